Context: an optimization exercise on an open-source flow, tuned for small area, a short achievable clock period and few clock cycles. The choices shown serve that exercise and are no tape-out recipe.
Function was checked by simulation only, so behaviour that the tests miss may differ from the original.
Order is by start time. A run may have started before the one above it ended, and the first run may already hold edits.
Not every run is shown, and edits may drop behaviour that the tests do not exercise.
No activity file was given, so power comes from the tool's default toggle rates.

==> flow/design.v <==
`timescale 1ns / 1ps
module ALU (
    input      [31:0] A,
    input      [31:0] B,
    input      [ 3:0] aluOp,
    input      [ 4:0] shamt,
    output reg [31:0] R
);
  always @(*) begin
    case (aluOp)
      4'd0: R = A + B;
      4'd1: R = A - B;
      4'd2: R = A & B;
      4'd3: R = A | B;
      4'd4: R = A ^ B;
      4'd5: R = ~(A | B);
      4'd6: R = B << shamt;
      4'd7: R = B >> shamt;
      4'd8: R = ($signed(B)) >>> shamt;
      4'd9: R = (A < B) ? 32'd1 : 32'd0;   
      4'd10: R = ($signed(A) < $signed(B)) ? 32'd1 : 32'd0;   
      4'd11: R = {B[15:0], {16{1'b0}}};   
      default: R = 32'd0;
    endcase
  end
endmodule
`timescale 1ns / 1ps
module CMP (
    input      [31:0] A,
    input      [31:0] B,
    input      [ 2:0] branchType,
    output reg        branchEn
);
  always @(*) begin
    case (branchType)
      3'd0: begin
        branchEn = 0;
      end
      3'd1: begin
        if (A == B) begin
          branchEn = 1;
        end else begin
          branchEn = 0;
        end
      end
      3'd2: begin
        if ($signed(A) > 0) begin
          branchEn = 1;
        end else begin
          branchEn = 0;
        end
      end
      3'd3: begin
        if ($signed(A) <= 0) begin
          branchEn = 1;
        end else begin
          branchEn = 0;
        end
      end
      3'd4: begin
        if ($signed(A) >= 0) begin
          branchEn = 1;
        end else begin
          branchEn = 0;
        end
      end
      3'd5: begin
        if ($signed(A) < 0) begin
          branchEn = 1;
        end else begin
          branchEn = 0;
        end
      end
      3'd6: begin
        if (A == B) begin
          branchEn = 0;
        end else begin
          branchEn = 1;
        end
      end
      default: branchEn = 0;
    endcase
  end
endmodule
`timescale 1ns / 1ps
module Controller (
    input  [31:0] nInstr,
    input  [ 5:0] op,
    input  [ 5:0] fn,
    output [ 1:0] regDst,
    output        aluSrc,
    output        regWrite,
    output        memRead,
    output        memWrite,
    output [ 2:0] memToR,
    output [ 1:0] extOp,
    output [ 2:0] branchType,
    output [ 2:0] jumpOp,
    output [ 3:0] aluOp,
    output        isShamt,
    output [ 2:0] mudiOp,
    output        hiWrite,
    output        loWrite,
    output        hiRead,
    output        loRead,
    output        start,
    output [ 2:0] loadOp,
    output [ 1:0] storeOp
);
  wire nInstr_20_16;
  assign nInstr_20_16 = nInstr[20:16];
  reg Addu, Subu, Sub, Add, And, Or, Xor, Nor, Sll, Sllv, Slt, Sltu, Sra, Srav, Srl, Srlv;
  reg Jr, Jalr, Jal, J;
  reg Lui, Ori, Addi, Addiu, Andi, Xori, Slti, Sltiu;
  reg Beq, Bne, Bgtz, Blez, Bgez, Bltz;
  reg Mfhi, Mflo;
  reg Mthi, Mtlo;
  reg Mult, Multu, Div, Divu;
  reg Lw, Lb, Lbu, Lh, Lhu;
  reg Sw, Sb, Sh;
  reg Nop;
  always @(*) begin
    Addu  = 0;
    Subu  = 0;
    Sub   = 0;
    Add   = 0;
    And   = 0;
    Or    = 0;
    Xor   = 0;
    Nor   = 0;
    Sll   = 0;
    Sllv  = 0;
    Slt   = 0;
    Sltu  = 0;
    Sra   = 0;
    Srav  = 0;
    Srl   = 0;
    Srlv  = 0;
    Beq   = 0;
    Bne   = 0;
    Bgtz  = 0;
    Blez  = 0;
    Bgez  = 0;
    Bltz  = 0;
    Jr    = 0;
    Jalr  = 0;
    Jal   = 0;
    J     = 0;
    Sw    = 0;
    Sb    = 0;
    Sh    = 0;
    Lw    = 0;
    Lb    = 0;
    Lbu   = 0;
    Lh    = 0;
    Lhu   = 0;
    Mfhi  = 0;
    Mflo  = 0;
    Mthi  = 0;
    Mtlo  = 0;
    Mult  = 0;
    Multu = 0;
    Div   = 0;
    Divu  = 0;
    Lui   = 0;
    Ori   = 0;
    Addi  = 0;
    Addiu = 0;
    Andi  = 0;
    Xori  = 0;
    Slti  = 0;
    Sltiu = 0;
    Nop   = 0;
    case (op)
      6'b000000: begin
        case (fn)
          6'b100001: Addu = 1;
          6'b100011: Subu = 1;
          6'b100010: Sub = 1;
          6'b100000: Add = 1;
          6'b100100: And = 1;
          6'b100101: Or = 1;
          6'b100110: Xor = 1;
          6'b100111: Nor = 1;
          6'b000000: begin
            if (nInstr != 32'b0) Sll = 1;
            else Nop = 1;
          end
          6'b000100: Sllv = 1;
          6'b101010: Slt = 1;
          6'b101011: Sltu = 1;
          6'b000011: Sra = 1;
          6'b000111: Srav = 1;
          6'b000010: Srl = 1;
          6'b000110: Srlv = 1;
          6'b001000: Jr = 1;
          6'b001001: Jalr = 1;
          6'b010000: Mfhi = 1;
          6'b010010: Mflo = 1;
          6'b010001: Mthi = 1;
          6'b010011: Mtlo = 1;
          6'b011000: Mult = 1;
          6'b011001: Multu = 1;
          6'b011010: Div = 1;
          6'b011011: Divu = 1;
          default: Nop = 1;
        endcase
      end
      6'b000100: Beq = 1;
      6'b000101: Bne = 1;
      6'b000111: Bgtz = 1;
      6'b000110: Blez = 1;
      6'b000001: begin
        if (nInstr_20_16 == 5'b0) Bltz = 1;
        else if (nInstr_20_16 == 5'b1) Bgez = 1;
      end
      6'b001111: Lui = 1;
      6'b001101: Ori = 1;
      6'b001000: Addi = 1;
      6'b001001: Addiu = 1;
      6'b001100: Andi = 1;
      6'b001110: Xori = 1;
      6'b001010: Slti = 1;
      6'b001011: Sltiu = 1;
      6'b100011: Lw = 1;
      6'b100000: Lb = 1;
      6'b100100: Lbu = 1;
      6'b100001: Lh = 1;
      6'b100101: Lhu = 1;
      6'b101011: Sw = 1;
      6'b101000: Sb = 1;
      6'b101001: Sh = 1;
      6'b000010: J = 1;
      6'b000011: Jal = 1;
      default: Nop = 1;
    endcase
  end
  wire cali, calr, calmudi, store, load, branch, jump1, jump2, writehl, readhl;
  assign cali = Lui | Ori | Addi | Addiu | Andi | Xori | Slti | Sltiu;
  assign calr = Add | Addu | Sub | Subu | And | Or | Xor | Nor | Sll | Sllv | Sra | Srav | Srl | Srlv | Slt | Sltu;
  assign calmudi = Mult | Multu | Div | Divu;
  assign readhl = Mflo | Mfhi;
  assign writehl = Mthi | Mtlo;
  assign jump1 = Jalr | Jr;
  assign jump2 = J | Jal;
  assign branch = Beq | Bgtz | Blez | Bgez | Bltz | Bne;
  assign load = Lw | Lb | Lbu | Lh | Lhu;
  assign store = Sw | Sb | Sh;
  assign regDst = (calr | Jalr | readhl) ? 2'b01 : (Jal) ? 2'b10 : 2'b00;
  assign regWrite = calr | cali | readhl | Jal | Jalr | load;
  assign memWrite = store;
  assign aluSrc = cali | store | load;
  assign memRead = load;
  assign extOp = (Xori | Andi | Ori) ? 2'b00 : 2'b01;
  assign memToR = (load) ? 3'b001 : (Jal | Jalr) ? 3'b010 : (Mfhi | Mflo) ? 3'b011 : 3'b000;
  assign branchType = Beq ? 3'b001 : Bgtz ? 3'b010 : Blez ? 3'b011 : Bgez ? 3'b100 : Bltz ? 3'b101 : Bne ? 3'b110 : 3'b000;
  assign jumpOp = branch ? 3'b001 : jump2 ? 3'b010 : jump1 ? 3'b011 : 3'b000;
  assign aluOp =  (Addu||Add||Addi||Addiu||load||store)?4'b0000:
    (Subu|Sub)?4'b0001:
    (And|Andi)?4'b0010:
						 (Ori|Or)?4'b0011:
						 (Xor|Xori)?4'b0100:
              (Nor)?4'b0101:
						 (Sll|Sllv)?4'b0110:
						 (Srl|Srlv)?4'b0111:
						 (Sra|Srav)?4'b1000:
             (Sltu|Sltiu)?4'b1001:
						 (Slt|Slti)?4'b1010:
						 (Lui)?4'b1011:
						 4'b0000;
  assign isShamt = Srl | Sra | Sll;
  assign loadOp = Lbu ? 3'b001 : Lb ? 3'b010 : Lhu ? 3'b011 : Lh ? 3'b100 : 3'b000;
  assign storeOp = Sh ? 2'b01 : Sb ? 2'b10 : 2'b00;
  assign start = calmudi;
  assign mudiOp = Mult ? 3'b000 : Multu ? 3'b001 : Div ? 3'b010 : Divu ? 3'b011 : 3'b000;
  assign hiRead = Mfhi;
  assign loRead = Mflo;
  assign hiWrite = Mthi;
  assign loWrite = Mtlo;
endmodule
`timescale 1ns / 1ps
module DM (
    input             clk,
    input             reset,
    input             WE,
    input             RE,
    input      [ 1:0] storeOp,
    input      [ 2:0] loadOp,
    input      [31:0] A,
    input      [31:0] m_data_rdata,
    output reg [ 3:0] writeBytesEn,
    output reg [31:0] RD
);
  reg     [31:0] ram   [0:4095];
  wire    [11:0] addr;
  integer        i;
  wire    [ 1:0] A_1_0;
  assign A_1_0 = A[1:0];
  always @(*) begin
    if (WE == 1'b0 || reset) begin
      writeBytesEn = 4'b0000;
    end else begin
      writeBytesEn = 4'b0000;
      case (storeOp)
        2'd0: begin   
          writeBytesEn = 4'b1111;
        end
        2'd1: begin   
          writeBytesEn = (A_1_0[1] == 1'b1) ? 4'b1100 : 4'b0011;
        end
        2'd2: begin   
          writeBytesEn = (A_1_0 == 2'b00) ? 4'b0001 : (A_1_0 == 2'b01) ? 4'b0010 : (A_1_0 == 2'b10) ? 4'b0100 : (A_1_0 == 2'b11) ? 4'b1000 : 4'b0000;
        end
        default: begin
          writeBytesEn = 4'b0000;
        end
      endcase
    end
  end
  always @(*) begin
    if (RE == 1) begin
      case (loadOp)
        3'd0: begin   
          RD = m_data_rdata;
        end
        3'd1: begin   
          case (A_1_0)
            2'b00:   RD = {{24{1'b0}}, m_data_rdata[7:0]};
            2'b01:   RD = {{24{1'b0}}, m_data_rdata[15:8]};
            2'b10:   RD = {{24{1'b0}}, m_data_rdata[23:16]};
            2'b11:   RD = {{24{1'b0}}, m_data_rdata[31:24]};
            default: RD = 32'b0;
          endcase
        end
        3'd2: begin   
          case (A_1_0)
            2'b00:   RD = {{24{m_data_rdata[7]}}, m_data_rdata[7:0]};
            2'b01:   RD = {{24{m_data_rdata[15]}}, m_data_rdata[15:8]};
            2'b10:   RD = {{24{m_data_rdata[23]}}, m_data_rdata[23:16]};
            2'b11:   RD = {{24{m_data_rdata[31]}}, m_data_rdata[31:24]};
            default: RD = 32'b0;
          endcase
        end
        3'd3: begin   
          case (A_1_0[1])
            1'b0: RD = {{16{1'b0}}, m_data_rdata[15:0]};
            1'b1: RD = {{16{1'b0}}, m_data_rdata[31:16]};
            default: RD = 32'b0;
          endcase
        end
        3'd4: begin   
          case (A_1_0[1])
            1'b0: RD = {{16{m_data_rdata[15]}}, m_data_rdata[15:0]};
            1'b1: RD = {{16{m_data_rdata[31]}}, m_data_rdata[31:16]};
            default: RD = 32'b0;
          endcase
        end
        default: RD = 32'b0;
      endcase
    end else begin
      RD = 32'b0;
    end
  end
endmodule
`timescale 1ns / 1ps
module EXT (
    input      [15:0] dataIn,
    input      [ 1:0] extOp,
    output reg [31:0] dataOut
);
  always @(*) begin
    if (extOp == 2'b00) begin
      dataOut = {{16{1'b0}}, dataIn};
    end else if (extOp == 2'b01) begin
      dataOut = {{16{dataIn[15]}}, dataIn};
    end else begin
      dataOut = 0;
    end
  end
endmodule
`timescale 1ns / 1ps
module EX_MEM (
    input             clk,
    input             reset,
    input             enable,
    input      [31:0] E_nInstr,
    input      [31:0] E_pc,
    input      [31:0] E_pcPlus4,
    input      [31:0] E_pcPlus8,
    input      [31:0] E_rtData,
    input      [31:0] E_aluRes,
    input      [31:0] E_extImm,
    input      [31:0] E_hiloData,
    output reg [31:0] nInstr_M,
    output reg [31:0] pc_M,
    output reg [31:0] pcPlus4_M,
    output reg [31:0] pcPlus8_M,
    output reg [31:0] rtData_M,
    output reg [31:0] aluRes_M,
    output reg [31:0] extImm_M,
    output reg [31:0] hiloData_M
);
  always @(posedge clk) begin
    if (reset) begin
      nInstr_M   <= 0;
      pc_M       <= 32'h00003000;
      pcPlus4_M  <= 32'h00003004;
      pcPlus8_M  <= 32'h00003008;
      rtData_M   <= 0;
      aluRes_M   <= 0;
      extImm_M   <= 0;
      hiloData_M <= 0;
    end else if (enable) begin
      nInstr_M   <= E_nInstr;
      pc_M       <= E_pc;
      pcPlus4_M  <= E_pcPlus4;
      pcPlus8_M  <= E_pcPlus8;
      rtData_M   <= E_rtData;
      aluRes_M   <= E_aluRes;
      extImm_M   <= E_extImm;
      hiloData_M <= E_hiloData;
    end
  end
endmodule
`timescale 1ns / 1ps
module GRF (
    input         clk,
    input         reset,
    input         WE,
    input  [ 4:0] A1,
    input  [ 4:0] A2,
    input  [ 4:0] A3,
    input  [31:0] WD,
    input  [31:0] pc,
    output [31:0] RD1,
    output [31:0] RD2
);
  reg     [31:0] regfile[0:31];
  integer        i;
  always @(posedge clk) begin
    if (reset == 1'b1) begin
      for (i = 0; i < 32; i = i + 1) begin
        regfile[i] <= 32'd0;
      end
    end else begin
      if (WE == 1'b1) begin
        if (A3 != 5'd0) begin
          regfile[A3] <= WD;
        end else begin
          regfile[0] <= 32'd0;
        end
      end
    end
  end
  assign RD1 = (WE == 1 && A3 != 5'd0 && A3 == A1) ? WD : regfile[A1];
  assign RD2 = (WE == 1 && A3 != 5'd0 && A3 == A2) ? WD : regfile[A2];
endmodule
`timescale 1ns / 1ps
module Haz_Decoder (
    input      [31:0] nInstr,
    output            cali,
    output            calr,
    output            calmudi,
    output            store,
    output            load,
    output            branch,
    output            writehl,
    output            readhl,
    output            allmudi,
    output reg        Jr,
    output reg        Jalr,
    output reg        Jal
);
  wire nInstr_20_16;
  assign nInstr_20_16 = nInstr[20:16];
  reg Addu, Subu, Sub, Add, And, Or, Xor, Nor, Sll, Sllv, Slt, Sltu, Sra, Srav, Srl, Srlv;
  reg J;
  reg Lui, Ori, Addi, Addiu, Andi, Xori, Slti, Sltiu;
  reg Beq, Bne, Bgtz, Blez, Bgez, Bltz;
  reg Mfhi, Mflo;
  reg Mthi, Mtlo;
  reg Mult, Multu, Div, Divu;
  reg Lw, Lb, Lbu, Lh, Lhu;
  reg Sw, Sb, Sh;
  reg Nop;
  always @(*) begin
    Addu  = 0;
    Subu  = 0;
    Sub   = 0;
    Add   = 0;
    And   = 0;
    Or    = 0;
    Xor   = 0;
    Nor   = 0;
    Sll   = 0;
    Sllv  = 0;
    Slt   = 0;
    Sltu  = 0;
    Sra   = 0;
    Srav  = 0;
    Srl   = 0;
    Srlv  = 0;
    Beq   = 0;
    Bne   = 0;
    Bgtz  = 0;
    Blez  = 0;
    Bgez  = 0;
    Bltz  = 0;
    Jr    = 0;
    Jalr  = 0;
    Jal   = 0;
    J     = 0;
    Sw    = 0;
    Sb    = 0;
    Sh    = 0;
    Lw    = 0;
    Lb    = 0;
    Lbu   = 0;
    Lh    = 0;
    Lhu   = 0;
    Mfhi  = 0;
    Mflo  = 0;
    Mthi  = 0;
    Mtlo  = 0;
    Mult  = 0;
    Multu = 0;
    Div   = 0;
    Divu  = 0;
    Lui   = 0;
    Ori   = 0;
    Addi  = 0;
    Addiu = 0;
    Andi  = 0;
    Xori  = 0;
    Slti  = 0;
    Sltiu = 0;
    Nop   = 0;
    case (nInstr[31:26])
      6'b000000: begin
        case (nInstr[5:0])
          6'b100001: Addu = 1;
          6'b100011: Subu = 1;
          6'b100010: Sub = 1;
          6'b100000: Add = 1;
          6'b100100: And = 1;
          6'b100101: Or = 1;
          6'b100110: Xor = 1;
          6'b100111: Nor = 1;
          6'b000000: begin
            if (nInstr != 32'b0) Sll = 1;
            else Nop = 1;
          end
          6'b000100: Sllv = 1;
          6'b101010: Slt = 1;
          6'b101011: Sltu = 1;
          6'b000011: Sra = 1;
          6'b000111: Srav = 1;
          6'b000010: Srl = 1;
          6'b000110: Srlv = 1;
          6'b001000: Jr = 1;
          6'b001001: Jalr = 1;
          6'b010000: Mfhi = 1;
          6'b010010: Mflo = 1;
          6'b010001: Mthi = 1;
          6'b010011: Mtlo = 1;
          6'b011000: Mult = 1;
          6'b011001: Multu = 1;
          6'b011010: Div = 1;
          6'b011011: Divu = 1;
          default: Nop = 1;
        endcase
      end
      6'b000100: Beq = 1;
      6'b000101: Bne = 1;
      6'b000111: Bgtz = 1;
      6'b000110: Blez = 1;
      6'b000001: begin
        if (nInstr_20_16 == 5'b0) Bltz = 1;
        else if (nInstr_20_16 == 5'b1) Bgez = 1;
      end
      6'b001111: Lui = 1;
      6'b001101: Ori = 1;
      6'b001000: Addi = 1;
      6'b001001: Addiu = 1;
      6'b001100: Andi = 1;
      6'b001110: Xori = 1;
      6'b001010: Slti = 1;
      6'b001011: Sltiu = 1;
      6'b100011: Lw = 1;
      6'b100000: Lb = 1;
      6'b100100: Lbu = 1;
      6'b100001: Lh = 1;
      6'b100101: Lhu = 1;
      6'b101011: Sw = 1;
      6'b101000: Sb = 1;
      6'b101001: Sh = 1;
      6'b000010: J = 1;
      6'b000011: Jal = 1;
      default: Nop = 1;
    endcase
  end
  assign cali    = Lui | Ori | Addi | Addiu | Andi | Xori | Slti | Sltiu;
  assign calr    = Add | Addu | Sub | Subu | And | Or | Xor | Nor | Sll | Sllv | Sra | Srav | Srl | Srlv | Slt | Sltu;
  assign calmudi = Mult | Multu | Div | Divu;
  assign readhl  = Mflo | Mfhi;
  assign writehl = Mthi | Mtlo;
  assign branch  = Beq | Bgtz | Blez | Bgez | Bltz | Bne;
  assign load    = Lw | Lb | Lbu | Lh | Lhu;
  assign store   = Sw | Sb | Sh;
  assign allmudi = calmudi | readhl | writehl;
endmodule
`timescale 1ns / 1ps
module Haz_Processor (
    input  [31:0] D_nInstr,
    input  [31:0] E_nInstr,
    input  [31:0] M_nInstr,
    input  [31:0] W_nInstr,
    input         busy,
    output        enableIFU,
    output        enableD,
    output        clearE,
    output [ 2:0] DrsSel,
    output [ 2:0] DrtSel,
    output [ 2:0] ErsSel,
    output [ 2:0] ErtSel,
    output [ 2:0] MrtSel
);
  wire [4:0] rsD, rsE, rtD, rtE, rsM, rtM, rdM, rsW, rtW, rdW, rdE;
  assign rsD = D_nInstr[25:21];
  assign rtD = D_nInstr[20:16];
  assign rsE = E_nInstr[25:21];
  assign rdE = E_nInstr[15:11];
  assign rtE = E_nInstr[20:16];
  assign rsM = M_nInstr[25:21];
  assign rtM = M_nInstr[20:16];
  assign rdM = M_nInstr[15:11];
  assign rsW = W_nInstr[25:21];
  assign rtW = W_nInstr[20:16];
  assign rdW = W_nInstr[15:11];
  wire branchD, calrD, caliD, loadD, storeD, jrD, jalD, jalrD, allmudiD, calmudiD, readhlD, writehlD;
  Haz_Decoder D_Decoder (
      .nInstr (D_nInstr),
      .cali   (caliD),
      .calr   (calrD),
      .calmudi(calmudiD),
      .store  (storeD),
      .load   (loadD),
      .branch (branchD),
      .writehl(writehlD),
      .readhl (readhlD),
      .allmudi(allmudiD),
      .Jr     (jrD),
      .Jalr   (jalrD),
      .Jal    (jalD)
  );
  wire branchE, calrE, caliE, loadE, storeE, jrE, jalE, jalrE, allmudiE, calmudiE, readhlE;
  Haz_Decoder E_Decoder (
      .nInstr (E_nInstr),
      .cali   (caliE),
      .calr   (calrE),
      .calmudi(calmudiE),
      .store  (storeE),
      .load   (loadE),
      .branch (branchE),
      .readhl (readhlE),
      .allmudi(allmudiE),
      .Jr     (jrE),
      .Jalr   (jalrE),
      .Jal    (jalE)
  );
  wire branchM, calrM, caliM, loadM, storeM, jrM, jalM, jalrM, allmudiM, calmudiM, readhlM;
  Haz_Decoder M_Decoder (
      .nInstr (M_nInstr),
      .cali   (caliM),
      .calr   (calrM),
      .calmudi(calmudiM),
      .store  (storeM),
      .load   (loadM),
      .branch (branchM),
      .readhl (readhlM),
      .allmudi(allmudiM),
      .Jr     (jrM),
      .Jalr   (jalrM),
      .Jal    (jalM)
  );
  wire branchW, calrW, caliW, loadW, storeW, jrW, jalW, jalrW, allmudiW, calmudiW, readhlW;
  Haz_Decoder W_Decoder (
      .nInstr (W_nInstr),
      .cali   (caliW),
      .calr   (calrW),
      .calmudi(calmudiW),
      .store  (storeW),
      .load   (loadW),
      .branch (branchW),
      .readhl (readhlW),
      .allmudi(allmudiW),
      .Jr     (jrW),
      .Jalr   (jalrW),
      .Jal    (jalW)
  );
  wire stall_rs;
  wire stall_rt;
  wire stall_mudi;
  wire stall;
  assign stall_rt = (branchD && loadE && rtE == rtD && rtD) || (branchD && caliE && rtE == rtD && rtD) || (branchD && calrE && rdE == rtD && rtD) || (branchD && loadM && rtM == rtD && rtD) || (calrD && loadE && rtD == rtE && rtE) || (calmudiD && loadE && rtD == rtE && rtD);
  assign stall_rs = (branchD && loadE && rtE == rsD && rsD) ||
                        (branchD && caliE && rtE == rsD && rsD) ||
                        (branchD && calrE && rdE == rsD && rsD) ||
                        (branchD && loadM && rtM == rsD && rsD) ||
                        (calrD && loadE && rsD == rtE && rsD) ||
                        (caliD && loadE && rsD == rtE && rsD) ||
                        (loadD && loadE && rsD == rtE && rsD) ||
                        (storeD && loadE && rsD == rtE && rsD) ||
                        (calmudiD && loadE && rsD==rtE && rsD) ||
                        (jrD && loadE && rtE == rsD && rsD) ||
                        (jrD && caliE && rtE == rsD && rsD) ||
                        (jrD && calrE && rdE == rsD && rsD) ||
                        (jrD && loadM && rtM == rsD && rsD)||
                        ((jalrD || writehlD) && loadE && rtE == rsD && rsD)||
                        (jalrD && caliE && rtE==rsD && rsD)||
                        (jalrD && calrE && rdE==rsD && rsD)||
                        (jalrD && loadM && rtM==rsD && rsD);
  assign stall_mudi = (allmudiD && busy) || (allmudiD && calmudiE);
  assign stall = stall_rs || stall_rt || stall_mudi;
  assign enableIFU = ~stall;
  assign enableD = ~stall;
  assign clearE = stall;
  assign DrsSel = (rsD == rdE && readhlE && rsD) ? 1 : (rsD == 5'd31 && jalE && rsD || rsD == rdE && jalrE && rsD) ? 2 : (rsD == rtM && (caliM||loadM) && rsD) || (rsD == rdM && calrM && rsD) ? 3 : (rsD == 5'd31 && jalM && rsD || rsD == rdM&& jalrM && rsD) ? 4 : (rsD==rdM && readhlM && rsD)? 5 :(rsD == rtW && (loadW || caliW) && rsD) || (rsD == rdW && calrW && rsD) || (rsD==rdW && readhlW && rsD)? 6 : (rsD == 31 && jalW && rsD|| rsD==rdW && jalrW && rsD) ? 7 : 0;
  assign DrtSel = (rtD == rdE && readhlE && rtD) ? 1 : (rtD == 5'd31 && jalE && rtD || rtD == rdE && jalrE && rtD) ? 2 : (rtD == rtM && (caliM||loadM) && rtD) || (rtD == rdM && calrM && rtD) ? 3 : (rtD == 5'd31 && jalM && rtD || rtD == rdM&& jalrM && rtD) ? 4 : (rtD==rdM && readhlM && rtD)? 5 :(rtD == rtW && (loadW || caliW) && rtD) || (rtD == rdW && calrW && rtD) || (rtD==rdW && readhlW && rtD)? 6 : (rtD == 31 && jalW && rtD|| rtD==rdW && jalrW && rtD) ? 7 : 0;
  assign ErsSel = (rsE == rtM && (caliM || loadM) && rsE) || (rsE == rdM && calrM && rsE) ? 1 : (rsE == 31 && jalM && rsE || rsE == rdM && jalrM && rsE) ? 2 : (rsE == rdM && readhlM && rsE ) ? 3 : (rsE == rtW && (loadW || caliW) && rsE) || (rsE == rdW && calrW && rsE) || (rsE == rdW && readhlW && rsE) ? 4 : (rsE == 31 && jalW && rsE||rsE == rdW && jalrW && rsE) ? 5 : 0;
  assign ErtSel = (rtE == rtM && (caliM || loadM) && rtE) || (rtE == rdM && calrM && rtE) ? 1 : (rtE == 31 && jalM && rtE || rtE == rdM && jalrM && rtE) ? 2 : (rtE == rdM && readhlM && rtE ) ? 3 : (rtE == rtW && (loadW || caliW) && rtE) || (rtE == rdW && calrW && rtE) || (rtE == rdW && readhlW && rtE) ? 4 : (rtE == 31 && jalW && rtE||rtE == rdW && jalrW && rtE) ? 5 : 0;
  assign MrtSel = (rtM == rtW && (loadW || caliW) && rtM) || (rtM == rdW && calrW && rtM) || (rtM == rdW && readhlW && rtM) ? 1 : (rtM == 31 && jalW && rtM || rtM == rdW && jalrW && rtM) ? 2 : 0;
endmodule
`timescale 1ns / 1ps
module ID_EX (
    input             clk,
    input             reset,
    input             enable,
    input      [31:0] D_nInstr,
    input      [31:0] D_pc,
    input      [31:0] D_pcPlus4,
    input      [31:0] D_pcPlus8,
    input      [31:0] D_RD1,
    input      [31:0] D_RD2,
    input      [31:0] D_dataOut,
    output reg [31:0] nInstr_E,
    output reg [31:0] pc_E,
    output reg [31:0] pcPlus4_E,
    output reg [31:0] pcPlus8_E,
    output reg [31:0] rsData_E,
    output reg [31:0] rtData_E,
    output reg [31:0] extImm_E
);
  always @(posedge clk) begin
    if (reset) begin
      nInstr_E  <= 0;
      pc_E      <= 32'h00003000;
      pcPlus4_E <= 32'h00003004;
      pcPlus8_E <= 32'h00003008;
      rsData_E  <= 0;
      rtData_E  <= 0;
      extImm_E  <= 0;
    end else if (enable) begin
      nInstr_E  <= D_nInstr;
      pc_E      <= D_pc;
      pcPlus4_E <= D_pcPlus4;
      pcPlus8_E <= D_pcPlus8;
      rsData_E  <= D_RD1;
      rtData_E  <= D_RD2;
      extImm_E  <= D_dataOut;
    end
  end
endmodule
`timescale 1ns / 1ps
module IFU (
    input             clk,
    input             reset,
    input             enable,
    input             branchEn,
    input      [15:0] offset,
    input      [25:0] instr_index,
    input      [31:0] rsIn,
    input      [31:0] D_pcPlus4,
    input      [ 2:0] jumpOp,
    output reg [31:0] pc
);
  reg [31:0] rom  [0:4095];
  reg [31:0] pc_;
  reg [11:0] addr;
  reg [31:0] npc;
  always @(*) begin
    case (jumpOp)
      3'd0: begin
        npc = pc + 4;
      end
      3'd1: begin
        if (branchEn == 1'b1) begin
          npc = D_pcPlus4 + ({{16{offset[15]}}, offset} << 2);
        end else begin
          npc = pc + 4;
        end
      end
      3'd2: begin
        npc = {D_pcPlus4[31:28], instr_index, {2{1'b0}}};
      end
      3'd3: begin
        npc = rsIn;
      end
      default: npc = pc + 4;
    endcase
  end
  always @(posedge clk) begin
    if (reset == 1'b1) begin
      pc <= 32'h00003000;
    end else if (enable) begin
      pc <= npc;
    end
  end
endmodule
`timescale 1ns / 1ps
module IF_ID (
    input             clk,
    input             reset,
    input             enable,
    input      [31:0] F_pc,
    input      [31:0] F_nInstr,
    output reg [31:0] pc_D,
    output reg [31:0] pcPlus4_D,
    output reg [31:0] pcPlus8_D,
    output reg [31:0] nInstr_D
);
  always @(posedge clk) begin
    if (reset == 1) begin
      pc_D      <= 32'h00003000;
      pcPlus4_D <= 32'h00003004;
      pcPlus8_D <= 32'h00003008;
      nInstr_D  <= 32'h00000000;
    end else if (enable) begin
      pc_D      <= F_pc;
      pcPlus4_D <= F_pc + 4;
      pcPlus8_D <= F_pc + 8;
      nInstr_D  <= F_nInstr;
    end
  end
endmodule
`timescale 1ns / 1ps
module MEM_WB (
    input             clk,
    input             reset,
    input             enable,
    input      [31:0] M_nInstr,
    input      [31:0] M_pc,
    input      [31:0] M_pcPlus4,
    input      [31:0] M_pcPlus8,
    input      [31:0] M_rtData,
    input      [31:0] M_aluRes,
    input      [31:0] M_extImm,
    input      [31:0] M_dmData,
    input      [31:0] M_hiloData,
    output reg [31:0] nInstr_W,
    output reg [31:0] pc_W,
    output reg [31:0] pcPlus4_W,
    output reg [31:0] pcPlus8_W,
    output reg [31:0] rtData_W,
    output reg [31:0] aluRes_W,
    output reg [31:0] extImm_W,
    output reg [31:0] dmData_W,
    output reg [31:0] hiloData_W
);
  always @(posedge clk) begin
    if (reset) begin
      nInstr_W   <= 0;
      pc_W       <= 32'h00003000;
      pcPlus4_W  <= 32'h00003004;
      pcPlus8_W  <= 32'h00003008;
      rtData_W   <= 0;
      aluRes_W   <= 0;
      extImm_W   <= 0;
      dmData_W   <= 0;
      hiloData_W <= 0;
    end else if (enable) begin
      nInstr_W   <= M_nInstr;
      pc_W       <= M_pc;
      pcPlus4_W  <= M_pcPlus4;
      pcPlus8_W  <= M_pcPlus8;
      rtData_W   <= M_rtData;
      aluRes_W   <= M_aluRes;
      extImm_W   <= M_extImm;
      dmData_W   <= M_dmData;
      hiloData_W <= M_hiloData;
    end
  end
endmodule
`timescale 1ns / 1ps
module MUDI_Processor (
    input              clk,
    input              reset,
    input       [31:0] A,
    input       [31:0] B,
    input              start,
    input       [ 2:0] mudiOp,
    input              hiWrite,
    input              loWrite,
    input              hiRead,
    input              loRead,
    output reg  [31:0] HI,
    output reg  [31:0] LO,
    output wire        busy,
    output wire [31:0] mudiRD
);
  reg [31:0] hi;
  reg [31:0] lo;
  reg [ 5:0] cnt;
  reg        isDiv;
  reg        negQ;
  reg        negR;
  reg [31:0] dvsr;
  wire [32:0] trial = {hi, lo[31]} - {1'b0, dvsr};
  wire [31:0] absA = (mudiOp == 3'd2 && A[31]) ? (~A + 32'd1) : A;
  wire [31:0] absB = (mudiOp == 3'd2 && B[31]) ? (~B + 32'd1) : B;
  always @(posedge clk) begin
    if (reset) begin
      HI    = 0;
      LO    = 0;
      hi    = 0;
      lo    = 0;
      cnt   = 0;
      isDiv = 0;
      negQ  = 0;
      negR  = 0;
      dvsr  = 0;
    end else if (start) begin
      case (mudiOp)
        3'd0: begin
          {hi, lo} <= $signed(A) * $signed(B);
          cnt      <= 5;
          isDiv    <= 0;
        end
        3'd1: begin
          {hi, lo} <= A * B;
          cnt      <= 5;
          isDiv    <= 0;
        end
        3'd2, 3'd3: begin
          hi    <= 0;
          lo    <= absA;
          dvsr  <= absB;
          negQ  <= (mudiOp == 3'd2) && (A[31] ^ B[31]);
          negR  <= (mudiOp == 3'd2) && A[31];
          isDiv <= 1;
          cnt   <= 33;
        end
      endcase
    end else if (hiWrite) begin
      HI <= A;
    end else if (loWrite) begin
      LO <= A;
    end else if (cnt != 0) begin
      if (cnt == 6'd1) begin
        if (isDiv) begin
          LO <= negQ ? (~lo + 32'd1) : lo;
          HI <= negR ? (~hi + 32'd1) : hi;
        end else begin
          LO <= lo;
          HI <= hi;
        end
      end else if (isDiv) begin
        if (!trial[32]) begin
          hi <= trial[31:0];
          lo <= {lo[30:0], 1'b1};
        end else begin
          hi <= {hi[30:0], lo[31]};
          lo <= {lo[30:0], 1'b0};
        end
      end
      cnt <= cnt - 1;
    end
  end
  assign busy   = (start || (cnt) != 0) ? 1 : 0;
  assign mudiRD = (hiRead) ? HI : (loRead) ? LO : 0;
endmodule
`timescale 1ns / 1ps
module regDst_sel (
    input      [4:0] rt,
    input      [4:0] rd,
    input      [1:0] regDst,
    output reg [4:0] A3
);
  always @(*) begin
    case (regDst)
      2'b00: begin
        A3 = rt;
      end
      2'b01: begin
        A3 = rd;
      end
      2'b10: begin
        A3 = 5'd31;
      end
      default: begin
        A3 = 5'd0;
      end
    endcase
  end
endmodule
module aluSrc_sel (
    input  [31:0] RD2,
    input  [31:0] dataOut,
    input         aluSrc,
    output [31:0] B
);
  assign B = (aluSrc) ? dataOut : RD2;
endmodule
module memToR_sel (
    input      [31:0] aluRes,
    input      [31:0] dmData,
    input      [31:0] W_pcPlus8,
    input      [31:0] W_hiloData,
    input      [ 2:0] memToR,
    output reg [31:0] WD
);
  always @(*) begin
    case (memToR)
      3'b000: begin
        WD = aluRes;
      end
      3'b001: begin
        WD = dmData;
      end
      3'b010: begin
        WD = W_pcPlus8;
      end
      3'b011: begin
        WD = W_hiloData;
      end
      default: begin
        WD = 0;
      end
    endcase
  end
endmodule
module isShamt_sel (
    input  [4:0] shamt,
    input  [4:0] rs_4_0,
    input        isShamt,
    output [4:0] shamtData
);
  assign shamtData = (isShamt == 1) ? shamt : rs_4_0;
endmodule
`timescale 1ns / 1ps
module Drs_fsel (
    input      [ 2:0] DrsSel,
    input      [31:0] RD1,
    input      [31:0] E_pcPlus8,
    input      [31:0] M_aluRes,
    input      [31:0] M_pcPlus8,
    input      [31:0] WD,
    input      [31:0] W_pcPlus8,
    input      [31:0] E_hiloData,
    input      [31:0] M_hiloData,
    output reg [31:0] Drs_f
);
  always @(*) begin
    case (DrsSel)
      3'd0: Drs_f = RD1;
      3'd1: Drs_f = E_hiloData;
      3'd2: Drs_f = E_pcPlus8;
      3'd3: Drs_f = M_aluRes;
      3'd4: Drs_f = M_pcPlus8;
      3'd5: Drs_f = M_hiloData;
      3'd6: Drs_f = WD;
      3'd7: Drs_f = W_pcPlus8;
      default: Drs_f = 0;
    endcase
  end
endmodule
module Drt_fsel (
    input      [ 2:0] DrtSel,
    input      [31:0] RD2,
    input      [31:0] E_pcPlus8,
    input      [31:0] M_aluRes,
    input      [31:0] M_pcPlus8,
    input      [31:0] WD,
    input      [31:0] W_pcPlus8,
    input      [31:0] E_hiloData,
    input      [31:0] M_hiloData,
    output reg [31:0] Drt_f
);
  always @(*) begin
    case (DrtSel)
      3'd0: Drt_f = RD2;
      3'd1: Drt_f = E_hiloData;
      3'd2: Drt_f = E_pcPlus8;
      3'd3: Drt_f = M_aluRes;
      3'd4: Drt_f = M_pcPlus8;
      3'd5: Drt_f = M_hiloData;
      3'd6: Drt_f = WD;
      3'd7: Drt_f = W_pcPlus8;
      default: Drt_f = 0;
    endcase
  end
endmodule
module Ers_fsel (
    input      [ 2:0] ErsSel,
    input      [31:0] E_rsData,
    input      [31:0] M_aluRes,
    input      [31:0] M_pcPlus8,
    input      [31:0] WD,
    input      [31:0] W_pcPlus8,
    input      [31:0] M_hiloData,
    output reg [31:0] Ers_f
);
  always @(*) begin
    case (ErsSel)
      3'd0: Ers_f = E_rsData;
      3'd1: Ers_f = M_aluRes;
      3'd2: Ers_f = M_pcPlus8;
      3'd3: Ers_f = M_hiloData;
      3'd4: Ers_f = WD;
      3'd5: Ers_f = W_pcPlus8;
      default: Ers_f = 0;
    endcase
  end
endmodule
module Ert_fsel (
    input      [ 2:0] ErtSel,
    input      [31:0] E_rtData,
    input      [31:0] M_aluRes,
    input      [31:0] M_pcPlus8,
    input      [31:0] WD,
    input      [31:0] W_pcPlus8,
    input      [31:0] M_hiloData,
    output reg [31:0] Ert_f
);
  always @(*) begin
    case (ErtSel)
      3'd0: Ert_f = E_rtData;
      3'd1: Ert_f = M_aluRes;
      3'd2: Ert_f = M_pcPlus8;
      3'd3: Ert_f = M_hiloData;
      3'd4: Ert_f = WD;
      3'd5: Ert_f = W_pcPlus8;
      default: Ert_f = 0;
    endcase
  end
endmodule
module Mrt_fsel (
    input      [ 2:0] MrtSel,
    input      [31:0] M_rtData,
    input      [31:0] WD,
    input      [31:0] W_pcPlus8,
    output reg [31:0] Mrt_f
);
  always @(*) begin
    case (MrtSel)
      3'd0: Mrt_f = M_rtData;
      3'd1: Mrt_f = WD;
      3'd2: Mrt_f = W_pcPlus8;
      default: Mrt_f = 0;
    endcase
  end
endmodule
`timescale 1ns / 1ps
module mips (
    input          reset,
    input          clk,
    input  [ 31:0] i_inst_rdata,
    input  [ 31:0] m_data_rdata,
    output [ 31:0] i_inst_addr,
    output [ 31:0] m_data_addr,
    output [ 31:0] m_data_wdata,
    output [3 : 0] m_data_byteen,
    output [ 31:0] m_inst_addr,
    output         w_grf_we,
    output [  4:0] w_grf_addr,
    output [ 31:0] w_grf_wdata,
    output [ 31:0] w_inst_addr
);
  wire enableIFU, branchEn;
  wire [31:0] Drs_f, pcPlus4_D, nInstr_F, nInstr_D, pc_F;
  wire [2:0] jumpOpD;
  assign nInstr_F = i_inst_rdata;
  IFU mips_IFU (
      .clk        (clk),
      .reset      (reset),
      .enable     (enableIFU),
      .branchEn   (branchEn),
      .offset     (nInstr_D[15:0]),
      .instr_index(nInstr_D[25:0]),
      .rsIn       (Drs_f),
      .D_pcPlus4  (pcPlus4_D),
      .jumpOp     (jumpOpD),
      .pc         (pc_F)
  );
  assign i_inst_addr = reset ? 32'h00003000 : pc_F;
  wire enableD;
  wire [31:0] pc_D, pcPlus8_D;
  IF_ID mips_Dreg (
      .clk      (clk),
      .reset    (reset),
      .enable   (enableD),
      .F_pc     (pc_F),
      .F_nInstr (nInstr_F),
      .pc_D     (pc_D),
      .pcPlus4_D(pcPlus4_D),
      .pcPlus8_D(pcPlus8_D),
      .nInstr_D (nInstr_D)
  );
  wire [1:0] regDstD, extOpD;
  wire [2:0] branchTypeD;
  Controller mips_CtrlD (
      .nInstr    (nInstr_D),
      .op        (nInstr_D[31:26]),
      .fn        (nInstr_D[5:0]),
      .regDst    (regDstD),
      .extOp     (extOpD),
      .jumpOp    (jumpOpD),
      .branchType(branchTypeD)
  );
  wire [31:0] RD1, RD2, WD, pc_W;
  wire [4:0] A3;
  wire       regWriteW;
  assign w_grf_we    = reset ? 1'b0 : regWriteW;
  assign w_grf_addr  = reset ? 5'd0 : A3;
  assign w_grf_wdata = reset ? 32'd0 : WD;
  assign w_inst_addr = reset ? 32'h00003000 : pc_W;
  GRF mips_GRF (
      .clk  (clk),
      .reset(reset),
      .WE   (regWriteW),
      .A1   (nInstr_D[25:21]),
      .A2   (nInstr_D[20:16]),
      .A3   (A3),
      .WD   (WD),
      .pc   (pc_W),
      .RD1  (RD1),
      .RD2  (RD2)
  );
  wire [31:0] extImmD;
  EXT mips_EXT (
      .dataIn (nInstr_D[15:0]),
      .extOp  (extOpD),
      .dataOut(extImmD)
  );
  wire [31:0] Drt_f;
  CMP mips_CMP (
      .A         (Drs_f),
      .B         (Drt_f),
      .branchType(branchTypeD),
      .branchEn  (branchEn)
  );
  wire clearE;
  wire [31:0] nInstr_E, pc_E, pcPlus4_E, pcPlus8_E, rsData_E, rtData_E, extImm_E;
  ID_EX mips_Ereg (
      .clk      (clk),
      .reset    (reset || clearE),
      .enable   (1'b1),
      .D_nInstr (nInstr_D),
      .D_pc     (pc_D),
      .D_pcPlus4(pcPlus4_D),
      .D_pcPlus8(pcPlus8_D),
      .D_RD1    (Drs_f),
      .D_RD2    (Drt_f),
      .D_dataOut(extImmD),
      .nInstr_E (nInstr_E),
      .pc_E     (pc_E),
      .pcPlus4_E(pcPlus4_E),
      .pcPlus8_E(pcPlus8_E),
      .rsData_E (rsData_E),
      .rtData_E (rtData_E),
      .extImm_E (extImm_E)
  );
  wire aluSrcE, isShamtE, hiWriteE, loWriteE, hiReadE, loReadE, startE;
  wire [2:0] memToRE, mudiOpE;
  wire [3:0] aluOpE;
  Controller mips_CtrlE (
      .nInstr (nInstr_E),
      .op     (nInstr_E[31:26]),
      .fn     (nInstr_E[5:0]),
      .aluSrc (aluSrcE),
      .aluOp  (aluOpE),
      .isShamt(isShamtE),
      .mudiOp (mudiOpE),
      .hiWrite(hiWriteE),
      .loWrite(loWriteE),
      .hiRead (hiReadE),
      .loRead (loReadE),
      .start  (startE),
      .memToR (memToRE)
  );
  wire [31:0] Ert_f, B;
  aluSrc_sel mips_aluSrc_sel (
      .RD2    (Ert_f),
      .dataOut(extImm_E),
      .aluSrc (aluSrcE),
      .B      (B)
  );
  wire [31:0] Ers_f, aluResE;
  wire       zero;
  wire [4:0] shamtE;
  isShamt_sel mips_isShamt_sel (
      .shamt    (nInstr_E[10:6]),
      .rs_4_0   (Ers_f[4:0]),
      .isShamt  (isShamtE),
      .shamtData(shamtE)
  );
  ALU mips_ALU (
      .A    (Ers_f),
      .B    (B),
      .aluOp(aluOpE),
      .shamt(shamtE),
      .R    (aluResE)
  );
  wire busyE;
  wire [31:0] HIE, LOE, hiloDataE;
  MUDI_Processor mips_MUDIP (
      .clk    (clk),
      .reset  (reset),
      .A      (Ers_f),
      .B      (Ert_f),
      .start  (startE),
      .mudiOp (mudiOpE),
      .hiWrite(hiWriteE),
      .loWrite(loWriteE),
      .hiRead (hiReadE),
      .loRead (loReadE),
      .HI     (HIE),
      .LO     (LOE),
      .busy   (busyE),
      .mudiRD (hiloDataE)
  );
  wire [31:0] hiloData_M, nInstr_M, pc_M, pcPlus4_M, pcPlus8_M, rtData_M, aluRes_M, extImm_M;
  EX_MEM mips_Mreg (
      .clk       (clk),
      .reset     (reset),
      .enable    (1'b1),
      .E_nInstr  (nInstr_E),
      .E_pc      (pc_E),
      .E_pcPlus4 (pcPlus4_E),
      .E_pcPlus8 (pcPlus8_E),
      .E_rtData  (Ert_f),
      .E_aluRes  (aluResE),
      .E_extImm  (extImm_E),
      .E_hiloData(hiloDataE),
      .nInstr_M  (nInstr_M),
      .pc_M      (pc_M),
      .pcPlus4_M (pcPlus4_M),
      .pcPlus8_M (pcPlus8_M),
      .rtData_M  (rtData_M),
      .aluRes_M  (aluRes_M),
      .extImm_M  (extImm_M),
      .hiloData_M(hiloData_M)
  );
  wire memReadM, memWriteM;
  wire [1:0] storeOpM;
  wire [2:0] loadOpM;
  Controller mips_CtrlM (
      .nInstr  (nInstr_M),
      .op      (nInstr_M[31:26]),
      .fn      (nInstr_M[5:0]),
      .memRead (memReadM),
      .memWrite(memWriteM),
      .storeOp (storeOpM),
      .loadOp  (loadOpM)
  );
  wire [31:0] Mrt_f, RD;
  assign m_data_wdata = reset ? 32'd0 : (memWriteM && storeOpM == 2'd1) ? {2{Mrt_f[15:0]}} : (memWriteM && storeOpM == 2'd2) ? {4{Mrt_f[7:0]}} : Mrt_f;
  assign m_data_addr  = reset ? 32'd0 : aluRes_M;
  assign m_inst_addr  = reset ? 32'h00003000 : pc_M;
  DM mips_DM (
      .clk         (clk),
      .reset       (reset),
      .WE          (memWriteM),
      .RE          (memReadM),
      .storeOp     (storeOpM),
      .loadOp      (loadOpM),
      .A           (aluRes_M),
      .m_data_rdata(m_data_rdata),
      .writeBytesEn(m_data_byteen),
      .RD          (RD)
  );
  wire [31:0] nInstr_W, pcPlus4_W, pcPlus8_W, rtData_W, aluRes_W, extImm_W, dmData_W, hiloData_W;
  MEM_WB mips_Wreg (
      .clk       (clk),
      .reset     (reset),
      .enable    (1'b1),
      .M_nInstr  (nInstr_M),
      .M_pc      (pc_M),
      .M_pcPlus4 (pcPlus4_M),
      .M_pcPlus8 (pcPlus8_M),
      .M_rtData  (rtData_M),
      .M_aluRes  (aluRes_M),
      .M_extImm  (extImm_M),
      .M_dmData  (RD),
      .M_hiloData(hiloData_M),
      .nInstr_W  (nInstr_W),
      .pc_W      (pc_W),
      .pcPlus4_W (pcPlus4_W),
      .pcPlus8_W (pcPlus8_W),
      .rtData_W  (rtData_W),
      .aluRes_W  (aluRes_W),
      .extImm_W  (extImm_W),
      .dmData_W  (dmData_W),
      .hiloData_W(hiloData_W)
  );
  wire [1:0] regDstW;
  wire [2:0] memToRW;
  Controller mips_CtrlW (
      .nInstr  (nInstr_W),
      .op      (nInstr_W[31:26]),
      .fn      (nInstr_W[5:0]),
      .regDst  (regDstW),
      .regWrite(regWriteW),
      .memToR  (memToRW)
  );
  regDst_sel mips_regDst_sel (
      .rt    (nInstr_W[20:16]),
      .rd    (nInstr_W[15:11]),
      .regDst(regDstW),
      .A3    (A3)
  );
  memToR_sel mips_memToR_sel (
      .aluRes    (aluRes_W),
      .dmData    (dmData_W),
      .W_hiloData(hiloData_W),
      .W_pcPlus8 (pcPlus8_W),
      .memToR    (memToRW),
      .WD        (WD)
  );
  wire [2:0] DrsSel, DrtSel, ErsSel, ErtSel, MrtSel;
  Haz_Processor mips_HazP (
      .D_nInstr (nInstr_D),
      .E_nInstr (nInstr_E),
      .M_nInstr (nInstr_M),
      .W_nInstr (nInstr_W),
      .busy     (busyE),
      .enableIFU(enableIFU),
      .enableD  (enableD),
      .clearE   (clearE),
      .DrsSel   (DrsSel),
      .DrtSel   (DrtSel),
      .ErsSel   (ErsSel),
      .ErtSel   (ErtSel),
      .MrtSel   (MrtSel)
  );
  Drs_fsel mips_Drs_fsel (
      .DrsSel    (DrsSel),
      .RD1       (RD1),
      .E_pcPlus8 (pcPlus8_E),
      .M_aluRes  (aluRes_M),
      .M_pcPlus8 (pcPlus8_M),
      .WD        (WD),
      .W_pcPlus8 (pcPlus8_W),
      .E_hiloData(hiloDataE),
      .M_hiloData(hiloData_M),
      .Drs_f     (Drs_f)
  );
  Drt_fsel mips_Drt_fsel (
      .DrtSel    (DrtSel),
      .RD2       (RD2),
      .E_pcPlus8 (pcPlus8_E),
      .M_aluRes  (aluRes_M),
      .M_pcPlus8 (pcPlus8_M),
      .WD        (WD),
      .W_pcPlus8 (pcPlus8_W),
      .E_hiloData(hiloDataE),
      .M_hiloData(hiloData_M),
      .Drt_f     (Drt_f)
  );
  Ers_fsel mips_Ers_fsel (
      .ErsSel    (ErsSel),
      .E_rsData  (rsData_E),
      .M_aluRes  (aluRes_M),
      .M_pcPlus8 (pcPlus8_M),
      .WD        (WD),
      .W_pcPlus8 (pcPlus8_W),
      .M_hiloData(hiloData_M),
      .Ers_f     (Ers_f)
  );
  Ert_fsel mips_Ert_fsel (
      .ErtSel    (ErtSel),
      .E_rtData  (rtData_E),
      .M_aluRes  (aluRes_M),
      .M_pcPlus8 (pcPlus8_M),
      .WD        (WD),
      .W_pcPlus8 (pcPlus8_W),
      .M_hiloData(hiloData_M),
      .Ert_f     (Ert_f)
  );
  Mrt_fsel mips_Mrt_fsel (
      .MrtSel   (MrtSel),
      .M_rtData (rtData_M),
      .WD       (WD),
      .W_pcPlus8(pcPlus8_W),
      .Mrt_f    (Mrt_f)
  );
endmodule
==> flow/run.sh <==
#!/bin/bash
# synth_recipe.tcl (not shown) runs the flow's synth.tcl, then flattens the netlist and writes it again
# the make line also repeats each setting of config.mk as NAME=value (left out here)
make -C /OpenROAD-flow-scripts/flow DESIGN_CONFIG=/design/flow/config.mk WORK_HOME=/design/flow/orfs CLKGATE_MAP_FILE= SYNTH_SCRIPT=/design/flow/synth_recipe.tcl finish
==> flow/config.mk <==
export PLATFORM = sky130hd
export DESIGN_NAME = mips
export DESIGN_NICKNAME = mips
export VERILOG_FILES = /design/flow/design.v
export SDC_FILE = /design/flow/constraint.sdc
export NUM_CORES = 4
export LEC_CHECK = 0
export CAP_MARGIN = 20
export CORE_MARGIN = 2
export CORE_UTILIZATION = 40
export PLACE_DENSITY = 0.6
export SLEW_MARGIN = 20
==> flow/constraint.sdc <==
create_clock -name core_clock -period 20.0 [get_ports {clk}]
set_input_delay 4.0000 -clock core_clock [delete_from_list [all_inputs] [get_ports {clk}]]
set_output_delay 4.0000 -clock core_clock [all_outputs]
set_load 0.01 [all_outputs]
==> flow_summary.yaml, run 1 <==
outcome:
  status: "complete, no violations"
sta:
  setup_violations: 0
  worst_slack_ps: 5511
  max_freq_ghz: 0.06902
  grt_setup_unrepaired: "false"
  fin_skew_ps: 83.20
  setup-tns-final_ps: 0
  period_needed_ps: 14490
  maxSlewHeadroom_pct: 8.114
  slew_violations: 0
  fin_crit_sh_pct: 72.45
  worst_pin_slew_ps: 1378
  hold_violations: 0
finish:
  regMostFlops: "mips_GRF.regfile"
  fillers: 37195
  final_core_util_pct: 44.55
  layout.nets: 17755
  layout.cells.non_filler: 21090
  drive_gt1_share_pct: 11.77
  largest_reg_flops: 1024
  synthToLayoutAreaGrowth_pct: 10.93
drt:
  wl_met1_um: 269400
  post_drt_via_cell_ratio: 6.299
  final_antenna_net_count: 0
  wl_met3_um: 101900
  drt_first_pass_iters: 10
  avgRoutedWirePerCell_um: 35.06
  dr_total_vias: 132844
  drt-initial-drc-count: 20171
  wirelength_um: 739500
  top_layer: "met5"
  drcViolationCount: 0
  met2_length_um: 301100
pwr:
  peakVddDrop_v: 0.0002912
  p_per_area_mw_per_mm2: 157.4
  p_leak_nw: 69.58
  power_mw: 27.48
worst_setup_path:
  critPathTopFamily: "compound AO/OA/AOI/OAI gates"
  cp_num_cells: 44
  required_ps: 20840
  cp-end-kind: "flop"
  critPathLaunchType: "flop"
  arrival_ps: 15330
  reg2regPathDepth: 44
  crit_fanout: 51
  slowest_stage: "clkinv_1"
  critPathMaxStageDelay_ps: 670
  cp.buffers_inverters: 9
  criticalPathCategory: "flop to flop"
  path_common_cell: "fa_1"
clock_network:
  ctsLongestPathBuffers: 4
  cts_tree: "done"
  cts.sinks: 1897
  clock_latency_ps: 950
  cts_setup_buffers: 0
  root_buffer: "clkbuf_16"
  h-tree-depth: 4
  post_cts_resized: 0
  clk_pin_slew_ps: 60
  numCtsBuffers: 213
  hold_buffers: 0
global_route:
  grt_usage_pct: 36.54
  grt_max_degree: 205
  grt-ovfl-total: 0
  grt_pass1_wl_um: 1022000
  grt_antenna_before_repair: 93
  grt_pass1_vias: 129408
hold_path:
  holdPathStages: 1
  hp-class: "flop to flop"
logic_synthesis:
  async_flop_share_pct: 0
  synth_warnings: 20
  synth-edff-count: 1024
  synth_cell_types: 123
  synth_area_mm2: 0.1574
  synth_cells: 15808
  yosysSeqAreaShare_pct: 30.64
  yosys_most_used_dff: "edfxtp_1"
  synth-seq-cells: 1897
  syn_avg_cell_area_um2: 9.956
place:
  pre_cts_slack_ps: 5397
  port_buffers: 267
  gp_congestion: 1.066
  dp.cells: 20661
  hpwl_um: 527900
floorplanning:
  die_y_um: 631.3
  fp-row-count: 230
  pin_count: 268
  dieArea_mm2: 0.3985
  start_util_pct: 40.16
  core_mm2: 0.3920
  chipWidth_um: 631.3
run:
  drv_cap: 0
-- placed cells by master (no fill, tap or decap), drive strengths merged, types with 475 or more instances in the layout --
cell type and instances:
ha 554, mux4 639, dfxtp 873, nor2 2464, nand2 1173, buf 475
fa 1476, inv 1835, edfxtp 1024, a21oi 673
-- layer usage --
layer | track usage, % | vias to the layer above
li1 | - | 53711
met2 | 51.67 | 9838
met3 | 12.81 | 2466
met1 | 46.31 | 66743
met5 | 0.2295 | -
met4 | 26.19 | 86
-- report_power, final --
part	internal [mW]	leakage [nW]	switching [mW]
Clock	2.26	3.38	1.75
Sequential	4.33	17.7	0.275
Combinational	6.50	48.5	12.4
-- cell type report --
type	count	area, um^2	area share (%)
Clock inverter	94	904.6	0.5181
Tap cell	5220	6531	3.741
Timing Repair Buffer	741	6375	3.651
Inverter	1844	6927	3.967
Sequential cell	1897	48260	27.64
Multi-Input combinational cell	10962	99530	57.00
Antenna cell	45	112.6	0.06449
Clock buffer	287	5964	3.416
-- worst reg2reg max path: cells and delay by family (launching register included) --
| family | cells | cell delay (ps) |
|---|---|---|
| flip-flops | 1 | 440 |
| buffers and inverters | 9 | 2560 |
| AO/OA/AOI/OAI | 15 | 4250 |
| adder cells (fa/ha/maj) | 9 | 4180 |
| AND/OR/NAND/NOR | 10 | 2670 |
| XOR/XNOR | 1 | 340 |
-- kinds of logic (layout without fill, tap and decap cells) --
kind of cell / count (synthesis) / in the layout / synth area share, %
and+or+nand+nor: 4923 / 4923 / 13.76
AOI/OAI and AO/OA: 2497 / 2497 / 11.02
xor gates and xnor gates: 502 / 502 / 2.794
DFF: 1897 / 1897 / 30.64
muxes: 978 / 978 / 11.36
buffers and inverters: 2980 / 2966 / 7.243
adders and majority gates: 2030 / 2030 / 23.18
other: 1 / 77 / 0.002383
-- cells in the mapped netlist, types with 59 or more instances --
master	instances	area share (%)
nor2_1	2463	5.9
inv_1	1825	4.4
fa_1	1476	19
nand2_1	1170	2.8
edfxtp_1	1024	20
clkbuf_1	912	2.2
dfxtp_1	873	11
a21oi_1	670	2.1
mux4_2	639	9.1
ha_1	554	4.4
o21ai_0	357	1.1
nor2b_1	310	1.2
xnor2_1	306	1.7
mux2i_1	267	1.7
a211oi_1	242	1.2
and2_1	200	0.79
xor2_1	196	1.1
nor3_1	163	0.52
nand3_1	154	0.49
a221oi_1	125	0.70
buf_1	109	0.26
buf_2	100	0.32
a22o_1	98	0.55
a21o_1	91	0.43
o211ai_1	89	0.42
a31oi_1	79	0.31
nand2b_1	79	0.31
a22oi_1	77	0.37
a222oi_1	75	0.48
nor4_1	73	0.29
a221o_1	68	0.43
mux2_2	62	0.44
and3_1	59	0.23
-- worst paths after layout --
path | start | end | slack, ps
max | mips_Mreg.nInstr_M[28] | mips_MUDIP.hi[31] | 5510
min | mips_Mreg.nInstr_M[7] | mips_Wreg.nInstr_W[7] | 400
max reg2reg | mips_Mreg.nInstr_M[28] | mips_MUDIP.hi[31] | 5510
min reg2reg | mips_Mreg.nInstr_M[7] | mips_Wreg.nInstr_W[7] | 400
-- stage by stage --
stage	hold slack (ps)	cell area, um^2
finish	399.2	174600
global route	427.8	174500
CTS	414.9	174400
detailed placement	403.0	167600
global placement	414.2	167500
floorplan	389.5	157500
Testbench counts, summed over its fixed seeds: cycles 68,684.
==> run 2, diff against run 1 <==
==> flow/design.v (replaced) <==
`timescale 1ns / 1ps
module mips (
    input          reset,
    input          clk,
    input  [ 31:0] i_inst_rdata,
    input  [ 31:0] m_data_rdata,
    output [ 31:0] i_inst_addr,
    output [ 31:0] m_data_addr,
    output [ 31:0] m_data_wdata,
    output [3 : 0] m_data_byteen,
    output [ 31:0] m_inst_addr,
    output         w_grf_we,
    output [  4:0] w_grf_addr,
    output [ 31:0] w_grf_wdata,
    output [ 31:0] w_inst_addr
);
  reg rq;
  always @(posedge clk) rq <= reset;
  reg  [31:0] pcF;
  assign i_inst_addr = pcF;
  reg  [31:0] irX, pcX;
  wire [ 5:0] op = irX[31:26];
  wire [ 5:0] fn = irX[5:0];
  wire [ 4:0] rs = irX[25:21];
  wire [ 4:0] rt = irX[20:16];
  wire [ 4:0] rd = irX[15:11];
  wire [15:0] imm = irX[15:0];
  wire opR = op == 6'b000000;
  wire opRegimm = op == 6'b000001;
  wire opJ = op == 6'b000010;
  wire opJal = op == 6'b000011;
  wire opBeq = op == 6'b000100;
  wire opBne = op == 6'b000101;
  wire opBlez = op == 6'b000110;
  wire opBgtz = op == 6'b000111;
  wire opImm = op[5:3] == 3'b001;
  wire opLoad = op[5:3] == 3'b100;
  wire opStore = op[5:3] == 3'b101;
  wire opLui = op == 6'b001111;
  wire opLogImm = opImm & op[2] & ~(op[1] & op[0]);   
  wire rShift = opR & (fn[5:3] == 3'b000);
  wire rJr = opR & (fn[5:1] == 5'b00100);
  wire rJalr = opR & (fn == 6'b001001);
  wire rMf = opR & (fn[5:3] == 3'b010) & ~fn[0];
  wire rMt = opR & (fn[5:3] == 3'b010) & fn[0];
  wire rMd = opR & (fn[5:3] == 3'b011);
  wire rAlu = opR & fn[5];
  wire regWrite = rAlu | rShift | rJalr | rMf | opImm | opLoad | opJal;
  wire [4:0] dest = (opImm | opLoad) ? rt : opJal ? 5'd31 : rd;
  wire usesRs = ~(opJ | opJal);
  wire usesRt = opR | opBeq | opBne | opStore;
  reg         weM, ldM;
  reg  [ 4:0] rdM;
  reg  [31:0] resM;
  wire [31:0] wdM;
  wire [31:0] rfq[0:31];
  assign rfq[0] = 32'd0;
  wire [31:0] rfD = rq ? 32'd0 : wdM;
  genvar g;
  generate
    for (g = 1; g < 32; g = g + 1) begin : RF
      reg [31:0] r;
      wire en = rq | (weM && rdM == g);
      always @(posedge clk) if (en) r <= rfD;
      assign rfq[g] = r;
    end
  endgenerate
  wire hitS = weM && (rdM == rs);
  wire hitT = weM && (rdM == rt);
  wire ldStall = ldM & ((hitS & usesRs) | (hitT & usesRt));
  wire [31:0] rsv = hitS ? resM : rfq[rs];
  wire [31:0] rtv = hitT ? resM : rfq[rt];
  wire eq = rsv == rtv;
  wire rsNeg = rsv[31];
  wire rsZero = rsv == 32'd0;
  wire taken = (opBeq & eq) | (opBne & ~eq) | (opBlez & (rsNeg | rsZero)) |
               (opBgtz & ~rsNeg & ~rsZero) | (opRegimm & (rsNeg ^ rt[0]));
  wire [31:0] pcX4 = pcX + 32'd4;
  wire [31:0] brTarget = pcX4 + {{14{imm[15]}}, imm, 2'b00};
  reg [31:0] HI, LO, MD;
  reg nHI, nLO;   
  reg [1:0] mdState;   
  wire busy = mdState != 2'd0;
  wire stall = (busy & (rMd | rMf | rMt)) | ldStall;
  wire [31:0] immExt = opLui ? {imm, 16'd0} : opLogImm ? {16'd0, imm} : {{16{imm[15]}}, imm};
  wire useImm = opImm | opLoad | opStore;
  wire [31:0] A = rsv;
  wire [31:0] B = useImm ? immExt : rtv;
  wire isSlt = (opR & (fn[5:1] == 5'b10101)) | (opImm & (op[2:1] == 2'b01));
  wire doSub = (opR & (fn[5:1] == 5'b10001)) | isSlt;
  wire [32:0] sum = {1'b0, A} + {1'b0, doSub ? ~B : B} + {32'd0, doSub};
  wire ltu = ~sum[32];
  wire lts = (A[31] ^ B[31]) ? A[31] : sum[31];
  wire sltUns = opR ? fn[0] : op[0];
  wire [1:0] lop = opR ? fn[1:0] : op[1:0];
  reg [31:0] logicR;
  always @(*) begin
    case (lop)
      2'd0: logicR = A & B;
      2'd1: logicR = A | B;
      2'd2: logicR = A ^ B;
      default: logicR = opR ? ~(A | B) : B;   
    endcase
  end
  wire [4:0] shamt = fn[2] ? rsv[4:0] : irX[10:6];
  wire shLeft = ~fn[1];
  wire shArith = fn[0];
  reg [31:0] shIn, shOutR;
  integer k;
  always @(*) begin
    for (k = 0; k < 32; k = k + 1) shIn[k] = shLeft ? rtv[31-k] : rtv[k];
  end
  wire [32:0] shTmp = $signed({shArith & rtv[31], shIn}) >>> shamt;
  always @(*) begin
    for (k = 0; k < 32; k = k + 1) shOutR[k] = shLeft ? shTmp[31-k] : shTmp[k];
  end
  wire [31:0] link = pcX + 32'd8;
  wire [31:0] hlMag = fn[1] ? LO : HI;
  wire hlNeg = fn[1] ? nLO : nHI;
  wire [31:0] hlVal = hlNeg ? (~hlMag + 32'd1) : hlMag;
  wire selLogic = (opR & (fn[5:2] == 4'b1001)) | opLogImm | opLui;
  wire selLink = opJal | rJalr;
  reg [31:0] resX;
  always @(*) begin
    if (rShift) resX = shOutR;
    else if (isSlt) resX = {31'd0, sltUns ? ltu : lts};
    else if (selLogic) resX = logicR;
    else if (selLink) resX = link;
    else if (rMf) resX = hlVal;
    else resX = sum[31:0];
  end
  wire [1:0] ea = sum[1:0];
  reg [3:0] beX;
  always @(*) begin
    if (!opStore) beX = 4'b0000;
    else if (op[1]) beX = 4'b1111;
    else if (op[0]) beX = ea[1] ? 4'b1100 : 4'b0011;
    else beX = 4'b0001 << ea;
  end
  wire [31:0] sdX = op[1] ? rtv : op[0] ? {2{rtv[15:0]}} : {4{rtv[7:0]}};
  reg [31:0] sdM, pcM;
  reg [3:0] beM;
  reg lsM;   
  reg [1:0] lzM;   
  assign m_data_addr = resM;
  assign m_data_wdata = sdM;
  assign m_inst_addr = pcM;
  assign m_data_byteen = reset ? 4'd0 : beM;
  wire [7:0] ldB = resM[1] ? (resM[0] ? m_data_rdata[31:24] : m_data_rdata[23:16]) :
                             (resM[0] ? m_data_rdata[15:8] : m_data_rdata[7:0]);
  wire [15:0] ldH = resM[1] ? m_data_rdata[31:16] : m_data_rdata[15:0];
  wire [31:0] ldV = lzM[1] ? m_data_rdata :
                    lzM[0] ? {{16{~lsM & ldH[15]}}, ldH} : {{24{~lsM & ldB[7]}}, ldB};
  assign wdM = ldM ? ldV : resM;
  reg        weW;
  reg [ 4:0] rdW;
  reg [31:0] wdW, pcW;
  assign w_grf_we = reset ? 1'b0 : weW;
  assign w_grf_addr = rdW;
  assign w_grf_wdata = wdW;
  assign w_inst_addr = pcW;
  always @(posedge clk) begin
    if (rq) begin
      pcF <= 32'h00003000;
      irX <= 32'd0;
    end else if (!stall) begin
      irX <= i_inst_rdata;
      pcX <= pcF;
      if (taken) pcF <= brTarget;
      else if (opJ | opJal) pcF <= {pcX4[31:28], irX[25:0], 2'b00};
      else if (rJr) pcF <= rsv;
      else pcF <= pcF + 32'd4;
    end
  end
  always @(posedge clk) begin
    if (rq) begin
      weM <= 1'b0;
      beM <= 4'd0;
      ldM <= 1'b0;
    end else begin
      weM <= ~stall & regWrite & (dest != 5'd0);
      beM <= (stall | reset) ? 4'd0 : beX;
      ldM <= ~stall & opLoad;
    end
    rdM  <= dest;
    resM <= resX;
    sdM  <= sdX;
    pcM  <= pcX;
    lsM  <= op[2];
    lzM  <= op[1:0];
  end
  always @(posedge clk) begin
    if (rq | reset) weW <= 1'b0;
    else weW <= weM;
    rdW <= rdM;
    wdW <= wdM;
    pcW <= pcM;
  end
  reg [5:0] cnt;
  reg mdSigned, mPrev;
  wire mLast = cnt == 6'd0;
  wire [32:0] mA = {mdSigned & MD[31], MD};
  wire [8:0] mBits = {LO[7:0], mPrev};
  wire [41:0] mRow[0:3];
  wire [3:0] mNeg;
  generate
    for (g = 0; g < 4; g = g + 1) begin : BOOTH
      wire b0 = mBits[2*g];
      wire b1 = mBits[2*g+1];
      wire b2 = mBits[2*g+2];
      wire one = b0 ^ b1;
      wire two = (b2 & ~b1 & ~b0) | (~b2 & b1 & b0);
      wire neg = b2 & ~(b1 & b0);
      wire [33:0] x = one ? {mA[32], mA} : two ? {mA, 1'b0} : 34'd0;
      wire [33:0] y = neg ? ~x : x;
      assign mRow[g] = {8'd0, ~y[33], y[32:0]} << (2 * g);
      assign mNeg[g] = neg;
    end
  endgenerate
  wire [41:0] mNegRow = {35'd0, mNeg[3], 1'b0, mNeg[2], 1'b0, mNeg[1], 1'b0, mNeg[0]};
  wire [41:0] mHiRow = {10'd0, ~HI[31], HI[30:0]};
  wire [41:0] mTopRow = (mLast & ~mdSigned & LO[7]) ? {2'd0, MD, 8'd0} : 42'd0;
  wire [41:0] mAcc = mHiRow + mRow[0] + mRow[1] + mRow[2] + mRow[3] + mNegRow + mTopRow +
                     42'h355_8000_0000;
  wire dSA = ~fn[0] & rsv[31];
  wire dSB = ~fn[0] & rtv[31];
  wire [31:0] dA = dSA ? (~rsv + 32'd1) : rsv;
  wire [31:0] dB = dSB ? (~rtv + 32'd1) : rtv;
  function [5:0] clz32(input [31:0] v);
    integer j;
    begin
      clz32 = 6'd32;
      for (j = 0; j < 32; j = j + 1) if (v[j]) clz32 = 6'd31 - j[5:0];
    end
  endfunction
  wire [5:0] zA = clz32(HI);
  wire [5:0] zB = clz32(MD);
  wire [5:0] dN = zB - zA;
  wire dZero = zB < zA;   
  wire [32:0] dDiff = {1'b0, HI} - {1'b0, MD};
  wire dGe = ~dDiff[32];
  wire mdGo = ~stall & ~busy;
  always @(posedge clk) begin
    if (rq) begin
      HI <= 32'd0;
      LO <= 32'd0;
      nHI <= 1'b0;
      nLO <= 1'b0;
      mdState <= 2'd0;
    end else begin
      case (mdState)
        2'd0: begin
          if (mdGo & rMd) begin
            mdSigned <= ~fn[0];
            if (fn[1]) begin
              HI <= dA;
              MD <= dB;
              nHI <= dSA;
              nLO <= dSA ^ dSB;
              mdState <= 2'd2;
            end else begin
              MD <= rsv;
              HI <= 32'd0;
              LO <= rtv;
              nHI <= 1'b0;
              nLO <= 1'b0;
              mPrev <= 1'b0;
              cnt <= 6'd3;
              mdState <= 2'd1;
            end
          end else if (mdGo & rMt) begin
            if (fn[1]) begin
              LO  <= rsv;
              nLO <= 1'b0;
            end else begin
              HI  <= rsv;
              nHI <= 1'b0;
            end
          end
        end
        2'd1: begin
          HI <= mAcc[39:8];
          LO <= {mAcc[7:0], LO[31:8]};
          mPrev <= LO[7];
          cnt <= cnt - 6'd1;
          if (mLast) mdState <= 2'd0;
        end
        2'd2: begin
          LO <= 32'd0;
          if (dZero) begin
            mdState <= 2'd0;
          end else begin
            MD <= MD << dN;
            cnt <= dN;
            mdState <= 2'd3;
          end
        end
        default: begin
          if (dGe) HI <= dDiff[31:0];
          LO <= {LO[30:0], dGe};
          MD <= MD >> 1;
          cnt <= cnt - 6'd1;
          if (mLast) mdState <= 2'd0;
        end
      endcase
    end
  end
endmodule
==> run 2 against run 1 <==
Still clean. Synthesized area down 44%. Combinational power decreased by 78%. Via count fell by 33%. Wire length fell by 34%. Largest cell class unchanged. Largest power group is now registers. Highest routed layer unchanged.
==> flow_summary.yaml, run 2 <==
logic_synthesis:
  yosys.cell_count.top_type: "edfxtp_1"
  synth_cells: 9088
  async_flop_share_pct: 0
  yosysSeqAreaShare_pct: 43.10
  synth_top_area_share_pct: 36.03
  synth_common_cells: "edfxtp_1 (1,064), and3_1 (875), nand2_1 (686)"
  synth.area.top_cells: "edfxtp_1 (36%), dfxtp_1 (7.1%), and3_1 (6.2%)"
  synth_area_mm2: 0.08867
  yosysTopAreaCell: "edfxtp_1"
  yosys_most_used_dff: "edfxtp_1"
  syn_avg_cell_area_um2: 9.757
  synth_cell_types: 102
  synth_warnings: 1
  synth-seq-cells: 1377
  synth-edff-count: 1064
pwr:
  p_leak_nw: 41.16
  peakVddDrop_v: 0.0001134
  comb_power_share_pct: 36.2
  clkPwrFrac_pct: 27.3
  seqPwrFrac_pct: 36.5
  power_mw: 11.38
  p_per_area_mw_per_mm2: 112.1
  netSwitchingPower_mw: 4.568
  p_sw_share_pct: 40.14
  p_int_mw: 6.813
global_route:
  grt_antenna_before_repair: 55
  grt_pass1_vias: 81474
  grt_max_degree: 124
  grt_usage_pct: 41.71
  grt_pass1_wl_um: 658500
  grt-ovfl-total: 0
sta:
  worst_pin_slew_ps: 1337
  maxSlewHeadroom_pct: 10.78
  slew_violations: 0
  fin_crit_sh_pct: 48.32
  hold_violations: 0
  timing.hold.ws_ps: 349.8
  fin_skew_ps: 78.41
  setup_violations: 0
  grt_setup_unrepaired: "false"
  max_freq_ghz: 0.1035
  period_needed_ps: 9665
  setup-tns-final_ps: 0
place:
  hpwl_um: 314800
  gp_congestion: 1.045
  place_area_mm2: 0.09584
  port_buffers: 267
drt:
  wirelength_um: 487400
  drcViolationCount: 0
  final_antenna_net_count: 0
  avgRoutedWirePerCell_um: 39.71
  dr_total_vias: 88370
  post_drt_via_cell_ratio: 7.199
  drt_first_pass_iters: 13
  drt-initial-drc-count: 16573
worst_setup_path:
  critPathLaunchType: "input pin"
  cp-startpoint: "reset"
  path_common_cell: "clkdlybuf4s50_1"
  slowest_stage: "clkdlybuf4s50_1"
  cp-end-kind: "output pin"
  cp.buffers_inverters: 2
  required_ps: 16000
  critPathTopFamily: "buffers and inverters"
  crit_fanout: 8
  reg2reg_from: "irX[16]"
  critPathMaxStageDelay_ps: 810
  crit_chain: "clkdlybuf4s50_1 -> nor2b_1 -> clkdlybuf4s50_1"
  arrival_ps: 5660
  criticalPathCategory: "input pin to output pin"
finish:
  regMostFlops: "RF.r"
  final_area_mm2: 0.1015
  largest_reg_flops: 992
  final_cell_mix: "edfxtp_1 (1,064), and3_1 (872), nand2_1 (677)"
  final_common_cell: "edfxtp_1"
  layout.nets: 9601
  synthToLayoutAreaGrowth_pct: 14.50
  drive_gt1_share_pct: 10.31
  final_core_util_pct: 46.16
clock_network:
  post_cts_resized: 0
  hold_buffers: 0
  cts_tree: "done"
  clk_pin_slew_ps: 60
  ctsLongestPathBuffers: 3
  numCtsBuffers: 157
  root_buffer: "clkbuf_16"
  h-tree-depth: 4
  clock_latency_ps: 890
  cts_setup_buffers: 0
  cts.sinks: 1377
floorplanning:
  core_mm2: 0.2199
  dieArea_mm2: 0.2255
  start_util_pct: 40.32
  pin_count: 268
  chipWidth_um: 474.8
  fp-row-count: 172
  die_y_um: 474.8
outcome:
  status: "complete, no violations"
hold_path:
  hp-class: "flop to flop"
  hold_start: "pcM[4]"
run:
  drv_cap: 0
## run 2: changes by cell type in the layout (fill, tap and decap cells not counted), moves of 275 or more
| cell | change |
|---|---|
| nor2_1 | -1882 |
| inv_1 | -1498 |
| and3_1 | +816 |
| nor2b_1 | -275 |
| mux4_2 | -605 |
| dfxtp_1 | -561 |
| ha_1 | -295 |
| fa_1 | -1349 |
| nand2_1 | -428 |
## run 2: metal layers
layer  GRT usage [%]  part of all wire (%)
met5           1.319                  0.22
met4           33.69                    10
met3           17.25                    15
met2           59.31                    41
met1           49.08                    34
## run 2: kinds of logic (layout without fill, tap and decap cells)
kind of cell	after synthesis	count (layout)	share of synthesized area (%)
buffers and inverters	1067	1254	4.646
flip-flops	1377	1377	43.10
AND/OR/NAND/NOR	3136	3136	18.27
AO/OA/AOI/OAI	2354	2354	18.85
XOR/XNOR	430	430	4.247
other	0	42	0
multiplexers	334	334	4.312
adder cells (fa/ha/maj)	390	390	6.578
## run 2: power groups by stage
stage / combinational (mW) / clock [mW] / sequential (mW)
after floorplan: 2.22 / 0 / 3.99
after CTS: 3.92 / 3.10 / 4.12
after detailed placement: 3.89 / 0 / 4.18
after global routing: 4.27 / 3.21 / 4.17
final: 4.12 / 3.11 / 4.15
after global placement: 3.87 / 0 / 4.18
## run 2: final timing paths
| kind | to | slack, ps | cells after the start |
|---|---|---|---|
| min reg2reg | pcW[4] | 350 | 0 |
| max reg2reg | resM[0] | 10820 | 25 |
| max | m_data_byteen[3] | 10340 | 3 |
| min | pcW[4] | 350 | 0 |
## run 2: through the flow
stage               instances  worst slack (ps)
finish                  12275             10340
global route            12245             10260
CTS                     12229             10340
detailed placement      11940             10340
global placement        11939             10280
floorplan                9088             11820
## run 2: final cells by class
type	count	area, um^2
fillers	20588	118400
multi-input cells	6644	47230
flip-flops and latches	1377	38240
repair buffers	637	5573
clock buffers	184	4071
well taps	2958	3701
clock inverters	105	1384
inverters	328	1232
diodes	42	105.1
Testbench counts for the RTL of run 2, summed over its fixed seeds: cycles 41,537.
==> run 3, diff against run 2 <==
==> flow/flow/run.sh (new file) <==
#!/bin/bash
# Standard ORFS flow (standard.sh, unchanged synthesis, floorplan,
# power grid and routing), with timing repair aimed at the period the
# design can reach instead of the 20 ns clock, full-size port buffers,
# and sizing not limited to same-footprint cells.
set -euo pipefail
bash standard.sh \
  SETUP_SLACK_MARGIN=11.5 \
  MATCH_CELL_FOOTPRINT=0 \
  "BUFFER_PORTS_ARGS=-buffer_cell sky130_fd_sc_hd__buf_2" \
  finish > flow.log 2>&1
==> flow/standard.sh (new file) <==
#!/bin/bash
# synth_recipe.tcl (not shown) runs the flow's synth.tcl, then flattens the netlist and writes it again
# the make line also repeats each setting of config.mk as NAME=value (left out here)
make -C /OpenROAD-flow-scripts/flow DESIGN_CONFIG=/design/flow/config.mk WORK_HOME=/design/flow/orfs CLKGATE_MAP_FILE= SYNTH_SCRIPT=/design/flow/synth_recipe.tcl "${@:-finish}"
removed: flow/run.sh
==> run 3 against run 2 <==
Register-to-register slack gained 490 ps. Count of clock-buffer cells in the layout shrank 6. Non-clock buffer count shrank 7. Critical path depth grew 22. Worst setup slack gained 970 ps. Clock power is essentially flat. Highest routed layer unchanged. Synthesized cell count is the same.
==> flow_summary.yaml, run 3 <==
logic_synthesis:
  synth_common_cells: "edfxtp_1 (1,064), and3_1 (875), nand2_1 (686)"
  synth-seq-cells: 1377
  synth_cell_types: 102
  yosysSeqAreaShare_pct: 43.10
  yosysTopAreaCell: "edfxtp_1"
  yosys.cell_count.top_type: "edfxtp_1"
  synth_cells: 9088
  async_flop_share_pct: 0
  synth_warnings: 1
  yosys_most_used_dff: "edfxtp_1"
  syn_avg_cell_area_um2: 9.757
  synth.area.top_cells: "edfxtp_1 (36%), dfxtp_1 (7.1%), and3_1 (6.2%)"
  synth_top_area_share_pct: 36.03
  synth_area_mm2: 0.08867
  synth-edff-count: 1064
sta:
  setup_violations: 0
  grt_setup_unrepaired: "true"
  hold_violations: 0
  slew_violations: 0
  worst_pin_slew_ps: 1360
  fin_skew_ps: 77.72
  setup-tns-final_ps: 0
  fin_crit_sh_pct: 43.47
  period_needed_ps: 8694
  maxSlewHeadroom_pct: 8.601
  worst_slack_ps: 11310
  max_freq_ghz: 0.1150
drt:
  drt-initial-drc-count: 17173
  drcViolationCount: 0
  wirelength_um: 501500
  avgRoutedWirePerCell_um: 40.82
  drt_first_pass_iters: 11
  dr_total_vias: 89052
  post_drt_via_cell_ratio: 7.247
  final_antenna_net_count: 0
clock_network:
  ctsLongestPathBuffers: 3
  hold_buffers: 0
  h-tree-depth: 4
  cts.sinks: 1377
  clock_latency_ps: 870
  cts_setup_buffers: 0
  numCtsBuffers: 157
  clk_pin_slew_ps: 60
  root_buffer: "clkbuf_16"
  cts_tree: "done"
finish:
  drive_gt1_share_pct: 13.24
  synthToLayoutAreaGrowth_pct: 12.93
  fillers: 20803
  final_common_cell: "edfxtp_1"
  layout.nets: 9595
  layout.cells.non_filler: 12288
  regMostFlops: "RF.r"
  multiInputGateArea_mm2: 0.04725
  final_area_mm2: 0.1001
  final_cell_mix: "edfxtp_1 (1,064), and3_1 (872), nand2_1 (677)"
  regArea_mm2: 0.03824
  largest_reg_flops: 992
place:
  hpwl_um: 330300
  dp.cells: 11935
  port_buffers: 267
  place_area_mm2: 0.09440
  gp_congestion: 1.076
  pre_cts_slack_ps: 11420
floorplanning:
  chipWidth_um: 474.8
  fp-row-count: 172
  dieArea_mm2: 0.2255
  pin_count: 268
  die_y_um: 474.8
  core_mm2: 0.2199
  start_util_pct: 40.32
worst_setup_path:
  reg2regPathDepth: 25
  criticalPathCategory: "flop to flop"
  regToRegSetupSlack_ps: 11310
  critPathLaunchType: "flop"
  crit_fanout: 55
  r2r_end: "resM[0]"
  reg2reg_from: "irX[17]"
  required_ps: 20790
  cp-end-kind: "flop"
  arrival_ps: 9480
global_route:
  grt-ovfl-total: 0
  grt_antenna_before_repair: 56
  grt_pass1_wl_um: 674500
  grt_pass1_vias: 81601
  grt_max_degree: 122
  grt_usage_pct: 42.89
hold_path:
  holdPathStages: 0
  hp-class: "flop to flop"
  hold_start: "pcM[25]"
  min_to: "pcW[25]"
pwr:
  p_per_area_mw_per_mm2: 113.5
  p_int_mw: 6.713
  p_leak_nw: 41.30
  peakVddDrop_v: 0.0001159
  netSwitchingPower_mw: 4.649
  p_sw_share_pct: 40.92
  seqPwrFrac_pct: 37.1
  comb_power_share_pct: 35.5
  clkPwrFrac_pct: 27.4
outcome:
  status: "complete, no violations"
run:
  drv_cap: 0
run 3: worst max-delay path by stage:
stage | start | end | slack (ps) | cells after the start
2_1_floorplan | reset | m_data_byteen[0] | 11820 | 1
3_3_place_gp | reset | m_data_byteen[3] | 11410 | 3
3_5_place_dp | reset | m_data_byteen[2] | 11420 | 3
4_1_cts | reset | m_data_byteen[2] | 11500 | 3
5_1_grt | irX[17] | resM[0] | 11480 | 25
6_report | irX[17] | resM[0] | 11310 | 25
run 3: metrics by stage:
| stage | util [%] | hold WS (ps) | total power [mW] |
|---|---|---|---|
| after floorplan | - | 329.0 | 6.213 |
| after global placement | 42.91 | 329.9 | 8.042 |
| after detailed placement | 42.92 | 331.8 | 8.036 |
| after CTS | 45.41 | 345.2 | 11.11 |
| after global routing | 45.47 | 354.8 | 11.63 |
| final | 45.53 | 344.7 | 11.36 |
run 3: power by group through the flow:
stage	sequential, mW	combinational [mW]	clock [mW]
floorplan	3.99	2.22	0
global placement	4.24	3.80	0
detailed placement	4.22	3.81	0
CTS	4.17	3.84	3.11
global route	4.22	4.20	3.22
finish	4.21	4.04	3.11
run 3: timing repair:
action	in CTS	in global routing
cloned	0	1
setup endpoints to repair	6	9
resized for setup	3	5
run 3: cell type report:
class,count,area share (%)
inverters,328,1.231
clock buffers,178,4.126
repair buffers,630,4.094
clock inverters,109,1.327
diodes,63,0.1574
flip-flops and latches,1377,38.18
multi-input cells,6645,47.18
well taps,2958,3.696
run 3: routing by layer:
metal  part of all wire [%]  wire length, um  vias to the layer above  GRT usage [%]
met4                     11            52970                       28          35.32
li1                       -                -                    34720              -
met3                     14            72150                     2716          17.57
met2                     41           205200                     8614          61.24
met5                  0.079              397                        -         0.5191
met1                     34           170800                    42974          50.16
run 3: logic make-up after synthesis:
group	Yosys count	share of synthesized area, %
muxes	334	4.312
DFF	1377	43.10
buffers and inverters	1067	4.646
and+or+nand+nor	3136	18.27
adders and majority gates	390	6.578
xor gates and xnor gates	430	4.247
AOI/OAI and AO/OA	2354	18.85
run 3: critical path, cell delays in order, from the launching register on:
cell and delay [ps]:
dfxtp_2 360, buf_4 490, nor2b_4 630, buf_4 610
buf_4 690, and3_1 280, a2111oi_0 70, nand4_1 170
o31a_1 480, or2_2 550, a21oi_1 260, xnor2_1 180
ha_1 390, o21ai_0 100, nor2_1 90, o41a_1 410
a41oi_1 420, o211ai_1 240, nor4_2 360, o211ai_1 250
nand2_1 110, o21ai_0 160, or4_1 440, a311o_1 320
o311ai_0 120, a22o_1 200
==> run 4, diff against run 3 <==
==> flow/flow/run.sh (replaced) <==
#!/bin/bash
# Standard ORFS flow (standard.sh: unchanged synthesis, floorplan,
# power grid and routing), with timing repair aimed at the period the
# design can reach instead of the 20 ns clock (setup margin), plain port
# buffers, sizing not limited to same-footprint cells, and cell padding
# for pin access. make's output goes to flow.log; each ORFS step keeps its
# own log under orfs/logs.
set -euo pipefail
bash standard.sh \
  SETUP_SLACK_MARGIN=12.2 \
  MATCH_CELL_FOOTPRINT=0 \
  "BUFFER_PORTS_ARGS=-buffer_cell sky130_fd_sc_hd__buf_2" \
  CELL_PAD_IN_SITES_GLOBAL_PLACEMENT=2 \
  CELL_PAD_IN_SITES_DETAIL_PLACEMENT=1 \
  finish > flow.log 2>&1
==> run 4 against run 3 <==
Still clean on timing, DRC and antenna. Non-clock buffer count rose by 17. Clock power rose by 5%. Maximum frequency rose by 4.2%. Clock skew rose by 46 ps. Largest power group unchanged.
==> flow_summary.yaml, run 4 <==
logic_synthesis:
  yosys_most_used_dff: "edfxtp_1"
  synth_cells: 9088
  synth_top_area_share_pct: 36.03
  synth_warnings: 1
  async_flop_share_pct: 0
  synth-edff-count: 1064
  yosysSeqAreaShare_pct: 43.10
  synth_area_mm2: 0.08867
  yosysTopAreaCell: "edfxtp_1"
  synth.area.top_cells: "edfxtp_1 (36%), dfxtp_1 (7.1%), and3_1 (6.2%)"
  yosys.cell_count.top_type: "edfxtp_1"
  synth_cell_types: 102
  syn_avg_cell_area_um2: 9.757
  synth-seq-cells: 1377
  synth_common_cells: "edfxtp_1 (1,064), and3_1 (875), nand2_1 (686)"
drt:
  avgRoutedWirePerCell_um: 44.10
  post_drt_via_cell_ratio: 7.245
  wirelength_um: 544800
  drt_first_pass_iters: 10
  drcViolationCount: 0
  dr_total_vias: 89492
  final_antenna_net_count: 0
  drt-initial-drc-count: 14158
global_route:
  grt-ovfl-total: 0
  grt_max_degree: 122
  grt_pass1_vias: 85700
  grt_usage_pct: 46.80
  grt_antenna_before_repair: 63
  grt_pass1_wl_um: 729200
sta:
  fin_skew_ps: 123.9
  slew_violations: 0
  grt_setup_unrepaired: "true"
  worst_pin_slew_ps: 1373
  maxSlewHeadroom_pct: 6.090
  setup-tns-final_ps: 0
  fin_crit_sh_pct: 41.72
  timing.hold.ws_ps: 342.9
  setup_violations: 0
  period_needed_ps: 8345
  hold_violations: 0
  max_freq_ghz: 0.1198
clock_network:
  h-tree-depth: 4
  root_buffer: "clkbuf_16"
  clk_pin_slew_ps: 60
  cts_tree: "done"
  clock_latency_ps: 930
  cts.sinks: 1377
  ctsLongestPathBuffers: 3
  numCtsBuffers: 161
pwr:
  p_per_area_mw_per_mm2: 115.3
  p_leak_nw: 41.63
  peakVddDrop_v: 0.0001524
floorplanning:
  dieArea_mm2: 0.2255
  chipWidth_um: 474.8
  pin_count: 268
  die_y_um: 474.8
  fp-row-count: 172
  core_mm2: 0.2199
  start_util_pct: 40.32
run:
  drv_cap: 0
hold_path:
  hp-class: "flop to flop"
worst_setup_path:
  required_ps: 16000
  arrival_ps: 4340
  crit_fanout: 6
  critPathLaunchType: "input pin"
  criticalPathCategory: "input pin to output pin"
  cp-end-kind: "output pin"
finish:
  layout.nets: 9619
  final_common_cell: "edfxtp_1"
  synthToLayoutAreaGrowth_pct: 14.16
  regMostFlops: "RF.r"
  drive_gt1_share_pct: 13.96
  layout.cells.non_filler: 12352
  final_cell_mix: "edfxtp_1 (1,064), and3_1 (872), nand2_1 (676)"
  largest_reg_flops: 992
outcome:
  status: "complete, no violations"
place:
  gp_congestion: 1.011
  hpwl_um: 361600
  dp.cells: 11930
  port_buffers: 267
-- run 4: cell counts after synthesis --
No cell type changed its count.
-- run 4: stage by stage --
| step | utilization [%] | area [um^2] | setup slack (ps) | total power [mW] |
|---|---|---|---|---|
| after floorplan | - | 88710 | 11890 | 6.213 |
| after global placement | 42.94 | 94450 | 11000 | 8.173 |
| after detailed placement | 42.97 | 94510 | 11020 | 8.192 |
| after CTS | 45.68 | 100500 | 11650 | 11.42 |
| after global routing | 45.96 | 101100 | 11640 | 11.93 |
| final | 46.02 | 101200 | 11660 | 11.67 |
-- run 4: logic make-up after synthesis --
kind of cell             after synthesis  share of synthesized area, %
flip-flops                          1377                         43.10
buffers and inverters               1067                         4.646
adder cells (fa/ha/maj)              390                         6.578
AND/OR/NAND/NOR                     3136                         18.27
XOR/XNOR                             430                         4.247
AO/OA/AOI/OAI                       2354                         18.85
multiplexers                         334                         4.312
-- run 4: repair_timing --
action | in CTS | in global routing
setup endpoints to repair | 26 | 29
hold buffers | 0 | 0
resized for setup | 35 | 69
buffers inserted | 6 | 14
cloned | 0 | 5
pin swaps | 2 | 5
-- run 4: critical path: stages --
cell,delay [ps]
buf_12,130
nor2b_4,110
buf_6,110
-- run 4: power by group --
part	switching [mW]	internal [mW]	total, mW
Sequential	0.522	3.73	4.25
Combinational	2.92	1.23	4.15
Clock	1.42	1.85	3.27
Total	4.86	6.81	11.7
-- run 4: layout make-up --
| cell class | count | area, um^2 |
|---|---|---|
| Fill cell | 24188 | 118700 |
| Multi-Input combinational cell | 6648 | 47520 |
| Sequential cell | 1377 | 38250 |
| Timing Repair Buffer | 647 | 4488 |
| Clock buffer | 199 | 4358 |
| Tap cell | 2958 | 3701 |
| Clock inverter | 98 | 1428 |
| Inverter | 328 | 1234 |
| Antenna cell | 97 | 242.7 |
-- run 4: worst paths after layout --
check,start,endpoint,slack (ps),cells after the start
worst max-delay path,reset,m_data_byteen[3],11660,3
worst min-delay path,pcM[10],pcW[10],340,0
worst max register to register,irX[17],resM[0],12090,27
worst min register to register,pcM[10],pcW[10],340,0
-- run 4: per-layer routing --
layer / part of all wire [%] / up-vias / track usage [%]
met5: 0.056 / - / 0.4110
met4: 9.8 / 24 / 38.23
met3: 12 / 2440 / 14.85
met2: 42 / 7518 / 68.66
met1: 35 / 44681 / 56.11
li1: - / 34829 / -
==> run 5, diff against run 4 <==
==> flow/flow/run.sh (replaced) <==
#!/bin/bash
# Standard ORFS flow (standard.sh: unchanged synthesis, floorplan,
# power grid and routing), with timing repair aimed at the period the
# design can reach instead of the 20 ns clock (setup margin), plain port
# buffers and sizing not limited to same-footprint cells. make's output
# goes to flow.log; each ORFS step keeps its own log under orfs/logs.
set -euo pipefail
bash standard.sh \
  SETUP_SLACK_MARGIN=12.2 \
  MATCH_CELL_FOOTPRINT=0 \
  "BUFFER_PORTS_ARGS=-buffer_cell sky130_fd_sc_hd__buf_2" \
  finish > flow.log 2>&1
--- a/flow/config.mk
+++ b/flow/config.mk
@@ -7,6 +7,6 @@
 export LEC_CHECK = 0
 export CAP_MARGIN = 20
 export CORE_MARGIN = 2
-export CORE_UTILIZATION = 40
-export PLACE_DENSITY = 0.6
+export CORE_UTILIZATION = 50
+export PLACE_DENSITY = 0.65
 export SLEW_MARGIN = 20
==> run 5 against run 4 <==
Hold slack improved by 1.6 ps. Maximum frequency about the same. Non-clock buffer count decreased by 16. Wire length decreased by 11%. Worst setup slack got worse by 2.0 ps. First-iteration DRC count increased by 29%. Core utilization increased by 10 points. Synthesized cell count unchanged. Cell count decreased by 5.7%. Critical path type unchanged. Largest cell class unchanged. Highest routed layer unchanged.
==> flow_summary.yaml, run 5 <==
outcome:
  status: "complete, no violations"
drt:
  drcViolationCount: 0
  dr_total_vias: 89721
  drt_first_pass_iters: 13
  post_drt_via_cell_ratio: 7.706
  drt-initial-drc-count: 18305
  final_antenna_net_count: 0
  avgRoutedWirePerCell_um: 41.54
  wirelength_um: 483700
clock_network:
  clk_pin_slew_ps: 60
  clock_latency_ps: 880
  ctsLongestPathBuffers: 3
  hold_buffers: 0
  numCtsBuffers: 153
  root_buffer: "clkbuf_16"
  cts.sinks: 1377
  h-tree-depth: 4
  cts_tree: "done"
worst_setup_path:
  cp-end-kind: "output pin"
  reg2reg_from: "irX[20]"
  criticalPathCategory: "input pin to output pin"
  crit_fanout: 7
  arrival_ps: 4350
  critPathLaunchType: "input pin"
  regToRegSetupSlack_ps: 12160
  required_ps: 16000
  r2r_end: "resM[0]"
  reg2regPathDepth: 23
run:
  drv_cap: 0
logic_synthesis:
  synth_warnings: 1
  yosys_most_used_dff: "edfxtp_1"
  synth_area_mm2: 0.08867
  yosysTopAreaCell: "edfxtp_1"
  synth_top_area_share_pct: 36.03
  yosys.cell_count.top_type: "edfxtp_1"
  synth_cells: 9088
  synth-edff-count: 1064
  async_flop_share_pct: 0
  syn_avg_cell_area_um2: 9.757
  synth.area.top_cells: "edfxtp_1 (36%), dfxtp_1 (7.1%), and3_1 (6.2%)"
  synth_cell_types: 102
  yosysSeqAreaShare_pct: 43.10
  synth-seq-cells: 1377
  synth_common_cells: "edfxtp_1 (1,064), and3_1 (875), nand2_1 (686)"
floorplanning:
  pin_count: 268
  die_y_um: 425.1
  chipWidth_um: 425.1
  dieArea_mm2: 0.1807
  start_util_pct: 50.35
  fp-row-count: 154
  core_mm2: 0.1761
sta:
  max_freq_ghz: 0.1198
  fin_crit_sh_pct: 41.73
  worst_pin_slew_ps: 1406
  period_needed_ps: 8347
  slew_violations: 0
  setup-tns-final_ps: 0
  fin_skew_ps: 73.10
  maxSlewHeadroom_pct: 4.932
  hold_violations: 0
  grt_setup_unrepaired: "true"
  setup_violations: 0
pwr:
  p_leak_nw: 41.22
  p_per_area_mw_per_mm2: 113.2
  peakVddDrop_v: 0.0001057
  power_mw: 11.24
finish:
  drive_gt1_share_pct: 13.20
  layout.nets: 9591
  final_cell_mix: "edfxtp_1 (1,064), and3_1 (872), nand2_1 (676)"
  largest_reg_flops: 992
  fillers: 15562
  regMostFlops: "RF.r"
  final_common_cell: "edfxtp_1"
  synthToLayoutAreaGrowth_pct: 11.96
hold_path:
  hold_start: "pcM[9]"
  hp-class: "flop to flop"
  holdPathStages: 0
  min_to: "pcW[9]"
global_route:
  grt_max_degree: 122
  grt_usage_pct: 51.72
  grt_pass1_wl_um: 654100
  grt_pass1_vias: 81930
  grt_antenna_before_repair: 46
  grt-ovfl-total: 0
place:
  gp_congestion: 1.088
  port_buffers: 267
  hpwl_um: 315800
==> run 5: metrics by stage <==
step	utilization (%)	setup slack, ps	instances	instance area [um^2]	hold slack [ps]
after floorplan	-	11890	9088	88710	329.0
after global placement	53.16	11520	11313	93620	330.3
after detailed placement	53.19	11510	11315	93670	333.0
after CTS	56.20	11660	11598	98970	347.5
after global routing	56.32	11650	11608	99200	351.9
final	56.37	11650	11643	99280	344.5
==> run 5: per-layer routing <==
metal	global-route usage, %	vias up	wire length [um]
li1	-	34696	-
met1	59.86	42591	157800
met2	72.39	9226	193900
met3	23.00	3176	75800
met4	44.95	32	55830
met5	0.4762	-	355
==> run 5: logic make-up (layout without fill, tap and decap cells) <==
| kind of cell | after synthesis | after routing | share of synthesized area [%] |
|---|---|---|---|
| and+or+nand+nor | 3136 | 3136 | 18.27 |
| AOI/OAI and AO/OA | 2354 | 2354 | 18.85 |
| DFF | 1377 | 1377 | 43.10 |
| buffers and inverters | 1067 | 1241 | 4.646 |
| xor gates and xnor gates | 430 | 430 | 4.247 |
| adders and majority gates | 390 | 390 | 6.578 |
| muxes | 334 | 334 | 4.312 |
| other | 0 | 41 | 0 |
==> run 5: final cells by class <==
cell class	instances	area, um^2	share of cell area, %
timing repair buffer	631	4250	4.281
clock buffer	187	4060	4.089
clock inverter	95	1140	1.148
inverter	328	1232	1.241
antenna	41	102.6	0.1033
multi-input combinational	6644	47320	47.66
sequential	1377	38250	38.52
tap	2340	2928	2.949
==> run 5: how the worst max path moves through the flow <==
stage	startpoint	slack, ps	endpoint
2_1_floorplan	reset	11890	m_data_byteen[0]
3_3_place_gp	reset	11520	m_data_byteen[3]
3_5_place_dp	reset	11510	w_grf_we
4_1_cts	reset	11660	w_grf_we
5_1_grt	reset	11650	w_grf_we
6_report	reset	11650	w_grf_we
==> run 5: report_power, final <==
part | total (mW) | internal, mW | switching, mW
logic | 4.02 | 1.22 | 2.80
clock network | 2.98 | 1.67 | 1.31
registers | 4.24 | 3.73 | 0.512
==> run 5: worst max-delay path: stages <==
cell	delay, ps
buf_12	130
nor2b_4	110
buf_6	110
==> run 5: what timing repair did <==
action	4_1_cts	5_1_grt
cloned	0	1
setup buffers	1	1
pin swaps	0	1
setup endpoints to repair	14	18
resized for setup	22	29
==> run 6, diff against run 5 <==
==> flow/flow/run.sh (replaced) <==
#!/bin/bash
# Standard ORFS flow (standard.sh: unchanged synthesis, floorplan,
# power grid and routing), with timing repair aimed at the period the
# design can reach instead of the 20 ns clock (setup margin), plain port
# buffers, sizing not limited to same-footprint cells, cell padding for pin
# access, and a clock tree with larger sink clusters and no dummy loads.
# make's output goes to flow.log; each ORFS step keeps its own log under
# orfs/logs.
set -euo pipefail
bash standard.sh \
  SETUP_SLACK_MARGIN=12.2 \
  MATCH_CELL_FOOTPRINT=0 \
  "BUFFER_PORTS_ARGS=-buffer_cell sky130_fd_sc_hd__buf_2" \
  CELL_PAD_IN_SITES_GLOBAL_PLACEMENT=2 \
  CELL_PAD_IN_SITES_DETAIL_PLACEMENT=1 \
  "CTS_ARGS=-sink_clustering_enable -repair_clock_nets -sink_clustering_size 18 -sink_clustering_max_diameter 100 -dont_use_dummy_load" \
  finish > flow.log 2>&1
--- a/flow/config.mk
+++ b/flow/config.mk
@@ -7,6 +7,6 @@
 export LEC_CHECK = 0
 export CAP_MARGIN = 20
 export CORE_MARGIN = 2
-export CORE_UTILIZATION = 50
-export PLACE_DENSITY = 0.65
+export CORE_UTILIZATION = 40
+export PLACE_DENSITY = 0.6
 export SLEW_MARGIN = 20
==> run 6 against run 5 <==
Critical endpoint is now m_data_byteen[3]. Clock skew grew 80 ps. Still clean. Sequential share of layout area grew 0.64 points. Global-route usage shrank 5.3 points. Sequential power is essentially flat.
==> flow_summary.yaml, run 6 <==
logic_synthesis:
  async_flop_share_pct: 0
  synth_warnings: 1
  synth_common_cells: "edfxtp_1 (1,064), and3_1 (875), nand2_1 (686)"
  yosys.cell_count.top_type: "edfxtp_1"
  synth_top_area_share_pct: 36.03
  syn_avg_cell_area_um2: 9.757
  yosysTopAreaCell: "edfxtp_1"
  yosysSeqAreaShare_pct: 43.10
  synth-edff-count: 1064
  synth_cells: 9088
  synth.area.top_cells: "edfxtp_1 (36%), dfxtp_1 (7.1%), and3_1 (6.2%)"
  synth_cell_types: 102
  synth-seq-cells: 1377
  yosys_most_used_dff: "edfxtp_1"
  synth_area_mm2: 0.08867
worst_setup_path:
  regToRegSetupSlack_ps: 12130
  arrival_ps: 4340
  crit_fanout: 6
  reg2regPathDepth: 26
  required_ps: 16000
  critPathLaunchType: "input pin"
  criticalPathCategory: "input pin to output pin"
  cp-end-kind: "output pin"
clock_network:
  cts.sinks: 1377
  ctsLongestPathBuffers: 3
  clock_latency_ps: 860
  hold_buffers: 0
  root_buffer: "clkbuf_16"
  cts_tree: "done"
  h-tree-depth: 3
  numCtsBuffers: 93
  clk_pin_slew_ps: 70
finish:
  final_core_util_pct: 44.40
  layout.nets: 9546
  fillers: 24371
  synthToLayoutAreaGrowth_pct: 10.14
  drive_gt1_share_pct: 12.32
  final_cell_mix: "edfxtp_1 (1,064), and3_1 (872), nand2_1 (676)"
  multiInputGateArea_mm2: 0.04749
  regMostFlops: "RF.r"
  final_common_cell: "edfxtp_1"
  regArea_mm2: 0.03825
  final_area_mm2: 0.09766
  largest_reg_flops: 992
floorplanning:
  core_mm2: 0.2199
  die_y_um: 474.8
  start_util_pct: 40.32
  pin_count: 268
  dieArea_mm2: 0.2255
  chipWidth_um: 474.8
  fp-row-count: 172
pwr:
  p_per_area_mw_per_mm2: 104.9
  netSwitchingPower_mw: 4.472
  power_mw: 10.24
  p_sw_share_pct: 43.66
  p_leak_nw: 39.96
  seqPwrFrac_pct: 41.4
  comb_power_share_pct: 40.3
  p_int_mw: 5.771
  peakVddDrop_v: 0.0001386
  clkPwrFrac_pct: 18.3
outcome:
  status: "complete, no violations"
drt:
  drt-initial-drc-count: 14448
  drt_first_pass_iters: 7
  wirelength_um: 539700
  drcViolationCount: 0
  post_drt_via_cell_ratio: 7.295
  avgRoutedWirePerCell_um: 44.48
  dr_total_vias: 88515
  final_antenna_net_count: 0
global_route:
  grtUsageMet2_pct: 68.85
  grt_usage_pct: 46.44
  grt-ovfl-total: 0
  grt_pass1_vias: 84201
  grt_use_met1_pct: 56.19
  gr-max-usage-layer: "met2"
  grtUsageMet3_pct: 13.65
  grt_pass1_wl_um: 723900
  grt_max_degree: 122
  grt_antenna_before_repair: 65
sta:
  hold_violations: 0
  slew_violations: 0
  setup-tns-final_ps: 0
  max_freq_ghz: 0.1198
  worst_pin_slew_ps: 1367
  period_needed_ps: 8345
  fin_skew_ps: 153.6
  setup_violations: 0
  grt_setup_unrepaired: "true"
  fin_crit_sh_pct: 41.72
  maxSlewHeadroom_pct: 8.416
place:
  hpwl_um: 361600
  gp_congestion: 1.011
  place_area_mm2: 0.09451
  port_buffers: 267
hold_path:
  holdPathStages: 0
  hp-class: "flop to flop"
run:
  drv_cap: 0
==> run 6: cell counts after synthesis <==
No cell type changed its count.
==> run 6: worst max-delay path, stage by stage <==
cell and delay [ps]:
buf_12 130, nor2b_4 110, buf_6 110
==> run 6: stage by stage <==
step / instances / hold WS [ps] / setup WS, ps
2_1_floorplan: 9088 / 329.0 / 11890
5_1_grt: 12077 / 354.3 / 11640
3_3_place_gp: 11927 / 330.0 / 11000
4_1_cts: 12029 / 350.2 / 11650
3_5_place_dp: 11930 / 332.5 / 11020
6_report: 12133 / 347.5 / 11660
==> run 6: worst paths after layout <==
kind         startpoint               end
min             pcM[10]           pcW[10]
min reg2reg     pcM[10]           pcW[10]
max reg2reg     irX[25]           resM[0]
max               reset  m_data_byteen[3]
==> run 6: cell families after synthesis <==
family	after synthesis	share of synthesized area, %
simple gates	3136	18.27
flops	1377	43.10
fa+ha+maj	390	6.578
mux	334	4.312
compound gates	2354	18.85
xor+xnor	430	4.247
buf+inv	1067	4.646
==> run 6: metal layers <==
layer | vias up | wire length, um
met3 | 2359 | 66120
met1 | 44080 | 190500
met2 | 7538 | 231400
li1 | 34508 | -
met4 | 30 | 51490
met5 | - | 191
==> run 6: layout make-up <==
class                      count  area share (%)
inverter                     328           1.263
sequential                  1377           39.17
antenna                       87          0.2229
tap                         2958           3.790
timing repair buffer         643           4.552
clock buffer                  93           2.383
multi-input combinational   6647           48.62
==> run 6: power groups by stage <==
stage          combinational (mW)  clock [mW]  sequential (mW)
3_5_place_dp                 3.93           0             4.26
4_1_cts                      3.96        1.86             4.20
5_1_grt                      4.29        1.94             4.25
3_3_place_gp                 3.90           0             4.27
6_report                     4.13        1.87             4.24
2_1_floorplan                2.22           0             3.99
==> run 6: repair_timing <==
action,in CTS,in global routing
endpoints found under the setup margin,24,27
cloned,0,3
pin swaps,1,6
setup buffers,6,13
gates resized for setup,39,67

-- separate check: timing with driven ports --
In the flow no input, the clock included, has a driving cell. The finished layouts below were timed again as built, in two steps. Step 1: set_driving_cell puts a clkbuf_16 on clk and a buf_2 on each other input, an assumption about the parent block. Step 2 also shifts input and output timing later by t, the mid clock arrival at the registers, as if the neighbouring blocks saw the same clock. Slacks: ideal ports / drivers / drivers and shift; pairs: ideal ports / drivers.
run	shift t [ns]	setup slack, ns	hold slack, ns
run 1	1.010	5.511 / 5.511 / 5.511	0.399 / 0.399 / 0.399
run 2	0.929	10.335 / 10.311 / 10.311	0.350 / 0.350 / 0.350
run 3	0.923	11.306 / 11.306 / 11.306	0.345 / 0.345 / 0.345
run 4	0.975	11.655 / 11.610 / 11.610	0.343 / 0.343 / 0.343
run 5	0.942	11.653 / 11.605 / 11.605	0.345 / 0.345 / 0.345
run 6	0.887	11.655 / 11.610 / 11.610	0.348 / 0.348 / 0.348
After both steps setup and hold are still met in every run listed. The setup slack of run 5, which loses most, moves by -0.048 ns with the drivers and by -0.048 ns with both steps.
